From an optimization exercise on the open Yosys and OpenROAD flow, aimed at small area; shortcuts taken in it are not production practice.
At most, simulation tests tie the RTL to the original design; equivalence was not proved.
Order is by start time. A run may have started before the one above it ended, and the first run may already hold edits.
Some runs may be left out. An edit can pass the tests and still lose a function that they never use.
The RTL of run 11 was laid out without a check of its function.
The clock port is modelled as an ideal driver; clocking choices that lean on that would not hold on a real chip.
Power is estimated from default activity; no workload was simulated.

==> design.v <==
`timescale 1ns / 1ps
module clock_dividers(
    input wire clk,
    input wire reset,
    output wire one_hz_tick,
    output wire refresh_tick
);
    localparam ONE_HZ_HALF  = 400;
    localparam REFRESH_HALF = 35;
    reg one_hz_clk_reg;
    reg refresh_clk_reg;
    reg [31:0] one_hz_counter;
    reg [31:0] refresh_counter;
    always @ (posedge(clk))
    begin
    if(reset == 1'b1)
        begin
            one_hz_counter <= 32'b0;
            one_hz_clk_reg <= 1'b0;
        end
        else if(one_hz_counter == ONE_HZ_HALF - 1)
        begin
            one_hz_counter <= 32'b0;
            one_hz_clk_reg <= ~one_hz_clk_reg;
        end
        else
        begin
            one_hz_counter <= one_hz_counter + 32'b1;
            one_hz_clk_reg <= one_hz_clk_reg;
        end
    end
    always @ (posedge(clk))
    begin
        if(reset == 1'b1)
        begin
            refresh_counter <= 32'b0;
            refresh_clk_reg <= 1'b0;
        end
      else if(refresh_counter == REFRESH_HALF - 1)
        begin
            refresh_counter <= 32'b0;
            refresh_clk_reg <= ~refresh_clk_reg;
        end
        else
        begin
            refresh_counter <= refresh_counter + 32'b1;
            refresh_clk_reg <= refresh_clk_reg;
        end
    end
    assign one_hz_tick  = (one_hz_counter == ONE_HZ_HALF - 1) && !one_hz_clk_reg;
    assign refresh_tick = (refresh_counter == REFRESH_HALF - 1) && !refresh_clk_reg;
endmodule
module debouncer (
    input wire clk,
    input wire ce,
    input wire reset,
    input wire raw_signal,
    output wire debounced_signal
);
reg [1:0] debounce_state;  
always @(posedge clk) begin
    if (reset) begin
        debounce_state <= 2'b00;  
    end else if (ce) begin
        case (debounce_state)
            2'b00: if (raw_signal) debounce_state <= 2'b01;  
            2'b01: if (raw_signal) debounce_state <= 2'b10;
            2'b10: if (!raw_signal) debounce_state <= 2'b00;  
            default: debounce_state <= 2'b00;
        endcase
    end
end
assign debounced_signal = (debounce_state == 2'b10);
endmodule
module grid_controller(
    input clk, ce, reset,
    input up, down, left, right,
    output reg [35:0] grid
);
reg [2:0] x_pos, y_pos;
always @(posedge clk) begin
    if (reset) begin
        x_pos <= 3'b000;
        y_pos <= 3'b000;
        grid <= 36'b1;
    end else if (ce) begin
        if (up && y_pos > 0) y_pos <= y_pos - 1;
        if (down && y_pos < 5) y_pos <= y_pos + 1;
        if (left && x_pos > 0) x_pos <= x_pos - 1;
        if (right && x_pos < 5) x_pos <= x_pos + 1;
        grid <= 36'b0;
        grid[(y_pos * 6) + x_pos] <= 1'b1;
    end
end
endmodule
module grid_attack(
    input clk,
    input ce,
    input reset,
    input attack,
    input [35:0] cursor,
    input [35:0] ships,
    output reg [35:0] grid_state,
    output reg [14:0] lives
);
always @(posedge clk) begin
    if (reset) begin
        grid_state <= 36'b0;
        lives <= 15'b111111111111111;
    end else if (ce && attack && lives > 0) begin
        grid_state <= grid_state | cursor;
         if ((ships & cursor) == 0) begin
            lives <= lives << 1;
         end
    end
end
endmodule
`timescale 1ns / 1ps
module vga_display
(
input wire clk, reset,
output wire Hsync, Vsync,
input wire [35:0] coloring_array,
   input wire [35:0] hitmiss_array,
        input wire [35:0] cursor,
output reg [3:0] vgaRed,
output reg [3:0] vgaGreen,
output reg [3:0] vgaBlue
);
localparam H_DISPLAY       = 640;  
localparam H_L_BORDER      =  48;  
localparam H_R_BORDER      =  16;  
localparam H_RETRACE       =  96;  
localparam H_MAX           = H_DISPLAY + H_L_BORDER + H_R_BORDER + H_RETRACE - 1;
localparam START_H_RETRACE = H_DISPLAY + H_R_BORDER;
localparam END_H_RETRACE   = H_DISPLAY + H_R_BORDER + H_RETRACE - 1;
localparam V_DISPLAY       = 480;  
localparam V_T_BORDER      =  10;  
localparam V_B_BORDER      =  33;  
localparam V_RETRACE       =   2;  
localparam V_MAX           = V_DISPLAY + V_T_BORDER + V_B_BORDER + V_RETRACE - 1;
        localparam START_V_RETRACE = V_DISPLAY + V_B_BORDER;
localparam END_V_RETRACE   = V_DISPLAY + V_B_BORDER + V_RETRACE - 1;
reg [1:0] pixel_reg;
wire [1:0] pixel_next;
wire pixel_tick;
always @(posedge clk)
if(reset)
 pixel_reg <= 0;
else
 pixel_reg <= pixel_next;
assign pixel_next = pixel_reg + 1;  
assign pixel_tick = (pixel_reg == 0);  
reg [9:0] h_count_reg, h_count_next, v_count_reg, v_count_next;
reg vsync_reg, hsync_reg;
wire vsync_next, hsync_next;
always @(posedge clk)
if(reset)
   begin
                    v_count_reg <= 0;
                    h_count_reg <= 0;
                    vsync_reg   <= 0;
                    hsync_reg   <= 0;
   end
else
   begin
                    v_count_reg <= v_count_next;
                    h_count_reg <= h_count_next;
                    vsync_reg   <= vsync_next;
                    hsync_reg   <= hsync_next;
   end
always @*
begin
h_count_next = pixel_tick ?
              h_count_reg == H_MAX ? 0 : h_count_reg + 1
      : h_count_reg;
v_count_next = pixel_tick && h_count_reg == H_MAX ?
              (v_count_reg == V_MAX ? 0 : v_count_reg + 1)
      : v_count_reg;
end
        assign hsync_next = h_count_reg >= START_H_RETRACE
                            && h_count_reg <= END_H_RETRACE;
        assign vsync_next = v_count_reg >= START_V_RETRACE
                            && v_count_reg <= END_V_RETRACE;
        parameter width = 80;
        parameter height = 80;
        integer curr_cell;
always @(*)
begin
curr_cell = (v_count_reg / height) * 6 + (h_count_reg / width);
if (v_count_reg >= 0 && v_count_reg < V_DISPLAY)
begin
     if(h_count_reg >= 0 && h_count_reg < 480) begin
         if(cursor[curr_cell] == 1) begin
             vgaRed = 4'b1111;
             vgaGreen = 4'b1111;
             vgaBlue = 4'b0000;
         end
         else
         begin
         if(coloring_array[curr_cell] == 1) begin
             if(hitmiss_array[curr_cell] == 1) begin
                 vgaRed = 4'b0000;
                 vgaGreen = 4'b1111;
                 vgaBlue = 4'b0000;
             end
             else
             begin
                 vgaRed = 4'b1111;
                 vgaGreen = 4'b0000;
                 vgaBlue = 4'b0000;  
             end
           end
          else begin
             vgaRed = 4'b0000;
             vgaGreen = 4'b0000;
             vgaBlue = 4'b0000;
             end
         end
     end
else
begin
vgaRed = 0;
vgaGreen = 0;
vgaBlue = 0;
end
end
else
begin
vgaRed = 0;
vgaGreen = 0;
vgaBlue = 0;
end
end
        assign Hsync  = hsync_reg;
        assign Vsync  = vsync_reg;
endmodule
module seven_seg(
      input [1:0] digit,
      output reg [6:0] seg
  );
  always @* begin
      case(digit)
      0: seg = 'b1000000;
      1: seg = 'b1000111;
      2: seg = 'b1111111;
      default: seg = 'b1111111;
     endcase
     end
endmodule
module top(
input wire clk, reset, raw_up, raw_down, raw_left, raw_right, raw_attack,
output wire Hsync, Vsync,
output wire [3:0] vgaRed,
output wire [3:0] vgaGreen,
output wire [3:0] vgaBlue,
output wire [14:0] lives,
output reg [3:0] an,
output wire [6:0] seg
    );
    wire [35:0] cursor, coloring_array;
    wire one_hz_tick, refresh_tick, up, down, left, right, attack;
    clock_dividers c(.clk(clk),
                    .reset(reset),
                    .one_hz_tick(one_hz_tick),
                    .refresh_tick(refresh_tick));
    debouncer d1(.clk(clk),
    .ce(refresh_tick),
    .reset(reset),
    .raw_signal(raw_up),
    .debounced_signal(up));
        debouncer d2(.clk(clk),
    .ce(refresh_tick),
    .reset(reset),
    .raw_signal(raw_down),
    .debounced_signal(down));
        debouncer d3(.clk(clk),
    .ce(refresh_tick),
    .reset(reset),
    .raw_signal(raw_left),
    .debounced_signal(left));
        debouncer d4(.clk(clk),
    .ce(refresh_tick),
    .reset(reset),
    .raw_signal(raw_right),
    .debounced_signal(right));
    debouncer d5(.clk(clk),
        .ce(refresh_tick),
        .reset(reset),
        .raw_signal(raw_attack),
        .debounced_signal(attack));
wire [35:0] hitmiss_array = 36'b000000000111111010000010110010000010;
    grid_controller g(.clk(clk),
        .ce(one_hz_tick),
        .reset(reset),
        .up(up),
        .down(down),
        .left(left),
        .right(right),
        .grid(cursor));
    grid_attack ga(.clk(clk),
    .ce(one_hz_tick),
    .reset(reset),
    .attack(attack),
    .cursor(cursor),
    .ships(hitmiss_array),
    .grid_state(coloring_array),
    .lives(lives));
    vga_display v(.clk(clk)
    ,.reset(reset)
    ,.Hsync(Hsync),
    .Vsync(Vsync),
    .coloring_array(coloring_array),
    .hitmiss_array(hitmiss_array),
    .cursor(cursor),
    .vgaRed(vgaRed),
    .vgaGreen(vgaGreen),
    .vgaBlue(vgaBlue));
    reg [1:0] dig_display;
    always @ (posedge clk) begin
     if (reset) begin
        an <= 4'b1110;
        dig_display <= 2;
     end else if (refresh_tick) begin
     an <= 4'b1110;
     if ((hitmiss_array & coloring_array) == hitmiss_array) begin
                dig_display <= 0;
             end
      else if(lives == 0) begin
            dig_display <= 1;
            end
       else begin
              dig_display <= 2;
            end
       end
     end
      seven_seg sev(.digit(dig_display), .seg(seg));
endmodule
==> run.sh <==
#!/bin/bash
# synth_recipe.tcl (not shown) runs the flow's synth.tcl, then flattens the netlist and writes it again
# the make line also repeats each setting of config.mk as NAME=value (left out here)
make -C /OpenROAD-flow-scripts/flow DESIGN_CONFIG=/design/flow/config.mk WORK_HOME=/design/flow/orfs CLKGATE_MAP_FILE= SYNTH_SCRIPT=/design/flow/synth_recipe.tcl finish
==> config.mk <==
export PLATFORM = sky130hd
export DESIGN_NAME = top
export DESIGN_NICKNAME = top
export VERILOG_FILES = /design/flow/design.v
export SDC_FILE = /design/flow/constraint.sdc
export NUM_CORES = 4
export LEC_CHECK = 0
export CAP_MARGIN = 20
export CORE_MARGIN = 2
export CORE_UTILIZATION = 40
export SLEW_MARGIN = 20
==> constraint.sdc <==
create_clock -name core_clock -period 10.0 [get_ports {clk}]
set_input_delay 2.0000 -clock core_clock [delete_from_list [all_inputs] [get_ports {clk}]]
set_output_delay 2.0000 -clock core_clock [all_outputs]
set_load 0.01 [all_outputs]
==> key figures, run 1 <==
Cells and area
  • Area Overhead vs Synth: 10.32%
  • # nets final: 1254
  • # fillers: 2490
  • Area taken by multi-input logic gates: 5813 µm²
  • Biggest regs: g.grid: 36 flops, ga.grid_state: 36 flops
  • Proportion of layout cells with a drive suffix above 1: 6.041%
  • Final Util: 44.87%
  • Storage element area: 3904 µm²
  • Most common cell after layout, fill and taps aside: nor2_1
  • Post-layout instance area: 11270 µm²
  • Commonest cells after routing, fill and taps aside: nor2_1 (219), dfxtp_1 (195), a21oi_1 (79)
  • Antenna cells: 0

Synthesis
  • Synthesized area per cell: 8.357 µm²
  • #FFs+latches synth: 195
  • Main combinational cell family by area after synthesis: simple AND/OR/NAND/NOR gates
  • Most common flop cell mapped by yosys: dfxtp_1
  • Synth area leaders: dfxtp_1 (38%), nor2_1 (8.0%), xor2_1 (4.7%)
  • Synth warn: 7
  • Synth Area in Adders: 4.827%
  • Post-synthesis compound-gate area fraction: 14.85%
  • Post-Syn Area: 10210 µm²
  • Mux cell area share after synthesis: 4.680%
  • Post-synth cell types: 77
  • Post-Synth Simple-Gate Area: 24.53%
  • Register area share after synthesis: 38.23%
  • Share of the synthesized area in the top cell type: 38.23%
  • Share of synthesized registers carrying an async set or reset: 0%
  • XOR/XNOR share of the synthesized area: 7.547%
  • Number of synthesized flops with an enable pin: 0
  • Synth area leader: dfxtp_1
  • Mapped Cells: 1222

Status
  • Status: finished clean

Global route
  • Met1 usage: 23.51%
  • Met3 Use GR: 2.854%
  • Remaining global-route overflow: 0
  • Met2 usage: 27.98%
  • Tot GR Track Use: 17.17%
  • Vias in the first global route: 7844
  • Busiest layer in global routing: met2
  • First-pass GRT wire length: 38010 µm
  • Initial antenna violation count: 0
  • Largest net degree at the start of global routing: 81

Clock network
  • H-tree levels: 4
  • Post-CTS setup buffers: 0
  • Post-CTS sizing: 0
  • Worst-path clk slew: 80 ps
  • TritonCTS Sinks: 195
  • Worst skew pair latency: 450 ps
  • Hold buffers post-CTS: 0
  • Clock Path Buffers: 2
  • CTS tree: yes
  • CTS root buffer: clkbuf_16
  • Clock buffer count from CTS: 17

Setup path
  • Reg-to-Reg Start: c.one_hz_counter[13]
  • Crit path top cell by count: ha_1
  • CP required: 8000 ps
  • Worst Path Class, Setup: reg -> out
  • WP data arrival: 6610 ps
  • R2r worst-path depth: 10
  • R2R Setup Slk: 6110 ps
  • Nature of the critical path startpoint: flop
  • Slowest stage delay, CP: 650 ps
  • Cell Chain, Critical Path: or2_2 -> ha_1 -> nor2b_1 -> nand2_1 -> a22o_1 -> xor2_1 -> nor2_1 -> o21ai_0 -> ha_1 -> fa_1 -> ha_1 -> a21oi_1 -> xor2_1 -> nor2_1 -> nand3_1 -> a21oi_1 -> a31oi_1 -> o21ai_0 -> and3b_1 -> o31ai_1 -> clkdlybuf4s50_1
  • Setup crit end kind: output pin
  • Critical path peak fanout: 10
  • Worst flop-to-flop path endpoint: ga.lives[2]
  • CP max-delay cell: clkdlybuf4s50_1

STA
  • Worst-margin pin slew: 1098 ps
  • Setup violators final: 0
  • Slew headroom: 26.33%
  • RSZ-0062 raised after global routing: no
  • Fmax: 0.1161 GHz
  • Post-route setup TNS: 0 ps
  • Slew Limit Fails: 0
  • Post-layout worst setup margin: 1388 ps
  • Final Cycle Share: 86.12%
  • Final count of hold timing violations: 0
  • Clock Skew: 18.45 ps
  • Tmin final: 8612 ps

Die
  • Starting Density: 40.67%
  • Die Height: 163.8 µm
  • DIE AREA: 26830 µm²
  • Rows: 58
  • DIE WIDTH: 163.8 µm
  • Core area: 25110 µm²
  • Boundary Pins: 47

Route
  • DR vias: 8348
  • DRC: 0
  • Iteration-0 DRC count of the detailed router: 564
  • Number of routed nets with antenna violations: 0
  • Drt via density: 5.368
  • Detailed Routing Iterations Pass 1: 5
  • DRT Wirelength: 22340 µm
  • Wire per inst: 14.37 µm

Pwr
  • Power Density: 133.2 nW/µm²
  • VDD IR max: 0.0001043 V
  • Leakage: 4.103 nW

Worst hold path
  • HP Start: v.pixel_reg[0]
  • Hold Crit Class: reg -> reg
  • Hold path endpoint: v.pixel_reg[0]
  • Hold Path Cell Cnt: 1

Place
  • Placer Congestion: 0.8606
  • Dpl ws: 1874 ps
  • DP HPWL: 15380 µm
  • Placed cell area: 10690 µm²
  • Buffers on Ports: 37

Flow run
  • Max_cap viols: 0
==> cells by family after synthesis <==
| group | count (synthesis) |
|---|---|
| simple gates | 516 |
| compound gates | 231 |
| flops | 195 |
| buf+inv | 117 |
| xor+xnor | 88 |
| mux | 37 |
| fa+ha+maj | 36 |
| other cells | 2 |
==> synthesized netlist by cell type, drive strengths merged (7+ instances only) <==
master and number:
a211o 16, a211oi 8, a21oi 80, a22oi 37, a31oi 7, and3 19, buf 31, clkbuf 48
dfxtp 195, ha 29, inv 38, mux2i 23, mux4 8, nand2 76, nand2b 11, nand3 34
nand4 26, nor2 221, nor2b 31, nor3 21, nor3b 7, nor4 20, o21ai 37, o22ai 8
or3 17, xnor2 33, xor2 55
==> worst max path at each step <==
stage | startpoint | end
after CTS | v.v_count_reg[7] | vgaRed[2]
after detailed placement | v.v_count_reg[7] | vgaRed[2]
after floorplan | v.v_count_reg[7] | vgaRed[1]
after global placement | v.v_count_reg[7] | vgaRed[1]
final | v.v_count_reg[7] | vgaRed[2]
after global routing | v.v_count_reg[7] | vgaRed[2]
==> worst max-delay path: cells and delay by family (launching register included) <==
family | cells | cell delay, ps
adder cells (fa/ha/maj) | 4 | 1360
flip-flops | 1 | 390
buffers and inverters | 1 | 650
AND/OR/NAND/NOR | 7 | 1210
AO/OA/AOI/OAI | 7 | 1830
XOR/XNOR | 2 | 740
==> power breakdown <==
| group | switching (W) | internal, W |
|---|---|---|
| clock | 0.000347 | 0.000336 |
| combinational | 0.0000216 | 0.0000117 |
| sequential | 0.00000384 | 0.000780 |
==> stage by stage <==
stage | hold slack [ps] | power (W) | cells
finish | 410.8 | 0.001500 | 1555
detailed placement | 400.6 | 0.0008363 | 1523
global placement | 399.0 | 0.0008359 | 1523
global route | 436.6 | 0.001552 | 1555
floorplan | 385.6 | 0.0008300 | 1229
CTS | 412.8 | 0.001522 | 1555
==> per-layer routing <==
metal | vias to the layer above | share of wire (%) | wire length (µm)
met5 | - | 0 | 0
met4 | 0 | 1.3 | 282
met3 | 20 | 3.4 | 750
met2 | 145 | 46 | 10180
met1 | 3941 | 50 | 11130
li1 | 4242 | - | -
==> layout make-up <==
type | instances | share of cell area, %
inverters | 38 | 1.266
well taps | 330 | 3.665
clock inverters | 15 | 1.377
repair buffers | 43 | 3.665
clock buffers | 17 | 3.776
flip-flops and latches | 195 | 34.65
multi-input cells | 917 | 51.60
==> run 2: changes to the inputs <==
==> design.v (replaced) <==
module top(
    input  wire clk, reset, raw_up, raw_down, raw_left, raw_right, raw_attack,
    output wire Hsync, Vsync,
    output wire [3:0] vgaRed,
    output wire [3:0] vgaGreen,
    output wire [3:0] vgaBlue,
    output wire [14:0] lives,
    output wire [3:0] an,
    output wire [6:0] seg
);
    localparam [35:0] SHIPS = 36'b000000000111111010000010110010000010;
    reg [1:0] p;             
    reg [2:0] hb;            
    reg [3:0] ha;            
    reg [3:0] hc;            
    reg [6:0] vr;            
    reg [2:0] vc;            
    reg [2:0] r7;            
    reg hs, vs;
    wire pix   = (p == 2'd0);
    wire hb_w  = (hb == 3'd4);
    wire ha_w  = (ha == 4'd15);
    wire h_end = hb_w && ha_w && (hc == 4'd9);
    wire v_end = (vc == 3'd6) && (vr == 7'd44);
    wire vr_w  = (vr == 7'd79) || v_end;
    always @(posedge clk) begin
        if (reset) begin
            p <= 2'd0; hb <= 3'd0; ha <= 4'd0; hc <= 4'd0;
            vr <= 7'd0; vc <= 3'd0; r7 <= 3'd0; hs <= 1'b0; vs <= 1'b0;
        end else begin
            p  <= p + 2'd1;
            r7 <= (r7 == 3'd6) ? 3'd0 : r7 + 3'd1;
            if (pix) begin
                hb <= hb_w ? 3'd0 : hb + 3'd1;
                if (hb_w) begin
                    ha <= ha + 4'd1;
                    if (ha_w) hc <= (hc == 4'd9) ? 4'd0 : hc + 4'd1;
                end
                if (h_end) begin
                    vr <= vr_w ? 7'd0 : vr + 7'd1;
                    if (vr_w) vc <= v_end ? 3'd0 : vc + 3'd1;
                end
            end
            hs <= ((hc == 4'd8) && ((ha > 4'd3) || (ha == 4'd3 && hb != 3'd0))) ||
                  ((hc == 4'd9) && ((ha < 4'd6) || (ha == 4'd6 && hb <= 3'd1)));
            vs <= (vc == 3'd6) && (vr == 7'd33 || vr == 7'd34);
        end
    end
    wire game_tick = (p == 2'd3) && (hb == 3'd0) &&
                     (((ha == 4'd4)  && (hc == 4'd1 || hc == 4'd6)) ||
                      ((ha == 4'd12) && (hc == 4'd3 || hc == 4'd8)));
    wire refresh_tick = (r7 == 3'd6) &&
                        (((p == 2'd0) && (hb == 3'd1)) || ((p == 2'd2) && (hb == 3'd4)));
    wire [4:0] raw = {raw_attack, raw_right, raw_left, raw_down, raw_up};
    reg  [1:0] db [0:4];
    wire [4:0] btn;
    genvar gi;
    generate
        for (gi = 0; gi < 5; gi = gi + 1) begin : g_db
            always @(posedge clk) begin
                if (reset) db[gi] <= 2'd0;
                else if (refresh_tick) begin
                    case (db[gi])
                        2'd0: if (raw[gi]) db[gi] <= 2'd1;
                        2'd1: if (raw[gi]) db[gi] <= 2'd2;
                        2'd2: if (!raw[gi]) db[gi] <= 2'd0;
                        default: db[gi] <= 2'd0;
                    endcase
                end
            end
            assign btn[gi] = (db[gi] == 2'd2);
        end
    endgenerate
    wire up = btn[0], down = btn[1], left = btn[2], right = btn[3], attack = btn[4];
    reg [2:0] x, y, dx, dy;     
    reg [35:0] att;             
    reg [3:0] miss;             
    wire alive = (miss != 4'd15);
    wire [5:0] dcell = dy * 3'd6 + dx;
    wire [35:0] dsel = 36'd1 << dcell;
    wire dship = |(SHIPS & dsel);
    always @(posedge clk) begin
        if (reset) begin
            x <= 3'd0; y <= 3'd0; dx <= 3'd0; dy <= 3'd0;
            att <= 36'd0; miss <= 4'd0;
        end else if (game_tick) begin
            dx <= x; dy <= y;
            if (down && y < 3'd5) y <= y + 3'd1;
            else if (up && y > 3'd0) y <= y - 3'd1;
            if (right && x < 3'd5) x <= x + 3'd1;
            else if (left && x > 3'd0) x <= x - 3'd1;
            if (attack && alive) begin
                att <= att | dsel;
                if (!dship) miss <= miss + 4'd1;
            end
        end
    end
    genvar li;
    generate
        for (li = 0; li < 15; li = li + 1) begin : g_lives
            assign lives[li] = (miss <= li);
        end
    endgenerate
    reg seg_blank, seg_nwin;
    wire win = &(att | ~SHIPS);
    always @(posedge clk) begin
        if (reset) begin
            seg_blank <= 1'b1; seg_nwin <= 1'b1;
        end else if (refresh_tick) begin
            seg_blank <= !win && alive;
            seg_nwin  <= !win;
        end
    end
    assign seg = {1'b1, {3{seg_blank}}, {3{seg_nwin}}};
    assign an  = 4'b1110;
    wire active = (hc < 4'd6) && (vc < 3'd6);
    wire [5:0] pcell = vc * 3'd6 + hc[2:0];
    wire p_att  = att[pcell];
    wire p_ship = SHIPS[pcell];
    wire p_cur  = (hc[2:0] == dx) && (vc == dy);
    wire red    = active && (p_cur || (p_att && !p_ship));
    wire green  = active && (p_cur || (p_att && p_ship));
    assign vgaRed   = {4{red}};
    assign vgaGreen = {4{green}};
    assign vgaBlue  = 4'd0;
    assign Hsync = hs;
    assign Vsync = vs;
endmodule
==> key figures, run 2 <==
STA
  • Setup violators final: 0 (unchanged)
  • Tmin final: 5832 ps (was 8612 ps)
  • Slew headroom: 41.36% (was 26.33%)
  • Clock Skew: 7.641 ps (was 18.45 ps)
  • Final Cycle Share: 58.32% (was 86.12%)
  • RSZ-0062 raised after global routing: no (unchanged)
  • Slew Limit Fails: 0 (unchanged)
  • Fmax: 0.1715 GHz (was 0.1161 GHz)
  • Final count of hold timing violations: 0 (unchanged)
  • Worst-margin pin slew: 879.6 ps (was 1098 ps)
  • Post-route setup TNS: 0 ps (unchanged)
  • Post-layout worst setup margin: 4168 ps (was 1388 ps)

Route
  • DRT Wirelength: 11730 µm (was 22340 µm)
  • DRC: 0 (unchanged)
  • Drt via density: 5.313 (was 5.368)
  • Number of routed nets with antenna violations: 0 (unchanged)
  • DR vias: 4420 (was 8348)
  • Detailed Routing Iterations Pass 1: 4 (was 5)
  • Wire per inst: 14.10 µm (was 14.37 µm)
  • Iteration-0 DRC count of the detailed router: 229 (was 564)

Global route
  • First-pass GRT wire length: 20020 µm (was 38010 µm)
  • Met3 Use GR: 4.370% (was 2.854%)
  • Vias in the first global route: 4107 (was 7844)
  • Met2 usage: 28.20% (was 27.98%)
  • Largest net degree at the start of global routing: 89 (was 81)
  • Busiest layer in global routing: met2 (unchanged)
  • Remaining global-route overflow: 0 (unchanged)
  • Initial antenna violation count: 0 (unchanged)
  • Met1 usage: 21.90% (was 23.51%)
  • Tot GR Track Use: 17.02% (was 17.17%)

Setup path
  • Nature of the critical path startpoint: flop (unchanged)
  • WP data arrival: 3830 ps (was 6610 ps)
  • Worst Path Class, Setup: reg -> out (unchanged)
  • CP max-delay cell: mux4_2 (was clkdlybuf4s50_1)
  • Critical path peak fanout: 6 (was 10)
  • Setup crit end kind: output pin (unchanged)
  • Crit path top cell by count: inv_1 (was ha_1)
  • Cell Chain, Critical Path: inv_1 -> ha_1 -> inv_1 -> fa_1 -> xnor2_1 -> mux4_2 -> inv_1 -> a32oi_1 -> o21ai_0 -> a31oi_1 -> clkdlybuf4s50_1 (was or2_2 -> ha_1 -> nor2b_1 -> nand2_1 -> a22o_1 -> xor2_1 -> nor2_1 -> o21ai_0 -> ha_1 -> fa_1 -> ha_1 -> a21oi_1 -> xor2_1 -> nor2_1 -> nand3_1 -> a21oi_1 -> a31oi_1 -> o21ai_0 -> and3b_1 -> o31ai_1 -> clkdlybuf4s50_1)
  • CP required: 8000 ps (about the same)
  • Slowest stage delay, CP: 560 ps (was 650 ps)

Synthesis
  • Most common cell in the netlist: nor2_1 (unchanged)
  • Synth area leader: dfxtp_1 (unchanged)
  • Register area share after synthesis: 33.36% (was 38.23%)
  • Number of synthesized flops with an enable pin: 0 (unchanged)
  • Post-synth cell types: 72 (was 77)
  • Synthesized area per cell: 8.480 µm² (was 8.357 µm²)
  • Mapped Cells: 651 (was 1222)
  • #FFs+latches synth: 92 (was 195)
  • Synth area leaders: dfxtp_1 (33%), nor2_1 (7.7%), ha_1 (7.0%) (was dfxtp_1 (38%), nor2_1 (8.0%), xor2_1 (4.7%))
  • Post-Syn Area: 5520 µm² (was 10210 µm²)
  • Share of synthesized registers carrying an async set or reset: 0% (unchanged)
  • Most instantiated cells after synthesis: nor2_1 (113), dfxtp_1 (92), a21oi_1 (42), inv_1 (36), ha_1 (31) (was nor2_1 (219), dfxtp_1 (195), a21oi_1 (79), nand2_1 (76), xor2_1 (55))
  • Most common flop cell mapped by yosys: dfxtp_1 (unchanged)
  • Share of the synthesized area in the top cell type: 33.36% (was 38.23%)
  • Synth warn: 2 (was 7)

Die
  • Boundary Pins: 47 (unchanged)
  • Starting Density: 41.36% (was 40.67%)
  • Die Height: 121.5 µm (was 163.8 µm)
  • Core area: 13350 µm² (was 25110 µm²)
  • Rows: 42 (was 58)
  • DIE WIDTH: 121.5 µm (was 163.8 µm)
  • DIE AREA: 14760 µm² (was 26830 µm²)

Cells and area
  • # nets final: 695 (was 1254)
  • Biggest regs: att: 36 flops, db: 10 flops, vr: 7 flops (was g.grid: 36 flops, ga.grid_state: 36 flops)
  • Final Util: 46.25% (was 44.87%)
  • Area Overhead vs Synth: 11.83% (was 10.32%)
  • Antenna cells: 0 (unchanged)
  • Max reg flops: 36
  • Most common cell after layout, fill and taps aside: nor2_1 (unchanged)
  • Reg with most FFs: att
  • Commonest cells after routing, fill and taps aside: nor2_1 (113), dfxtp_1 (92), a21oi_1 (42) (was nor2_1 (219), dfxtp_1 (195), a21oi_1 (79))
  • # fillers: 1317 (was 2490)
  • Proportion of layout cells with a drive suffix above 1: 7.470% (was 6.041%)
  • Post-layout instance area: 6173 µm² (was 11270 µm²)
  • Non-filler cells, final: 832 (was 1555)

Place
  • Dpl ws: 4560 ps (was 1874 ps)
  • Buffers on Ports: 37 (unchanged)
  • DP HPWL: 8596 µm (was 15380 µm)
  • Placed cell area: 5826 µm² (was 10690 µm²)
  • Placer Congestion: 0.8378 (was 0.8606)
  • DP Cell Count: 816 (was 1523)

Clock network
  • Post-CTS sizing: 0 (unchanged)
  • CTS root buffer: clkbuf_16 (unchanged)
  • CTS tree: yes (unchanged)
  • Worst skew pair latency: 340 ps (was 450 ps)
  • Clock Path Buffers: 2 (unchanged)
  • Post-CTS setup buffers: 0 (unchanged)
  • Hold buffers post-CTS: 0 (unchanged)
  • Clock buffer count from CTS: 9 (was 17)
  • Worst-path clk slew: 60 ps (was 80 ps)
  • TritonCTS Sinks: 92 (was 195)
  • H-tree levels: 3 (was 4)

Status
  • Status: finished clean (unchanged)

Pwr
  • Power Density: 128.3 nW/µm² (was 133.2 nW/µm²)
  • VDD IR max: 0.0001250 V (was 0.0001043 V)
  • Leakage: 2.266 nW (was 4.103 nW)

Flow run
  • Max_cap viols: 0 (unchanged)

Worst hold path
  • Hold Crit Class: reg -> reg (unchanged)
run 2: cell types whose count changed after synthesis, moves of 19 or more:
cell | before | now
nor2_1 | 219 | 113
dfxtp_1 | 195 | 92
nand2_1 | 76 | 20
a21oi_1 | 79 | 42
xor2_1 | 55 | 18
a22oi_1 | 37 | 8
clkbuf_1 | 48 | 23
nor2b_1 | 30 | 8
xnor2_1 | 33 | 14
run 2: worst paths after layout:
check | start | cells after the start | slack [ps] | end
setup / recovery | vc[0] | 11 | 4170 | vgaRed[1]
hold / removal | p[0] | 1 | 440 | p[0]
setup reg to reg | dy[0] | 9 | 6900 | miss[0]
hold reg to reg | p[0] | 1 | 440 | p[0]
run 2: routing by layer:
layer  wire (µm)  share of wire (%)  vias up
met5           0                  0        -
met1        5603                 48     2098
met4         162                1.4        0
met3         411                3.5       11
met2        5552                 47       76
li1            -                  -     2235
run 2: power by group:
part / internal [W] / switching, W / total (W)
sequential: 0.000370 / 0.00000318 / 0.000373
combinational: 0.0000104 / 0.0000169 / 0.0000273
clock: 0.000245 / 0.000146 / 0.000392
total: 0.000626 / 0.000166 / 0.000792
run 2: per-stage QoR:
| step | hold slack (ps) | total power, W |
|---|---|---|
| after floorplan | 417.3 | 0.0004044 |
| after global placement | 428.3 | 0.0004079 |
| after detailed placement | 441.4 | 0.0004087 |
| after CTS | 450.1 | 0.0008037 |
| after global routing | 468.1 | 0.0008212 |
| final | 444.3 | 0.0007920 |
run 2: critical path: cells and delay by family (launching register included):
| family | cells | cell delay, ps |
|---|---|---|
| flip-flops | 1 | 410 |
| XOR/XNOR | 1 | 510 |
| multiplexers | 1 | 560 |
| AO/OA/AOI/OAI | 3 | 450 |
| buffers and inverters | 4 | 760 |
| adder cells (fa/ha/maj) | 2 | 800 |
run 2: area by class of cell:
| type | instances | area (µm²) | area share, % |
|---|---|---|---|
| clock buffer | 9 | 225.2 | 3.648 |
| clock inverter | 7 | 122.6 | 1.986 |
| multi-input combinational | 473 | 3248 | 52.61 |
| inverter | 36 | 135.1 | 2.189 |
| timing repair buffer | 39 | 380.4 | 6.161 |
| tap | 176 | 220.2 | 3.567 |
| sequential | 92 | 1842 | 29.83 |
run 2: logic make-up after synthesis:
family	Yosys count	share of synthesized area (%)
AOI/OAI and AO/OA	124	15.14
adders and majority gates	37	9.202
DFF	92	33.36
muxes	23	6.278
and+or+nand+nor	247	22.03
xor gates and xnor gates	33	5.576
other	2	0.1360
buffers and inverters	93	8.273
==> run 3: changes to the inputs <==
==> design.v (replaced) <==
module bs_timing(
    input  wire clk, reset,
    output wire game_tick, refresh_tick, active, hsync,
    output reg  [3:0] hc,
    output reg  [2:0] vc,
    output reg  vs
);
    reg [4:0] j10;           
    reg [4:0] c32;           
    reg [6:0] vr;            
    reg [2:0] r7;            
    wire j_is2 = j10[1] & ~j10[2];
    wire j_is7 = j10[2] & ~j10[1];
    wire j_is9 = j10[4] & ~j10[3];
    wire j_ge5 = j10[4];
    wire j_le8 = ~j_is9;
    wire c32_w = j_is9 & (&c32);
    wire hc_w  = c32_w & (hc == 4'd9);
    wire v_end = (vc == 3'd6) && (vr == 7'd44);
    wire vr_w  = (vr == 7'd79) || v_end;
    always @(posedge clk) begin
        if (reset) begin
            j10 <= 5'b00111;       
            c32 <= 5'd0; hc <= 4'd0;
            vr <= 7'd0; vc <= 3'd0; r7 <= 3'd0; vs <= 1'b0;
        end else begin
            j10 <= {j10[3:0], ~j10[4]};
            r7  <= (r7 == 3'd6) ? 3'd0 : r7 + 3'd1;
            if (j_is9) c32 <= c32 + 5'd1;
            if (c32_w) hc <= (hc == 4'd9) ? 4'd0 : hc + 4'd1;
            if (hc_w) begin
                vr <= vr_w ? 7'd0 : vr + 7'd1;
                if (vr_w) vc <= v_end ? 3'd0 : vc + 3'd1;
            end
            vs <= (vc == 3'd6) && (vr == 7'd33 || vr == 7'd34);
        end
    end
    assign hsync = ((hc == 4'd8) && ((c32 > 5'd6) || (c32 == 5'd6 && j_ge5))) ||
                   ((hc == 4'd9) && ((c32 < 5'd12) || (c32 == 5'd12 && j_le8)));
    assign game_tick = j_is2 && (c32[3:0] == 4'd8) &&
                       (c32[4] ? (hc == 4'd3 || hc == 4'd8) : (hc == 4'd1 || hc == 4'd6));
    assign refresh_tick = j_is7 && (r7 == 3'd6);
    assign active = (hc < 4'd6) && (vc < 3'd6);
endmodule
module bs_debounce(
    input wire clk, reset, ce, raw,
    output wire btn
);
    reg a, b;
    always @(posedge clk) begin
        if (reset) begin
            a <= 1'b0; b <= 1'b0;
        end else if (ce) begin
            a <= raw & b;
            b <= raw | (b & ~a);
        end
    end
    assign btn = a;
endmodule
module bs_pos(
    input wire clk, reset, tick, inc, dec,
    output reg [2:0] pos, dpos
);
    always @(posedge clk) begin
        if (reset) begin
            pos <= 3'd0; dpos <= 3'd0;
        end else if (tick) begin
            dpos <= pos;
            if (inc && pos < 3'd5) pos <= pos + 3'd1;
            else if (dec && pos > 3'd0) pos <= pos - 3'd1;
        end
    end
endmodule
module bs_attack(
    input wire clk, reset, tick, attack,
    input wire [2:0] dx, dy,
    output reg [35:0] att,
    output reg [3:0] miss
);
    localparam [35:0] SHIPS = 36'b000000000111111010000010110010000010;
    wire alive = (miss != 4'd15);
    wire [5:0] dxo, dyo;
    wire [35:0] dsel;
    genvar ci, cj;
    generate
        for (ci = 0; ci < 6; ci = ci + 1) begin : g_dec
            assign dxo[ci] = (dx == ci);
            assign dyo[ci] = (dy == ci);
            for (cj = 0; cj < 6; cj = cj + 1) begin : g_cell
                assign dsel[ci*6+cj] = dyo[ci] & dxo[cj];
            end
        end
    endgenerate
    wire dship = |(SHIPS & dsel);
    always @(posedge clk) begin
        if (reset) begin
            att <= 36'd0; miss <= 4'd0;
        end else if (tick && attack && alive) begin
            att <= att | dsel;
            if (!dship) miss <= miss + 4'd1;
        end
    end
endmodule
module bs_lives(input wire [3:0] miss, output wire [14:0] lives);
    genvar li;
    generate
        for (li = 0; li < 15; li = li + 1) begin : g_lives
            assign lives[li] = (miss <= li);
        end
    endgenerate
endmodule
module bs_seg(
    input wire clk, reset, tick,
    input wire [35:0] att,
    input wire [3:0] miss,
    output reg seg_blank, seg_nwin
);
    localparam [35:0] SHIPS = 36'b000000000111111010000010110010000010;
    wire win = &(att | ~SHIPS);
    always @(posedge clk) begin
        if (reset) begin
            seg_blank <= 1'b1; seg_nwin <= 1'b1;
        end else if (tick) begin
            seg_blank <= !win && (miss != 4'd15);
            seg_nwin  <= !win;
        end
    end
endmodule
module bs_pixel(
    input wire active,
    input wire [3:0] hc,
    input wire [2:0] vc, dx, dy,
    input wire [35:0] att,
    output wire red, green
);
    localparam [35:0] SHIPS = 36'b000000000111111010000010110010000010;
    reg [5:0] arow, srow;
    always @(*) begin
        case (vc)
            3'd0: begin arow = att[5:0];   srow = SHIPS[5:0];   end
            3'd1: begin arow = att[11:6];  srow = SHIPS[11:6];  end
            3'd2: begin arow = att[17:12]; srow = SHIPS[17:12]; end
            3'd3: begin arow = att[23:18]; srow = SHIPS[23:18]; end
            3'd4: begin arow = att[29:24]; srow = SHIPS[29:24]; end
            default: begin arow = att[35:30]; srow = SHIPS[35:30]; end
        endcase
    end
    wire p_att  = hc[2] ? (hc[0] ? arow[5] : arow[4]) : arow[hc[1:0]];
    wire p_ship = hc[2] ? (hc[0] ? srow[5] : srow[4]) : srow[hc[1:0]];
    wire p_cur  = (hc[2:0] == dx) && (vc == dy);
    assign red   = active && (p_cur || (p_att && !p_ship));
    assign green = active && (p_cur || (p_att && p_ship));
endmodule
module top(
    input  wire clk, reset, raw_up, raw_down, raw_left, raw_right, raw_attack,
    output wire Hsync, Vsync,
    output wire [3:0] vgaRed,
    output wire [3:0] vgaGreen,
    output wire [3:0] vgaBlue,
    output wire [14:0] lives,
    output wire [3:0] an,
    output wire [6:0] seg
);
    wire game_tick, refresh_tick, active, hs, vs;
    wire [3:0] hc;
    wire [2:0] vc;
    bs_timing t(.clk(clk), .reset(reset), .game_tick(game_tick),
                .refresh_tick(refresh_tick), .active(active), .hsync(hs),
                .hc(hc), .vc(vc), .vs(vs));
    wire up, down, left, right, attack;
    bs_debounce d1(.clk(clk), .reset(reset), .ce(refresh_tick), .raw(raw_up),     .btn(up));
    bs_debounce d2(.clk(clk), .reset(reset), .ce(refresh_tick), .raw(raw_down),   .btn(down));
    bs_debounce d3(.clk(clk), .reset(reset), .ce(refresh_tick), .raw(raw_left),   .btn(left));
    bs_debounce d4(.clk(clk), .reset(reset), .ce(refresh_tick), .raw(raw_right),  .btn(right));
    bs_debounce d5(.clk(clk), .reset(reset), .ce(refresh_tick), .raw(raw_attack), .btn(attack));
    wire [2:0] x, y, dx, dy;
    bs_pos px(.clk(clk), .reset(reset), .tick(game_tick), .inc(right), .dec(left), .pos(x), .dpos(dx));
    bs_pos py(.clk(clk), .reset(reset), .tick(game_tick), .inc(down),  .dec(up),   .pos(y), .dpos(dy));
    wire [35:0] att;
    wire [3:0] miss;
    bs_attack ga(.clk(clk), .reset(reset), .tick(game_tick), .attack(attack),
                 .dx(dx), .dy(dy), .att(att), .miss(miss));
    bs_lives lv(.miss(miss), .lives(lives));
    wire seg_blank, seg_nwin;
    bs_seg sg(.clk(clk), .reset(reset), .tick(refresh_tick), .att(att), .miss(miss),
              .seg_blank(seg_blank), .seg_nwin(seg_nwin));
    assign seg = {1'b1, {3{seg_blank}}, {3{seg_nwin}}};
    assign an  = 4'b1110;
    wire red, green;
    bs_pixel pp(.active(active), .hc(hc), .vc(vc), .dx(dx), .dy(dy), .att(att),
                .red(red), .green(green));
    assign vgaRed   = {4{red}};
    assign vgaGreen = {4{green}};
    assign vgaBlue  = 4'd0;
    assign Hsync = hs;
    assign Vsync = vs;
endmodule
==> key figures, run 3 <==
Synthesis
  • Share of synthesized registers carrying an async set or reset: 0% (unchanged)
  • Synth warn: 6 (was 2)
  • Post-Syn Area: 4832 µm² (was 5520 µm²)
  • Mapped Cells: 582 (was 651)
  • Synth area leaders: dfxtp_1 (38%), o22ai_1 (4.9%), ha_1 (4.7%) (was dfxtp_1 (33%), nor2_1 (7.7%), ha_1 (7.0%))
  • Register area share after synthesis: 38.11% (was 33.36%)
  • Share of the synthesized area in the top cell type: 38.11% (was 33.36%)
  • #FFs+latches synth: 92 (unchanged)
  • Synth area leader: dfxtp_1 (unchanged)
  • Most common flop cell mapped by yosys: dfxtp_1 (unchanged)
  • Most common cell in the netlist: dfxtp_1 (was nor2_1)
  • Synthesized area per cell: 8.303 µm² (was 8.480 µm²)
  • Number of synthesized flops with an enable pin: 0 (unchanged)
  • Most instantiated cells after synthesis: dfxtp_1 (92), inv_1 (52), nor2_1 (43), o22ai_1 (38), nand2_1 (31) (was nor2_1 (113), dfxtp_1 (92), a21oi_1 (42), inv_1 (36), ha_1 (31))
  • Post-synth cell types: 61 (was 72)

Cells and area
  • # fillers: 1184 (was 1317)
  • # nets final: 604 (was 695)
  • Storage element area: 1842 µm² (unchanged)
  • Area Overhead vs Synth: 11.26% (was 11.83%)
  • Post-layout instance area: 5376 µm² (was 6173 µm²)
  • Reg with most FFs: ga.att (was att)
  • Area taken by multi-input logic gates: 2492 µm² (was 3248 µm²)
  • Antenna cells: 0 (unchanged)
  • Commonest cells after routing, fill and taps aside: dfxtp_1 (92), inv_1 (52), nor2_1 (43) (was nor2_1 (113), dfxtp_1 (92), a21oi_1 (42))
  • Proportion of layout cells with a drive suffix above 1: 7.732% (was 7.470%)
  • Most common cell after layout, fill and taps aside: dfxtp_1 (was nor2_1)
  • Max reg flops: 36 (unchanged)
  • Biggest regs: ga.att: 36 flops, t.vr: 7 flops (was att: 36 flops, db: 10 flops, vr: 7 flops)

Status
  • Status: finished clean (unchanged)

Pwr
  • Power Density: 132.4 nW/µm² (was 128.3 nW/µm²)
  • Clock share of power: 45.5% (was 49.5%)
  • VDD IR max: 0.00005727 V (was 0.0001250 V)
  • Combinational share of power: 2.5% (was 3.4%)
  • Tot Pwr: 0.0007116 W (was 0.0007920 W)
  • P_sw: 0.0001652 W (was 0.0001665 W)
  • Leakage: 1.825 nW (was 2.266 nW)
  • Sw Ratio: 23.22% (was 21.02%)
  • Internal Pwr Total: 0.0005464 W (was 0.0006256 W)
  • Reg power frac: 52.0% (was 47.1%)

Global route
  • Initial antenna violation count: 0 (unchanged)
  • First-pass GRT wire length: 18650 µm (was 20020 µm)
  • Met2 usage: 29.46% (was 28.20%)
  • Vias in the first global route: 3691 (was 4107)
  • Busiest layer in global routing: met2 (unchanged)
  • Largest net degree at the start of global routing: 99 (was 89)
  • Tot GR Track Use: 17.91% (was 17.02%)
  • Met1 usage: 23.99% (was 21.90%)
  • Remaining global-route overflow: 0 (unchanged)
  • Met3 Use GR: 2.550% (was 4.370%)

STA
  • Setup violators final: 0 (unchanged)
  • Post-layout worst setup margin: 4505 ps (was 4168 ps)
  • Final Cycle Share: 54.95% (was 58.32%)
  • Tmin final: 5495 ps (was 5832 ps)
  • Post-route setup TNS: 0 ps (unchanged)
  • Slew Limit Fails: 0 (unchanged)
  • Clock Skew: 11.07 ps (was 7.641 ps)
  • Worst-margin pin slew: 913.7 ps (was 879.6 ps)
  • Slew headroom: 39.08% (was 41.36%)
  • Fmax: 0.1820 GHz (was 0.1715 GHz)
  • Final count of hold timing violations: 0 (unchanged)
  • RSZ-0062 raised after global routing: no (unchanged)

Clock network
  • CTS root buffer: clkbuf_16 (unchanged)
  • Hold buffers post-CTS: 0 (unchanged)
  • H-tree levels: 3 (unchanged)
  • Clock buffer count from CTS: 9 (unchanged)
  • Worst skew pair latency: 350 ps (was 340 ps)
  • TritonCTS Sinks: 92 (unchanged)
  • Post-CTS sizing: 0 (unchanged)
  • CTS tree: yes (unchanged)
  • Post-CTS setup buffers: 0 (unchanged)
  • Worst-path clk slew: 70 ps (was 60 ps)
  • Clock Path Buffers: 2 (unchanged)

Setup path
  • Nature of the critical path startpoint: flop (unchanged)
  • Reg-to-Reg Start: t.hc[0] (was dy[0])
  • R2r worst-path depth: 5 (was 9)
  • Critical path peak fanout: 10 (was 6)
  • Worst flop-to-flop path endpoint: ga.att[12] (was miss[0])
  • CP required: 8000 ps (about the same)
  • R2R Setup Slk: 7680 ps (was 6900 ps)
  • Setup crit end kind: output pin (unchanged)
  • Worst Path Class, Setup: reg -> out (unchanged)
  • WP data arrival: 3490 ps (was 3830 ps)

Worst hold path
  • Hold Path Cell Cnt: 1 (unchanged)
  • Hold path endpoint: t.j10[1] (was p[0])
  • Hold Crit Class: reg -> reg (unchanged)
  • HP Start: t.j10[0] (was p[0])

Place
  • Buffers on Ports: 37 (unchanged)
  • Placer Congestion: 0.9474 (was 0.8378)
  • Placed cell area: 5094 µm² (was 5826 µm²)
  • DP HPWL: 7929 µm (was 8596 µm)
  • Dpl ws: 4912 ps (was 4560 ps)

Route
  • Wire per inst: 15.14 µm (was 14.10 µm)
  • Number of routed nets with antenna violations: 0 (unchanged)
  • Detailed Routing Iterations Pass 1: 5 (was 4)
  • DRC: 0 (unchanged)
  • DRT Wirelength: 11040 µm (was 11730 µm)
  • DR vias: 3952 (was 4420)
  • Iteration-0 DRC count of the detailed router: 205 (was 229)
  • Drt via density: 5.421 (was 5.313)

Die
  • Core area: 11910 µm² (was 13350 µm²)
  • Die Height: 113.9 µm (was 121.5 µm)
  • Rows: 40 (was 42)
  • Starting Density: 40.57% (was 41.36%)
  • Boundary Pins: 47 (unchanged)
  • DIE WIDTH: 113.9 µm (was 121.5 µm)
  • DIE AREA: 12980 µm² (was 14760 µm²)

Flow run
  • Max_cap viols: 0 (unchanged)
## run 3: per-layer routing
layer  routed length, µm  vias to the layer above
met5                   0                        -
met4                 178                        0
met3                 370                       10
met2                5153                       75
met1                5334                     1874
li1                    -                     1993
## run 3: power by group through the flow
stage          clock network [W]  registers, W  logic [W]
2_1_floorplan                  0      0.000378  0.0000159
3_5_place_dp                   0      0.000379  0.0000179
6_report                0.000324      0.000370  0.0000178
5_1_grt                 0.000348      0.000370  0.0000204
3_3_place_gp                   0      0.000379  0.0000173
4_1_cts                 0.000334      0.000370  0.0000179
## run 3: worst max-delay path by stage
stage	start	to	slack, ps
after floorplan	t.vc[2]	vgaGreen[0]	5800
after global placement	t.vc[2]	vgaGreen[2]	5100
after detailed placement	t.vc[2]	vgaGreen[2]	4910
after CTS	t.vc[2]	vgaGreen[2]	4530
after global routing	t.vc[2]	vgaGreen[3]	4210
final	t.vc[2]	vgaGreen[2]	4510
## run 3: cells by family (layout without fill, tap and decap cells)
kind of cell / Yosys count / in the layout / synth area share (%)
AND/OR/NAND/NOR: 190 / 190 / 21.15
AO/OA/AOI/OAI: 134 / 134 / 18.36
flip-flops: 92 / 92 / 38.12
multiplexers: 11 / 11 / 2.434
buffers and inverters: 114 / 107 / 10.85
other: 2 / 9 / 0.1554
adder cells (fa/ha/maj): 20 / 20 / 5.489
XOR/XNOR: 19 / 19 / 3.444
## run 3: through the flow
stage               utilization, %  instances  hold slack (ps)
detailed placement           42.76        713            412.7
global route                 45.14        729            456.5
global placement             42.76        713            404.8
finish                       45.14        729            428.1
CTS                          45.14        729            434.5
floorplan                        -        589            389.5
## run 3: area by class of cell
class / instances / area share (%)
Timing Repair Buffer: 39 / 7.075
Inverter: 52 / 3.630
Sequential cell: 92 / 34.26
Multi-Input combinational cell: 383 / 46.36
Tap cell: 147 / 3.421
Clock buffer: 9 / 4.189
Clock inverter: 7 / 1.071
## run 3: critical path: stages, from the launching register on
cell,delay (ps)
dfxtp_1,570
inv_1,210
ha_1,370
nor2_1,380
nand2_1,190
a32oi_1,240
a311oi_1,90
a211oi_1,460
clkdlybuf4s50_1,630
==> run 4: changes to the inputs <==
==> flow/run.sh (new file) <==
#!/bin/bash
# Own layout flow: the standard synthesis and ORFS flow, with
#  - synthesis buffers removed and every logic cell set to its smallest drive
#    strength right after synthesis (POST_SYNTH hook), timing is repaired later
#    by the standard resizer steps;
#  - port buffers of the smallest buffer cell;
#  - CTS without dummy loads, with small clock buffers.
set -euo pipefail
W=$(pwd)
KNOBS=(
  "POST_SYNTH_TCL=$W/flow/post_synth.tcl"
  "BUFFER_PORTS_ARGS=-buffer_cell sky130_fd_sc_hd__buf_1"
  "CTS_ARGS=-sink_clustering_enable -repair_clock_nets -dont_use_dummy_load -buf_list {sky130_fd_sc_hd__clkbuf_2 sky130_fd_sc_hd__clkbuf_4 sky130_fd_sc_hd__clkbuf_8}"
)
bash standard.sh "${KNOBS[@]}" synth > "$W/log_synth.txt" 2>&1
bash standard.sh "${KNOBS[@]}" finish > "$W/log_finish.txt" 2>&1
==> flow/post_synth.tcl (new file) <==
# Replace every combinational cell with the smallest-area cell of the same function and footprint.
proc my_downsize {} {
  set n 0
  set saved 0.0
  foreach inst [get_cells *] {
    set lc [get_lib_cells -of_objects $inst]
    set name [get_full_name $lc]
    set cname [get_name $lc]
    if {[regexp {df|dl|sdf|edf|conb|tap|fill|decap|clkbuf|clkinv|clkdly|dlygate|dlymetal|buf_|bufinv|inv_} $cname]} { continue }
    set eq [sta::find_equiv_cells $lc]
    set best $lc
    set barea [get_property $lc area]
    foreach c $eq {
      set cn [get_name $c]
      if {[regexp {lpflow|probe} $cn]} { continue }
      if {[regexp {probe|lpflow} $cn]} { continue }
      set a [get_property $c area]
      if {$a < $barea} { set best $c; set barea $a }
    }
    if {$best != $lc} {
      set saved [expr {$saved + [get_property $lc area] - $barea}]
      replace_cell $inst $best
      incr n
    }
  }
  puts "my_downsize: replaced $n cells, saved $saved um2"
}

sta::make_equiv_cells [sta::get_libs *]
remove_buffers
my_downsize
==> standard.sh (new file) <==
#!/bin/bash
# synth_recipe.tcl (not shown) runs the flow's synth.tcl, then flattens the netlist and writes it again
# the make line also repeats each setting of config.mk as NAME=value (left out here)
make -C /OpenROAD-flow-scripts/flow DESIGN_CONFIG=/design/flow/config.mk WORK_HOME=/design/flow/orfs CLKGATE_MAP_FILE= SYNTH_SCRIPT=/design/flow/synth_recipe.tcl "${@:-finish}"
removed: run.sh
==> key figures, run 4 <==
Place
  • Placer Congestion: 0.8529 (was 0.9474)
  • DP HPWL: 7728 µm (was 7929 µm)
  • Buffers on Ports: 37 (unchanged)

Route
  • DRT Wirelength: 10610 µm (was 11040 µm)
  • Iteration-0 DRC count of the detailed router: 194 (was 205)
  • DRC: 0 (unchanged)
  • Wire per inst: 14.82 µm (was 15.14 µm)
  • Detailed Routing Iterations Pass 1: 5 (unchanged)
  • Drt via density: 5.443 (was 5.421)
  • DR vias: 3897 (was 3952)
  • Number of routed nets with antenna violations: 0 (unchanged)

Clock network
  • Clock buffer count from CTS: 9 (unchanged)
  • Worst-path clk slew: 80 ps (was 70 ps)
  • H-tree levels: 3 (unchanged)
  • Clock Path Buffers: 2 (unchanged)
  • CTS root buffer: clkbuf_8 (was clkbuf_16)
  • Post-CTS setup buffers: 0 (unchanged)
  • Hold buffers post-CTS: 0 (unchanged)
  • Post-CTS sizing: 0 (unchanged)
  • CTS tree: yes (unchanged)
  • Worst skew pair latency: 380 ps (was 350 ps)
  • TritonCTS Sinks: 92 (unchanged)

Pwr
  • Leakage: 1.634 nW (was 1.825 nW)
  • Combinational share of power: 2.8% (was 2.5%)
  • Reg power frac: 63.3% (was 52.0%)
  • P_sw: 0.0001308 W (was 0.0001652 W)
  • Sw Ratio: 22.38% (was 23.22%)
  • Internal Pwr Total: 0.0004538 W (was 0.0005464 W)
  • Clock share of power: 33.9% (was 45.5%)
  • VDD IR max: 0.00008333 V (was 0.00005727 V)
  • Power Density: 118.1 nW/µm² (was 132.4 nW/µm²)
  • Tot Pwr: 0.0005846 W (was 0.0007116 W)

Die
  • Die Height: 109.6 µm (was 113.9 µm)
  • Rows: 38 (was 40)
  • Boundary Pins: 47 (unchanged)
  • DIE WIDTH: 109.6 µm (was 113.9 µm)
  • Core area: 10840 µm² (was 11910 µm²)
  • Starting Density: 41.15% (was 40.57%)
  • DIE AREA: 12010 µm² (was 12980 µm²)

Setup path
  • Cell Chain, Critical Path: inv_1 -> ha_1 -> nor2_1 -> nand2_1 -> a32oi_1 -> a311oi_1 -> a211oi_1 -> buf_1 (was inv_1 -> ha_1 -> nor2_1 -> nand2_1 -> a32oi_1 -> a311oi_1 -> a211oi_1 -> clkdlybuf4s50_1)
  • Worst Path Class, Setup: reg -> out (unchanged)
  • R2R Setup Slk: 7330 ps (was 7680 ps)
  • Setup crit end kind: output pin (unchanged)
  • CP required: 8000 ps (about the same)
  • Critical path peak fanout: 10 (unchanged)
  • Slowest stage delay, CP: 540 ps (was 630 ps)
  • CP max-delay cell: dfxtp_1 (was clkdlybuf4s50_1)
  • Crit. Startpoint: t.vc[2] (unchanged)
  • Reg-to-Reg Start: t.c32[0] (was t.hc[0])
  • WP data arrival: 2960 ps (was 3490 ps)
  • Worst flop-to-flop path endpoint: ga.att[33] (was ga.att[12])
  • Top Family by Delay on Critical Path: compound AO/OA/AOI/OAI gates (was buffers and inverters)
  • Buf+Inv Stages, Crit Path: 2 (unchanged)
  • Nature of the critical path startpoint: flop (unchanged)
  • R2r worst-path depth: 7 (was 5)

Global route
  • Met1 usage: 25.81% (was 23.99%)
  • Vias in the first global route: 3604 (was 3691)
  • First-pass GRT wire length: 17880 µm (was 18650 µm)
  • Initial antenna violation count: 0 (unchanged)
  • Met2 usage: 29.41% (was 29.46%)
  • Busiest layer in global routing: met2 (unchanged)
  • Met3 Use GR: 3.379% (was 2.550%)
  • Tot GR Track Use: 19.06% (was 17.91%)
  • Remaining global-route overflow: 0 (unchanged)
  • Largest net degree at the start of global routing: 58 (was 99)

STA
  • Fmax: 0.2016 GHz (was 0.1820 GHz)
  • Setup violators final: 0 (unchanged)
  • RSZ-0062 raised after global routing: no (unchanged)
  • Slew headroom: 37.75% (was 39.08%)
  • Clock Skew: 16.13 ps (was 11.07 ps)
  • Tmin final: 4961 ps (was 5495 ps)
  • Worst-margin pin slew: 931.9 ps (was 913.7 ps)
  • Slew Limit Fails: 0 (unchanged)
  • Final Cycle Share: 49.61% (was 54.95%)
  • Post-route setup TNS: 0 ps (unchanged)
  • Final count of hold timing violations: 0 (unchanged)

Synthesis
  • Synth warn: 6 (unchanged)
  • Synthesized area per cell: 8.578 µm² (was 8.303 µm²)
  • Mapped Cells: 520 (was 582)
  • Post-Syn Area: 4461 µm² (was 4832 µm²)

Cells and area
  • Most common cell after layout, fill and taps aside: dfxtp_1 (unchanged)
  • # nets final: 605 (was 604)
  • Antenna cells: 0 (unchanged)
  • Reg with most FFs: ga.att (unchanged)
  • Final Util: 45.65% (was 45.14%)
  • Commonest cells after routing, fill and taps aside: dfxtp_1 (92), inv_1 (52), nor2_1 (43) (unchanged)
  • Proportion of layout cells with a drive suffix above 1: 5.729% (was 7.732%)
  • Biggest regs: ga.att: 36 flops, t.vr: 7 flops (unchanged)
  • Area Overhead vs Synth: 10.94% (was 11.26%)
  • Max reg flops: 36 (unchanged)

Worst hold path
  • Hold path endpoint: t.j10[1] (unchanged)
  • Hold Crit Class: reg -> reg (unchanged)
  • HP Start: t.j10[0] (unchanged)
  • Hold Path Cell Cnt: 1 (unchanged)

Status
  • Status: finished clean (unchanged)

Flow run
  • Max_cap viols: 0 (unchanged)
-- run 4: changes by cell type in the layout (fill, tap and decap cells not counted), moves of 2 or more --
cell | before | now
buf_1 | 0 | 36
clkbuf_16 | 9 | 0
clkbuf_8 | 0 | 9
clkdlybuf4s50_1 | 36 | 0
clkinvlp_4 | 2 | 0
inv_6 | 2 | 0
nor3_1 | 13 | 15
-- run 4: area by class of cell --
| class | count | area (µm²) |
|---|---|---|
| Sequential cell | 92 | 1842 |
| Multi-Input combinational cell | 383 | 2450 |
| Inverter | 52 | 195.2 |
| Timing Repair Buffer | 40 | 162.7 |
| Tap cell | 140 | 175.2 |
| Clock buffer | 9 | 123.9 |
| Fill cell | 1123 | 5892 |
-- run 4: layer usage --
layer | part of all wire (%) | vias to the layer above
met5 | 0 | -
met4 | 2.4 | 0
met3 | 4.1 | 22
met2 | 45 | 89
met1 | 48 | 1799
li1 | - | 1987
-- run 4: how the worst max path moves through the flow --
stage / slack, ps / cells past startpoint / end
2_1_floorplan: 5400 / 7 / vgaGreen[0]
3_3_place_gp: 5560 / 8 / vgaGreen[3]
3_5_place_dp: 5480 / 8 / vgaRed[1]
4_1_cts: 5070 / 8 / vgaRed[1]
5_1_grt: 4660 / 8 / vgaGreen[1]
6_report: 5040 / 8 / vgaRed[1]
-- run 4: stage by stage --
stage | std cells | hold slack [ps] | area (µm²) | setup slack [ps]
2_1_floorplan | 527 | 389.5 | 4487 | 5403
3_3_place_gp | 707 | 400.3 | 4825 | 5565
3_5_place_dp | 707 | 393.8 | 4825 | 5482
4_1_cts | 716 | 416.4 | 4949 | 5069
5_1_grt | 716 | 422.4 | 4949 | 4656
6_report | 716 | 414.6 | 4949 | 5039
-- run 4: power groups by stage --
| stage | combinational (W) | sequential (W) | clock [W] |
|---|---|---|---|
| 6_report | 0.0000164 | 0.000370 | 0.000198 |
| 5_1_grt | 0.0000190 | 0.000370 | 0.000222 |
| 4_1_cts | 0.0000165 | 0.000370 | 0.000206 |
| 3_5_place_dp | 0.0000164 | 0.000379 | 0 |
| 3_3_place_gp | 0.0000159 | 0.000379 | 0 |
| 2_1_floorplan | 0.00000804 | 0.000378 | 0 |
==> run 5: changes to the inputs <==
--- a/flow/run.sh
+++ b/flow/run.sh
@@ -2,3 +2,4 @@
 # Own layout flow: the standard synthesis and ORFS flow, with
-#  - synthesis buffers removed and every logic cell set to its smallest drive
+#  - synthesis buffers removed, the combinational logic resynthesised for area
+#    (OpenROAD restructure) and every logic cell set to its smallest drive
 #    strength right after synthesis (POST_SYNTH hook), timing is repaired later
@@ -9,2 +10,5 @@
 W=$(pwd)
+# liberty without the platform's dont-use cells, for restructure's abc run
+python3 "$W/flow/striplib.py" "$FLOW_HOME/platforms/sky130hd/lib/sky130_fd_sc_hd__tt_025C_1v80.lib" "$W/rmp.lib" 'lpflow|probe' > "$W/log_striplib.txt" 2>&1
+export FLOW_RMP_LIB="$W/rmp.lib"
 KNOBS=(
--- a/flow/post_synth.tcl
+++ b/flow/post_synth.tcl
@@ -30,2 +30,7 @@
 remove_buffers
+# area-oriented resynthesis of the combinational logic (OpenROAD rmp / abc)
+file mkdir $::env(RESULTS_DIR)/rmp
+restructure -target area -liberty_file [file normalize [file join [file dirname [info script]] .. rmp.lib]] \
+  -tielo_port sky130_fd_sc_hd__conb_1/LO -tiehi_port sky130_fd_sc_hd__conb_1/HI \
+  -work_dir $::env(RESULTS_DIR)/rmp
 my_downsize
==> flow/striplib.py (new file) <==
#!/usr/bin/env python3
# Copy a liberty file without the cells whose names match a pattern (dont-use cells).
import re, sys
src, dst, pat = sys.argv[1], sys.argv[2], re.compile(sys.argv[3])
text = open(src).read()
out = []
i = 0
cell_re = re.compile(r'\n(\s*)cell\s*\(\s*"?([\w]+)"?\s*\)\s*\{')
while True:
    m = cell_re.search(text, i)
    if not m:
        out.append(text[i:]); break
    # find matching brace
    j = m.end(); depth = 1
    while depth:
        c = text[j]
        if c == '{': depth += 1
        elif c == '}': depth -= 1
        j += 1
    out.append(text[i:m.start()])
    if not pat.search(m.group(2)):
        out.append(text[m.start():j])
    i = j
open(dst, 'w').write(''.join(out))
==> key figures, run 5 <==
Cells and area
  • Biggest regs: ga.att: 36 flops, t.vr: 7 flops (unchanged)
  • Max reg flops: 36 (unchanged)
  • Post-layout instance area: 4447 µm² (was 4949 µm²)
  • Commonest cells after routing, fill and taps aside: dfxtp_1 (92), clkinv_1 (80), nor2_1 (49) (was dfxtp_1 (92), inv_1 (52), nor2_1 (43))
  • # nets final: 553 (was 605)
  • Most common cell after layout, fill and taps aside: dfxtp_1 (unchanged)
  • Proportion of layout cells with a drive suffix above 1: 2.574% (was 5.729%)
  • Storage element area: 1842 µm² (unchanged)
  • # fillers: 984 (was 1123)
  • Area Overhead vs Synth: 12.33% (was 10.94%)
  • Non-filler cells, final: 677 (was 716)
  • Antenna cells: 0 (unchanged)
  • Area taken by multi-input logic gates: 1854 µm² (was 2450 µm²)
  • Reg with most FFs: ga.att (unchanged)

Synthesis
  • Post-Syn Area: 3959 µm² (was 4461 µm²)
  • Synth warn: 6 (unchanged)
  • Mapped Cells: 488 (was 520)
  • Synthesized area per cell: 8.112 µm² (was 8.578 µm²)

Global route
  • Vias in the first global route: 3431 (was 3604)
  • Largest net degree at the start of global routing: 57 (was 58)
  • Tot GR Track Use: 20.71% (was 19.06%)
  • Remaining global-route overflow: 0 (unchanged)
  • Initial antenna violation count: 0 (unchanged)
  • First-pass GRT wire length: 17070 µm (was 17880 µm)

Worst hold path
  • Hold Crit Class: reg -> reg (unchanged)

Place
  • Placed cell area: 4312 µm² (was 4825 µm²)
  • DP HPWL: 7483 µm (was 7728 µm)
  • Placer Congestion: 0.9274 (was 0.8529)
  • Dpl ws: 5333 ps (was 5482 ps)
  • DP Cell Count: 667 (was 707)
  • Buffers on Ports: 37 (unchanged)

Clock network
  • H-tree levels: 3 (unchanged)
  • CTS tree: yes (unchanged)
  • TritonCTS Sinks: 92 (unchanged)
  • Post-CTS setup buffers: 0 (unchanged)
  • Clock Path Buffers: 2 (unchanged)
  • Hold buffers post-CTS: 0 (unchanged)
  • Clock buffer count from CTS: 9 (unchanged)
  • Worst-path clk slew: 90 ps (was 80 ps)
  • Post-CTS sizing: 0 (unchanged)
  • CTS root buffer: clkbuf_8 (unchanged)
  • Worst skew pair latency: 370 ps (was 380 ps)

Route
  • DR vias: 3812 (was 3897)
  • Wire per inst: 15.70 µm (was 14.82 µm)
  • DRT Wirelength: 10630 µm (was 10610 µm)
  • Number of routed nets with antenna violations: 0 (unchanged)
  • Drt via density: 5.631 (was 5.443)
  • Detailed Routing Iterations Pass 1: 5 (unchanged)
  • DRC: 0 (unchanged)
  • Iteration-0 DRC count of the detailed router: 327 (was 194)

Setup path
  • Nature of the critical path startpoint: flop (unchanged)
  • WP data arrival: 3120 ps (was 2960 ps)
  • Setup crit end kind: output pin (unchanged)
  • Critical path peak fanout: 8 (was 10)
  • CP required: 8000 ps (about the same)
  • Worst Path Class, Setup: reg -> out (unchanged)

STA
  • Slew Limit Fails: 0 (unchanged)
  • Final Cycle Share: 51.21% (was 49.61%)
  • Slew headroom: 53.24% (was 37.75%)
  • Post-layout worst setup margin: 4879 ps (was 5039 ps)
  • Setup violators final: 0 (unchanged)
  • Post-route setup TNS: 0 ps (unchanged)
  • RSZ-0062 raised after global routing: no (unchanged)
  • Fmax: 0.1953 GHz (was 0.2016 GHz)
  • Worst-margin pin slew: 700.6 ps (was 931.9 ps)
  • Tmin final: 5121 ps (was 4961 ps)
  • Final count of hold timing violations: 0 (unchanged)
  • Clock Skew: 29.03 ps (was 16.13 ps)

Pwr
  • Leakage: 1.396 nW (was 1.634 nW)
  • Tot Pwr: 0.0005993 W (was 0.0005846 W)
  • VDD IR max: 0.00006655 V (was 0.00008333 V)
  • Power Density: 134.8 nW/µm² (was 118.1 nW/µm²)

Flow run
  • Max_cap viols: 0 (unchanged)

Die
  • Die Height: 103.5 µm (was 109.6 µm)
  • Starting Density: 40.88% (was 41.15%)
  • Core area: 9684 µm² (was 10840 µm²)
  • Boundary Pins: 47 (unchanged)
  • DIE AREA: 10710 µm² (was 12010 µm²)
  • Rows: 36 (was 38)
  • DIE WIDTH: 103.5 µm (was 109.6 µm)

Status
  • Status: finished clean (unchanged)
[run 5: per-layer routing]
layer | share of wire, % | GRT usage (%) | vias up | wire length [µm]
met5 | 0 | 0 | - | 0
met4 | 0.91 | 5.769 | 0 | 97
met3 | 5.3 | 4.973 | 8 | 560
met2 | 47 | 33.65 | 106 | 4962
met1 | 47 | 27.56 | 1778 | 5008
li1 | - | - | 1920 | -
[run 5: area by class of cell]
class | instances | area share, %
clock buffer | 9 | 2.786
inverter | 80 | 6.753
multi-input combinational | 323 | 41.70
sequential | 92 | 41.42
tap | 133 | 3.742
timing repair buffer | 40 | 3.602
[run 5: worst paths after layout]
check	startpoint	end	slack [ps]	depth (start not counted)
worst max-delay path	t.vc[0]	vgaGreen[3]	4880	12
worst min-delay path	t.r7[0]	t.r7[0]	420	1
worst max register to register	t.hc[0]	ga.miss[0]	6530	10
worst min register to register	t.r7[0]	t.r7[0]	420	1
[run 5: report_power, final]
| group | switching [W] | leakage [nW] | internal (W) |
|---|---|---|---|
| clock | 0.000118 | 0.0647 | 0.0000809 |
| sequential | 0.00000185 | 0.743 | 0.000368 |
| combinational | 0.0000215 | 0.589 | 0.00000833 |
[run 5: worst max-delay path, stage by stage, from the launching register on]
cell	delay (ps)
dfxtp_1	350
nor2_1	480
nor2_1	90
clkinv_1	80
nor2_1	50
nor3_1	380
clkinv_1	290
nor2_1	150
nor2_1	60
o32a_1	160
or3_1	340
o2111a_1	180
buf_1	140
[run 5: through the flow]
stage | hold WS (ps) | util [%]
after floorplan | 374.6 | -
final | 423.5 | 45.92
after global placement | 400.1 | 44.52
after CTS | 423.0 | 45.80
after detailed placement | 400.7 | 44.52
after global routing | 441.0 | 45.92
==> run 6: changes to the inputs <==
--- a/design.v
+++ b/design.v
@@ -24,6 +24,6 @@
             c32 <= 5'd0; hc <= 4'd0;
-            vr <= 7'd0; vc <= 3'd0; r7 <= 3'd0; vs <= 1'b0;
+            vr <= 7'd0; vc <= 3'd0; r7 <= 3'b001; vs <= 1'b0;
         end else begin
             j10 <= {j10[3:0], ~j10[4]};
-            r7  <= (r7 == 3'd6) ? 3'd0 : r7 + 3'd1;
+            r7  <= {r7[1:0], r7[2] ^ r7[1]};
             if (j_is9) c32 <= c32 + 5'd1;
@@ -41,3 +41,3 @@
                        (c32[4] ? (hc == 4'd3 || hc == 4'd8) : (hc == 4'd1 || hc == 4'd6));
-    assign refresh_tick = j_is7 && (r7 == 3'd6);
+    assign refresh_tick = j_is7 && (r7 == 3'b100);
     assign active = (hc < 4'd6) && (vc < 3'd6);
@@ -76,5 +76,7 @@
     input wire [2:0] dx, dy,
-    output reg [35:0] att,
+    output wire [35:0] att,
     output reg [3:0] miss
 );
+    reg [35:0] natt;         
+    assign att = ~natt;
     localparam [35:0] SHIPS = 36'b000000000111111010000010110010000010;
@@ -96,5 +98,5 @@
         if (reset) begin
-            att <= 36'd0; miss <= 4'd0;
+            natt <= {36{1'b1}}; miss <= 4'd0;
         end else if (tick && attack && alive) begin
-            att <= att | dsel;
+            natt <= natt & ~dsel;
             if (!dship) miss <= miss + 4'd1;
==> flow/run.sh (replaced) <==
#!/bin/bash
# Own layout flow: the standard synthesis and ORFS flow, with
#  - the combinational logic of the synthesised netlist remapped for area by
#    yosys/abc (&deepsyn, several seeds in parallel, the smallest kept); the
#    registers are untouched black boxes;
#  - synthesis buffers removed and every logic cell set to its smallest drive
#    strength (POST_SYNTH hook); timing is repaired by the standard steps;
#  - port buffers of the smallest buffer cell;
#  - CTS without dummy loads, with small clock buffers.
set -euo pipefail
W=$(pwd)
R="$W/orfs/results/sky130hd/top/base"
# liberty without the platform's dont-use cells
python3 "$W/flow/striplib.py" "$FLOW_HOME/platforms/sky130hd/lib/sky130_fd_sc_hd__tt_025C_1v80.lib" "$W/rmp.lib" 'lpflow|probe' > "$W/log_striplib.txt" 2>&1
KNOBS=(
  "POST_SYNTH_TCL=$W/flow/post_synth.tcl"
  "BUFFER_PORTS_ARGS=-buffer_cell sky130_fd_sc_hd__buf_1"
  "CTS_ARGS=-sink_clustering_enable -repair_clock_nets -dont_use_dummy_load -buf_list {sky130_fd_sc_hd__clkbuf_2 sky130_fd_sc_hd__clkbuf_4 sky130_fd_sc_hd__clkbuf_8}"
)
bash standard.sh "${KNOBS[@]}" "$R/1_2_yosys.v" > "$W/log_synth_yosys.txt" 2>&1
cp "$R/1_2_yosys.v" "$W/std_1_2_yosys.v"

mkdir -p "$W/remap"
best=""; best_area=""
for s in 1 2 3 4; do
  printf 'strash\n&get -n\n&deepsyn -T 20 -S %s\n&dch -f\n&nf -R 1000\n&put\ntopo\n' "$s" > "$W/remap/s$s.abc"
  sed -e "s|@LIB@|$W/rmp.lib|g" -e "s|@IN@|$W/std_1_2_yosys.v|" -e "s|@TOP@|$FLOW_TOP|" \
      -e "s|@SCRIPT@|$W/remap/s$s.abc|" -e "s|@STAT@|$W/remap/s$s.stat|" -e "s|@OUT@|$W/remap/s$s.v|" \
      "$W/flow/remap.ys.in" > "$W/remap/s$s.ys"
  yosys -s "$W/remap/s$s.ys" > "$W/log_remap_s$s.txt" 2>&1 &
done
wait
for s in 1 2 3 4; do
  a=$(grep -o "Chip area for module '\\\\$FLOW_TOP': [0-9.]*" "$W/remap/s$s.stat" | awk '{print $NF}' || true)
  echo "seed $s area $a" >> "$W/log_remap_pick.txt"
  if [[ -n "$a" && -s "$W/remap/s$s.v" ]]; then
    if [[ -z "$best" ]] || awk -v a="$a" -v b="$best_area" 'BEGIN{exit !(a<b)}'; then best=$s; best_area=$a; fi
  fi
done
echo "picked seed $best area $best_area" >> "$W/log_remap_pick.txt"
if [[ -n "$best" ]]; then cp "$W/remap/s$best.v" "$R/1_2_yosys.v"; fi

bash standard.sh "${KNOBS[@]}" synth > "$W/log_synth.txt" 2>&1
bash standard.sh "${KNOBS[@]}" finish > "$W/log_finish.txt" 2>&1
--- a/flow/post_synth.tcl
+++ b/flow/post_synth.tcl
@@ -30,7 +30,2 @@
 remove_buffers
-# area-oriented resynthesis of the combinational logic (OpenROAD rmp / abc)
-file mkdir $::env(RESULTS_DIR)/rmp
-restructure -target area -liberty_file [file normalize [file join [file dirname [info script]] .. rmp.lib]] \
-  -tielo_port sky130_fd_sc_hd__conb_1/LO -tiehi_port sky130_fd_sc_hd__conb_1/HI \
-  -work_dir $::env(RESULTS_DIR)/rmp
 my_downsize
==> flow/remap.ys.in (new file) <==
# Area remap of the combinational logic of the standard synthesis netlist.
# The flip-flop cells are kept as black boxes, so every register keeps its
# instance name and cell type.
read_liberty -ignore_miss_func @LIB@
setattr -mod -set blackbox 1 sky130_fd_sc_hd__dfxtp_1
read_verilog @IN@
hierarchy -top @TOP@
flatten
techmap
opt
abc -script @SCRIPT@ -liberty @LIB@
setattr -mod -set blackbox 1 sky130_fd_sc_hd__*
opt_clean -purge
setundef -zero
hilomap -singleton -hicell sky130_fd_sc_hd__conb_1 HI -locell sky130_fd_sc_hd__conb_1 LO
splitnets
insbuf -buf sky130_fd_sc_hd__buf_1 A X
opt_clean -purge
tee -o @STAT@ stat -liberty @LIB@
write_verilog -noexpr -noattr -nohex -nodec @OUT@
==> key figures, run 6 <==
Die
  • Core area: 9153 µm² (was 9684 µm²)
  • DIE WIDTH: 100.8 µm (was 103.5 µm)
  • Rows: 35 (was 36)
  • Die Height: 100.8 µm (was 103.5 µm)
  • DIE AREA: 10160 µm² (was 10710 µm²)
  • Boundary Pins: 47 (unchanged)
  • Starting Density: 40.96% (was 40.88%)

Pwr
  • Clock share of power: 32.8% (was 33.2%)
  • Combinational share of power: 5.1% (was 5.0%)
  • Leakage: 1.424 nW (was 1.396 nW)
  • Power Density: 142.7 nW/µm² (was 134.8 nW/µm²)
  • Internal Pwr Total: 0.0004588 W (was 0.0004577 W)
  • Sw Ratio: 23.33% (was 23.63%)
  • VDD IR max: 0.00008159 V (was 0.00006655 V)
  • Tot Pwr: 0.0005984 W (was 0.0005993 W)
  • Reg power frac: 62.1% (was 61.8%)
  • P_sw: 0.0001396 W (was 0.0001416 W)

Route
  • Wire per inst: 14.97 µm (was 15.70 µm)
  • Drt via density: 5.527 (was 5.631)
  • DRT Wirelength: 9056 µm (was 10630 µm)
  • DRT met1 WL: 4344 µm (was 5008 µm)
  • Iteration-0 DRC count of the detailed router: 158 (was 327)
  • Number of routed nets with antenna violations: 0 (unchanged)
  • Top Metal Used: met4 (unchanged)
  • Metal3 WL: 479 µm (was 560 µm)
  • DRC: 0 (unchanged)
  • Detailed Routing Iterations Pass 1: 4 (was 5)
  • Met2 WL: 4048 µm (was 4962 µm)
  • DR vias: 3344 (was 3812)

STA
  • Slew Limit Fails: 0 (unchanged)
  • Slew headroom: 32.84% (was 53.24%)
  • Tmin final: 4646 ps (was 5121 ps)
  • RSZ-0062 raised after global routing: no (unchanged)
  • Fmax: 0.2153 GHz (was 0.1953 GHz)
  • Post-layout worst setup margin: 5354 ps (was 4879 ps)
  • Setup violators final: 0 (unchanged)
  • Post-route setup TNS: 0 ps (unchanged)
  • Clock Skew: 28.11 ps (was 29.03 ps)
  • Final Cycle Share: 46.46% (was 51.21%)
  • Final count of hold timing violations: 0 (unchanged)
  • Worst-margin pin slew: 993.4 ps (was 700.6 ps)

Clock network
  • Worst-path clk slew: 90 ps (about the same)
  • Post-CTS setup buffers: 0 (unchanged)
  • Clock Path Buffers: 2 (unchanged)
  • TritonCTS Sinks: 92 (unchanged)
  • CTS tree: yes (unchanged)
  • Post-CTS sizing: 0 (unchanged)
  • Hold buffers post-CTS: 0 (unchanged)
  • Clock buffer count from CTS: 9 (unchanged)
  • H-tree levels: 3 (unchanged)
  • Worst skew pair latency: 360 ps (was 370 ps)
  • CTS root buffer: clkbuf_8 (unchanged)

Setup path
  • Worst flop-to-flop path endpoint: t.vc[2] (was ga.miss[0])
  • R2R Setup Slk: 6410 ps (was 6530 ps)
  • Crit. path cell count: 10 (was 12)
  • CP max-delay cell: dfxtp_1 (was nor2_1)
  • WP data arrival: 2650 ps (was 3120 ps)
  • Cell Chain, Critical Path: nand2b_1 -> or2_0 -> o22ai_1 -> nor3_1 -> o311ai_0 -> nor3_1 -> o211ai_1 -> nand2_1 -> a21oi_1 -> buf_1 (was nor2_1 -> nor2_1 -> clkinv_1 -> nor2_1 -> nor3_1 -> clkinv_1 -> nor2_1 -> nor2_1 -> o32a_1 -> or3_1 -> o2111a_1 -> buf_1)
  • Critical path peak fanout: 10 (was 8)
  • Buf+Inv Stages, Crit Path: 1 (was 3)
  • Top Family by Delay on Critical Path: compound AO/OA/AOI/OAI gates (was simple AND/OR/NAND/NOR gates)
  • Worst Path Class, Setup: reg -> out (unchanged)
  • R2r worst-path depth: 15 (was 10)
  • Slowest stage delay, CP: 400 ps (was 480 ps)
  • Crit path top cell by count: nor3_1 (was nor2_1)
  • Setup crit end kind: output pin (unchanged)
  • Nature of the critical path startpoint: flop (unchanged)
  • Reg-to-Reg Start: t.j10[4] (was t.hc[0])
  • CP required: 8000 ps (about the same)

Worst hold path
  • HP Start: t.j10[0] (was t.r7[0])
  • Hold path endpoint: t.j10[1] (was t.r7[0])
  • Hold Path Cell Cnt: 1 (unchanged)
  • Hold Crit Class: reg -> reg (unchanged)

Place
  • DP HPWL: 6177 µm (was 7483 µm)
  • Buffers on Ports: 37 (unchanged)
  • Placed cell area: 4070 µm² (was 4312 µm²)
  • Placer Congestion: 0.8561 (was 0.9274)
  • Dpl ws: 5697 ps (was 5333 ps)

Cells and area
  • Storage element area: 1842 µm² (unchanged)
  • Area taken by multi-input logic gates: 1901 µm² (was 1854 µm²)
  • # fillers: 900 (was 984)
  • Commonest cells after routing, fill and taps aside: dfxtp_1 (92), nor2_1 (76), a21oi_1 (59) (was dfxtp_1 (92), clkinv_1 (80), nor2_1 (49))
  • Area Overhead vs Synth: 11.88% (was 12.33%)
  • # nets final: 503 (was 553)
  • Reg with most FFs: ga.natt (was ga.att)
  • Proportion of layout cells with a drive suffix above 1: 2.632% (was 2.574%)
  • Antenna cells: 0 (unchanged)
  • Max reg flops: 36 (unchanged)
  • Most common cell after layout, fill and taps aside: dfxtp_1 (unchanged)
  • Post-layout instance area: 4194 µm² (was 4447 µm²)
  • Biggest regs: ga.natt: 36 flops, t.vr: 7 flops (was ga.att: 36 flops, t.vr: 7 flops)

Global route
  • First-pass GRT wire length: 15190 µm (was 17070 µm)
  • Largest net degree at the start of global routing: 65 (was 57)
  • Remaining global-route overflow: 0 (unchanged)
  • Vias in the first global route: 3102 (was 3431)
  • Initial antenna violation count: 0 (unchanged)
  • Tot GR Track Use: 18.87% (was 20.71%)

Synthesis
  • Synth warn: 6 (unchanged)
  • Mapped Cells: 439 (was 488)
  • Synthesized area per cell: 8.539 µm² (was 8.112 µm²)
  • Post-Syn Area: 3749 µm² (was 3959 µm²)

Flow run
  • Max_cap viols: 0 (unchanged)

Status
  • Status: finished clean (unchanged)
-- run 6: cell type report --
type,count,share of cell area (%)
Tap cell,111,3.311
Timing Repair Buffer,39,3.699
Sequential cell,92,43.91
Clock buffer,9,2.953
Multi-Input combinational cell,345,45.32
Inverter,9,0.8055
-- run 6: routing by layer --
| metal | GRT usage (%) | vias to the layer above |
|---|---|---|
| met2 | 29.90 | 82 |
| met1 | 24.70 | 1533 |
| met3 | 5.270 | 16 |
| met4 | 6.533 | 0 |
| met5 | 0 | - |
| li1 | - | 1713 |
-- run 6: stage by stage --
step	std cells	hold WS, ps	util [%]
finish	605	412.9	45.82
global placement	596	401.8	44.47
global route	605	441.9	45.82
CTS	605	416.3	45.82
floorplan	446	374.6	-
detailed placement	596	392.3	44.47
-- run 6: how the worst max path moves through the flow --
stage                       start        end  slack (ps)
after floorplan           t.vc[2]  vgaRed[0]        5780
after global placement      reset    t.vc[2]        5720
after detailed placement    reset    t.vc[2]        5700
after CTS                 t.vc[2]  vgaRed[1]        5340
after global routing      t.vc[2]  vgaRed[1]        5040
final                     t.vc[2]  vgaRed[1]        5350
-- run 6: worst register-to-register path, cell delays in order, from the launching register on --
cell     delay [ps]
dfxtp_1         360
nor2b_1         190
and2_0          260
and3_1          240
and3_1          230
and2_0          250
and3_1          260
and3_1          250
and3_1          270
a21oi_1         110
and3_1          220
o21ai_0         160
nand2_1         200
o21ai_0         210
nor3_1           80
a21o_1          170
-- run 6: power by group through the flow --
stage | Combinational, W | Clock (W) | Sequential (W)
final | 0.0000303 | 0.000196 | 0.000372
after floorplan | 0.0000178 | 0 | 0.000379
after detailed placement | 0.0000306 | 0 | 0.000380
after global routing | 0.0000341 | 0.000217 | 0.000373
after global placement | 0.0000305 | 0 | 0.000380
after CTS | 0.0000307 | 0.000201 | 0.000372
==> run 7: changes to the inputs <==
--- a/flow/run.sh
+++ b/flow/run.sh
@@ -7,4 +7,5 @@
 #    strength (POST_SYNTH hook); timing is repaired by the standard steps;
-#  - port buffers of the smallest buffer cell;
-#  - CTS without dummy loads, with small clock buffers.
+#  - port buffers of the smallest buffer cell; tie cells shared, not one per pin;
+#  - CTS without dummy loads, with small clock buffers, each then downsized
+#    while the flip-flop clock-pin slews stay below 110 ps (POST_CTS hook).
 set -euo pipefail
@@ -16,2 +17,4 @@
   "POST_SYNTH_TCL=$W/flow/post_synth.tcl"
+  "POST_CTS_TCL=$W/flow/post_cts.tcl"
+  "SKIP_REPAIR_TIE_FANOUT=1"
   "BUFFER_PORTS_ARGS=-buffer_cell sky130_fd_sc_hd__buf_1"
==> flow/post_cts.tcl (new file) <==
proc my_worst_clk_slew {} {
  set w 0.0
  foreach p [get_pins -hierarchical */CLK] {
    if {[catch {get_property $p slew_max} s]} { continue }
    if {$s > $w} { set w $s }
  }
  return $w
}
proc my_downsize_clock_buffers { limit } {
  estimate_parasitics -placement
  set n 0
  foreach inst [get_cells *] {
    if {[catch {get_lib_cells -of_objects $inst} lc] || $lc == "" || $lc == "NULL"} { continue }
    set m [get_name $lc]
    if {![string match sky130_fd_sc_hd__clkbuf_* $m]} { continue }
    set area [get_property $lc area]
    foreach cand {sky130_fd_sc_hd__clkbuf_1 sky130_fd_sc_hd__clkbuf_2 sky130_fd_sc_hd__clkbuf_4} {
      set clc [lindex [get_lib_cells */$cand] 0]
      if {[get_property $clc area] >= $area} { continue }
      replace_cell $inst $clc
      estimate_parasitics -placement
      if {[my_worst_clk_slew] <= $limit} {
        incr n
        break
      }
      replace_cell $inst $lc
      estimate_parasitics -placement
    }
  }
  puts "my_downsize_clock_buffers: downsized $n, worst clock slew [my_worst_clk_slew]"
}
my_downsize_clock_buffers 0.110
detailed_placement
check_placement -verbose
estimate_parasitics -placement
==> key figures, run 7 <==
Status
  • Status: finished clean (unchanged)

Setup path
  • Crit path top cell by count: nor3_1 (unchanged)
  • CP required: 8000 ps (about the same)
  • Slowest stage delay, CP: 420 ps (was 400 ps)
  • Worst Path Class, Setup: reg -> out (unchanged)
  • Setup crit end kind: output pin (unchanged)
  • CP max-delay cell: dfxtp_1 (unchanged)
  • Critical path peak fanout: 10 (unchanged)
  • WP data arrival: 3280 ps (was 2650 ps)
  • Cell Chain, Critical Path: nand2b_1 -> or2_0 -> o22ai_1 -> nor3_1 -> o311ai_0 -> nor3_1 -> o211ai_1 -> nand2_1 -> a21oi_1 -> buf_1 (unchanged)
  • Nature of the critical path startpoint: flop (unchanged)

Place
  • Buffers on Ports: 37 (unchanged)
  • DP HPWL: 6107 µm (was 6177 µm)
  • DP Cell Count: 589 (was 596)
  • Placer Congestion: 0.8167 (was 0.8561)

Die
  • Boundary Pins: 47 (unchanged)
  • DIE WIDTH: 100.8 µm (unchanged)
  • DIE AREA: 10160 µm² (unchanged)
  • Rows: 35 (unchanged)
  • Starting Density: 40.96% (unchanged)
  • Core area: 9153 µm² (unchanged)
  • Die Height: 100.8 µm (unchanged)

Global route
  • Initial antenna violation count: 1 (was 0)
  • Remaining global-route overflow: 0 (unchanged)
  • First-pass GRT wire length: 14770 µm (was 15190 µm)
  • Largest net degree at the start of global routing: 65 (unchanged)
  • Vias in the first global route: 3035 (was 3102)
  • Tot GR Track Use: 18.48% (was 18.87%)

Clock network
  • Worst-path clk slew: 100 ps (was 90 ps)
  • Worst skew pair latency: 850 ps (was 360 ps)
  • CTS tree: yes (unchanged)
  • TritonCTS Sinks: 92 (unchanged)

Worst hold path
  • Hold Crit Class: reg -> reg (unchanged)

Cells and area
  • Biggest regs: ga.natt: 36 flops, t.vr: 7 flops (unchanged)
  • # nets final: 496 (was 503)
  • Commonest cells after routing, fill and taps aside: dfxtp_1 (92), nor2_1 (76), a21oi_1 (59) (unchanged)
  • Reg with most FFs: ga.natt (unchanged)
  • Area Overhead vs Synth: 11.08% (was 11.88%)
  • Proportion of layout cells with a drive suffix above 1: 2.464% (was 2.632%)
  • Max reg flops: 36 (unchanged)
  • Most common cell after layout, fill and taps aside: dfxtp_1 (unchanged)
  • # fillers: 904 (was 900)
  • Non-filler cells, final: 599 (was 605)

Pwr
  • Reg power frac: 62.6% (was 62.1%)
  • P_sw: 0.0001439 W (was 0.0001396 W)
  • Clock share of power: 32.1% (was 32.8%)
  • Combinational share of power: 5.3% (was 5.1%)
  • Leakage: 1.392 nW (was 1.424 nW)
  • Sw Ratio: 24.23% (was 23.33%)
  • VDD IR max: 0.00005514 V (was 0.00008159 V)
  • Internal Pwr Total: 0.0004500 W (was 0.0004588 W)
  • Power Density: 142.6 nW/µm² (was 142.7 nW/µm²)

Route
  • Iteration-0 DRC count of the detailed router: 198 (was 158)
  • Number of routed nets with antenna violations: 0 (unchanged)
  • DRC: 0 (unchanged)
  • Top Metal Used: met4 (unchanged)
  • DR vias: 3386 (was 3344)
  • DRT met1 WL: 4371 µm (was 4344 µm)
  • Wire per inst: 14.97 µm (about the same)
  • Met2 WL: 3978 µm (was 4048 µm)
  • DRT Wirelength: 8970 µm (was 9056 µm)
  • Drt via density: 5.653 (was 5.527)
  • Detailed Routing Iterations Pass 1: 4 (unchanged)
  • Metal3 WL: 473 µm (was 479 µm)

STA
  • Slew headroom: 32.57% (was 32.84%)
  • Post-route setup TNS: 0 ps (unchanged)
  • Worst-margin pin slew: 997.4 ps (was 993.4 ps)
  • Slew Limit Fails: 0 (unchanged)
  • Setup violators final: 0 (unchanged)
  • Clock Skew: 23.43 ps (was 28.11 ps)
  • Final Cycle Share: 52.79% (was 46.46%)
  • RSZ-0062 raised after global routing: no (unchanged)
  • Fmax: 0.1894 GHz (was 0.2153 GHz)
  • Tmin final: 5279 ps (was 4646 ps)
  • Final count of hold timing violations: 0 (unchanged)

Synthesis
  • Synthesized area per cell: 8.539 µm² (unchanged)
  • Mapped Cells: 439 (unchanged)
  • Post-Syn Area: 3749 µm² (unchanged)
  • Synth warn: 6 (unchanged)

Flow run
  • Max_cap viols: 0 (unchanged)
==> run 7: cell types whose count changed in the layout (fill, tap and decap cells not counted) <==
cell       before  now
clkbuf_8        9    8
conb_1          9    2
a2111oi_1       1    0
clkbuf_1        0    2
diode_2         0    1
a2111oi_2       0    1
clkbuf_2        1    0
==> run 7: per-layer routing <==
metal	vias up	track usage, %
li1	1708	-
met1	1581	25.09
met2	84	28.56
met3	13	4.161
met4	0	7.271
met5	-	0
==> run 7: layout make-up <==
type,instances,area [µm²],share of cell area [%]
Timing Repair Buffer,39,153.9,3.696
Sequential cell,92,1842,44.23
Clock buffer,9,113.9,2.734
Multi-Input combinational cell,338,1879,45.13
Antenna cell,1,2.502,0.06010
Inverter,9,33.78,0.8113
Tap cell,111,138.9,3.335
==> run 7: critical path: cells and delay by family, from the launching register on <==
family	cells	cell delay, ps
AO/OA/AOI/OAI	4	1000
AND/OR/NAND/NOR	5	820
flip-flops	1	420
buffers and inverters	1	190
==> run 7: metrics by stage <==
| step | instance area (µm²) | utilization (%) | hold slack [ps] | worst slack (ps) | total power [W] |
|---|---|---|---|---|---|
| finish | 4164 | 45.50 | 419.5 | 4722 | 0.0005939 |
| floorplan | 3749 | - | 374.6 | 5778 | 0.0003973 |
| global placement | 4049 | 44.24 | 403.0 | 5625 | 0.0004114 |
| global route | 4164 | 45.50 | 445.4 | 4413 | 0.0006158 |
| detailed placement | 4049 | 44.24 | 398.9 | 5617 | 0.0004118 |
==> run 7: final timing paths <==
path	startpoint	endpoint	slack [ps]	cells after the start
worst max-delay path	t.vc[2]	vgaRed[2]	4720	10
worst min-delay path	t.j10[4]	t.j10[0]	420	1
worst max register to register	t.j10[4]	t.vc[2]	6370	15
worst min register to register	t.j10[4]	t.j10[0]	420	1
==> run 7: power groups by stage <==
stage	Clock, W	Combinational, W	Sequential, W
after floorplan	0	0.0000178	0.000379
after detailed placement	0	0.0000314	0.000380
after global routing	0.000208	0.0000350	0.000373
final	0.000191	0.0000313	0.000372
after global placement	0	0.0000312	0.000380
==> run 8: changes to the inputs <==
--- a/design.v
+++ b/design.v
@@ -61,11 +61,13 @@
     input wire clk, reset, tick, inc, dec,
-    output reg [2:0] pos, dpos
-);
-    always @(posedge clk) begin
-        if (reset) begin
-            pos <= 3'd0; dpos <= 3'd0;
+    output reg [2:0] dpos
+);
+    reg [1:0] mv;
+    wire [2:0] pos = mv[0] ? dpos + 3'd1 : mv[1] ? dpos - 3'd1 : dpos;
+    always @(posedge clk) begin
+        if (reset) begin
+            dpos <= 3'd0; mv <= 2'd0;
         end else if (tick) begin
             dpos <= pos;
-            if (inc && pos < 3'd5) pos <= pos + 3'd1;
-            else if (dec && pos > 3'd0) pos <= pos - 3'd1;
+            mv[0] <= inc && pos != 3'd5;
+            mv[1] <= !(inc && pos != 3'd5) && dec && pos != 3'd0;
         end
@@ -177,5 +179,5 @@
     bs_debounce d5(.clk(clk), .reset(reset), .ce(refresh_tick), .raw(raw_attack), .btn(attack));
-    wire [2:0] x, y, dx, dy;
-    bs_pos px(.clk(clk), .reset(reset), .tick(game_tick), .inc(right), .dec(left), .pos(x), .dpos(dx));
-    bs_pos py(.clk(clk), .reset(reset), .tick(game_tick), .inc(down),  .dec(up),   .pos(y), .dpos(dy));
+    wire [2:0] dx, dy;
+    bs_pos px(.clk(clk), .reset(reset), .tick(game_tick), .inc(right), .dec(left), .dpos(dx));
+    bs_pos py(.clk(clk), .reset(reset), .tick(game_tick), .inc(down),  .dec(up),   .dpos(dy));
     wire [35:0] att;
--- a/config.mk
+++ b/config.mk
@@ -9,3 +9,3 @@
 export CORE_MARGIN = 2
-export CORE_UTILIZATION = 40
+export CORE_UTILIZATION = 60
 export SLEW_MARGIN = 20
==> key figures, run 8 <==
Status
  • Status: finished clean (unchanged)

Clock network
  • TritonCTS Sinks: 90 (was 92)
  • CTS tree: yes (unchanged)
  • Worst-path clk slew: 80 ps (was 100 ps)
  • Worst skew pair latency: 830 ps (was 850 ps)

Die
  • Core area: 5956 µm² (was 9153 µm²)
  • DIE WIDTH: 82.90 µm (was 100.8 µm)
  • Die Height: 82.90 µm (was 100.8 µm)
  • Starting Density: 62.71% (was 40.96%)
  • Boundary Pins: 47 (unchanged)
  • Rows: 28 (was 35)
  • DIE AREA: 6872 µm² (was 10160 µm²)

Synthesis
  • Post-Syn Area: 3735 µm² (was 3749 µm²)
  • Mapped Cells: 449 (was 439)
  • Synthesized area per cell: 8.318 µm² (was 8.539 µm²)
  • Synth warn: 6 (unchanged)

STA
  • Post-layout worst setup margin: 4945 ps (was 4722 ps)
  • Hold Slack: 408.8 ps (was 419.5 ps)
  • Tmin final: 5055 ps (was 5279 ps)
  • Clock Skew: 15.16 ps (was 23.43 ps)
  • Fmax: 0.1978 GHz (was 0.1894 GHz)
  • Slew Limit Fails: 0 (unchanged)
  • Setup violators final: 0 (unchanged)
  • Worst-margin pin slew: 1185 ps (was 997.4 ps)
  • Slew headroom: 20.26% (was 32.57%)
  • Post-route setup TNS: 0 ps (unchanged)
  • RSZ-0062 raised after global routing: no (unchanged)
  • Final count of hold timing violations: 0 (unchanged)
  • Final Cycle Share: 50.55% (was 52.79%)

Setup path
  • WP data arrival: 3050 ps (was 3280 ps)
  • Slowest stage delay, CP: 560 ps (was 420 ps)
  • Critical path peak fanout: 14 (was 10)
  • Nature of the critical path startpoint: flop (unchanged)
  • CP max-delay cell: dfxtp_1 (unchanged)
  • Worst flop-to-flop path endpoint: ga.natt[24] (was t.vc[2])
  • Worst Path Class, Setup: reg -> out (unchanged)
  • R2R Setup Slk: 6790 ps (was 6370 ps)
  • Setup crit end kind: output pin (unchanged)
  • CP required: 8000 ps (about the same)
  • Reg-to-Reg Start: t.hc[1] (was t.j10[4])
  • Cell Chain, Critical Path: nor2b_1 -> nand2b_1 -> o22ai_1 -> nor3_1 -> o32ai_1 -> nand3_1 -> o21bai_1 -> buf_1 (was nand2b_1 -> or2_0 -> o22ai_1 -> nor3_1 -> o311ai_0 -> nor3_1 -> o211ai_1 -> nand2_1 -> a21oi_1 -> buf_1)
  • R2r worst-path depth: 11 (was 15)

Global route
  • First-pass GRT wire length: 14660 µm (was 14770 µm)
  • Initial antenna violation count: 0 (was 1)
  • Largest net degree at the start of global routing: 56 (was 65)
  • Remaining global-route overflow: 0 (unchanged)
  • Vias in the first global route: 3064 (was 3035)
  • Tot GR Track Use: 25.69% (was 18.48%)

Cells and area
  • Proportion of layout cells with a drive suffix above 1: 2.213% (was 2.464%)
  • Reg with most FFs: ga.natt (unchanged)
  • Max reg flops: 36 (unchanged)
  • Post-layout instance area: 4100 µm² (was 4164 µm²)
  • Commonest cells after routing, fill and taps aside: dfxtp_1 (90), nor2_1 (68), a21oi_1 (55) (was dfxtp_1 (92), nor2_1 (76), a21oi_1 (59))
  • Most common cell after layout, fill and taps aside: dfxtp_1 (unchanged)
  • Antenna cells: 0 (was 1)
  • Biggest regs: ga.natt: 36 flops, t.vr: 7 flops (unchanged)
  • Area Overhead vs Synth: 9.782% (was 11.08%)
  • # nets final: 506 (was 496)

Worst hold path
  • HP Start: t.j10[4] (unchanged)
  • Hold Crit Class: reg -> reg (unchanged)
  • Hold Path Cell Cnt: 1 (unchanged)
  • Hold path endpoint: t.j10[0] (unchanged)

Pwr
  • Leakage: 1.411 nW (was 1.392 nW)
  • Power Density: 135.2 nW/µm² (was 142.6 nW/µm²)
  • Tot Pwr: 0.0005545 W (was 0.0005939 W)
  • VDD IR max: 0.0001010 V (was 0.00005514 V)

Place
  • Buffers on Ports: 37 (unchanged)
  • DP HPWL: 6242 µm (was 6107 µm)
  • Placer Congestion: 0.9730 (was 0.8167)
  • Placed cell area: 3983 µm² (was 4049 µm²)
  • Dpl ws: 5770 ps (was 5617 ps)

Flow run
  • Max_cap viols: 0 (unchanged)

Route
  • Drt via density: 6.295 (was 5.653)
  • Detailed Routing Iterations Pass 1: 5 (was 4)
  • Wire per inst: 16.02 µm (was 14.97 µm)
  • Iteration-0 DRC count of the detailed router: 356 (was 198)
  • DR vias: 3601 (was 3386)
  • DRC: 0 (unchanged)
  • Number of routed nets with antenna violations: 0 (unchanged)
  • DRT Wirelength: 9164 µm (was 8970 µm)
-- run 8: cell count changes in the layout (fill, tap and decap cells not counted), sizes merged, moves of 3 or more --
cell / previous run / this run
o311ai: 3 / 0
nor4: 2 / 8
a22o: 6 / 1
nor2: 76 / 68
o21bai: 0 / 3
a21oi: 59 / 55
nand2: 23 / 48
or2: 6 / 3
nor3: 30 / 27
and3: 10 / 13
-- run 8: area by class of cell --
type / count / area (µm²)
multi-input combinational: 350 / 1906
fill: 505 / 1856
sequential: 90 / 1802
timing repair buffer: 39 / 151.4
clock buffer: 9 / 113.9
tap: 75 / 93.84
inverter: 9 / 33.78
-- run 8: how the worst max path moves through the flow --
| stage | depth (start not counted) | startpoint | end |
|---|---|---|---|
| global route | 8 | t.vc[0] | vgaGreen[3] |
| global placement | 6 | reset | t.vr[4] |
| floorplan | 6 | t.vc[2] | vgaGreen[0] |
| detailed placement | 6 | reset | t.vr[4] |
| finish | 8 | t.vc[0] | vgaGreen[0] |
-- run 8: metal layers --
| metal | share of wire [%] | global-route usage, % | wire (µm) | vias to the layer above |
|---|---|---|---|---|
| met1 | 46 | 35.91 | 4241 | 1665 |
| met5 | 0 | 0 | 0 | - |
| met3 | 6.9 | 4.672 | 635 | 26 |
| met4 | 2.5 | 11.03 | 228 | 0 |
| li1 | - | - | - | 1751 |
| met2 | 44 | 39.08 | 4059 | 159 |
-- run 8: report_power, final --
| part | switching [W] | internal (W) | total, W | leakage [nW] |
|---|---|---|---|---|
| clock network | 0.000108 | 0.0000721 | 0.000180 | 0.0587 |
| registers | 0.00000129 | 0.000360 | 0.000361 | 0.728 |
| logic | 0.00000990 | 0.00000302 | 0.0000129 | 0.624 |
-- run 8: per-stage QoR --
step / utilization, % / std cells
final: 68.84 / 572
after global routing: 68.84 / 572
after detailed placement: 66.87 / 562
after global placement: 66.76 / 562
after floorplan: - / 449
-- run 8: critical path, delay by kind of cell (launching register included) --
family                 cells  cell delay, ps
AOI/OAI and AO/OA          3             860
and+or+nand+nor            4             630
buffers and inverters      1             190
DFF                        1             560
==> run 9: changes to the inputs <==
--- a/flow/run.sh
+++ b/flow/run.sh
@@ -9,3 +9,3 @@
 #  - CTS without dummy loads, with small clock buffers, each then downsized
-#    while the flip-flop clock-pin slews stay below 110 ps (POST_CTS hook).
+#    while the flip-flop clock-pin slews stay below 115 ps (POST_CTS hook).
 set -euo pipefail
--- a/flow/post_cts.tcl
+++ b/flow/post_cts.tcl
@@ -31,3 +31,3 @@
 }
-my_downsize_clock_buffers 0.110
+my_downsize_clock_buffers 0.115
 detailed_placement
--- a/config.mk
+++ b/config.mk
@@ -9,3 +9,3 @@
 export CORE_MARGIN = 2
-export CORE_UTILIZATION = 60
+export CORE_UTILIZATION = 75
 export SLEW_MARGIN = 20
==> key figures, run 9 <==
Status
  • Status: finished clean (unchanged)

Cells and area
  • Most common cell after layout, fill and taps aside: dfxtp_1 (unchanged)
  • Area taken by multi-input logic gates: 1918 µm² (was 1906 µm²)
  • Proportion of layout cells with a drive suffix above 1: 2.419% (was 2.213%)
  • Max reg flops: 36 (unchanged)
  • Storage element area: 1802 µm² (unchanged)
  • # fillers: 317 (was 505)
  • Reg with most FFs: ga.natt (unchanged)
  • Area Overhead vs Synth: 9.380% (was 9.782%)
  • Commonest cells after routing, fill and taps aside: dfxtp_1 (90), nor2_1 (68), a21oi_1 (55) (unchanged)
  • Final Util: 85.92% (was 68.84%)
  • Antenna cells: 0 (unchanged)
  • Biggest regs: ga.natt: 36 flops, t.vr: 7 flops (unchanged)
  • Post-layout instance area: 4085 µm² (was 4100 µm²)
  • # nets final: 505 (was 506)

Setup path
  • WP data arrival: 3150 ps (was 3050 ps)
  • Buf+Inv Stages, Crit Path: 1 (unchanged)
  • Worst flop-to-flop path endpoint: t.vc[2] (was ga.natt[24])
  • Setup crit end kind: output pin (unchanged)
  • CP max-delay cell: dfxtp_1 (unchanged)
  • Crit. path cell count: 10 (was 8)
  • Nature of the critical path startpoint: flop (unchanged)
  • CP required: 8000 ps (about the same)
  • Cell Chain, Critical Path: nor2b_1 -> nand2b_1 -> o22ai_1 -> nor3_1 -> a21oi_1 -> a21oi_1 -> o32ai_1 -> nand3_1 -> o21bai_1 -> buf_1 (was nor2b_1 -> nand2b_1 -> o22ai_1 -> nor3_1 -> o32ai_1 -> nand3_1 -> o21bai_1 -> buf_1)
  • R2r worst-path depth: 12 (was 11)
  • Crit path top cell by count: a21oi_1
  • Critical Path End: vgaGreen[0] (unchanged)
  • Worst Path Class, Setup: reg -> out (unchanged)
  • Top Family by Delay on Critical Path: compound AO/OA/AOI/OAI gates (unchanged)
  • Slowest stage delay, CP: 590 ps (was 560 ps)
  • Reg-to-Reg Start: t.j10[4] (was t.hc[1])
  • Critical path peak fanout: 14 (unchanged)
  • R2R Setup Slk: 6810 ps (was 6790 ps)
  • Crit. Startpoint: t.vc[0] (unchanged)

Worst hold path
  • Hold Crit Class: reg -> reg (unchanged)
  • HP Start: t.j10[0] (was t.j10[4])

Place
  • Buffers on Ports: 37 (unchanged)
  • DP HPWL: 6655 µm (was 6242 µm)
  • Placer Congestion: 1.017 (was 0.9730)
  • Placed cell area: 3966 µm² (was 3983 µm²)

Global route
  • Tot GR Track Use: 37.67% (was 25.69%)
  • Largest net degree at the start of global routing: 56 (unchanged)
  • Vias in the first global route: 3434 (was 3064)
  • Initial antenna violation count: 0 (unchanged)
  • Remaining global-route overflow: 0 (unchanged)
  • First-pass GRT wire length: 15880 µm (was 14660 µm)

STA
  • Post-route setup TNS: 0 ps (unchanged)
  • Clock Skew: 46.04 ps (was 15.16 ps)
  • Final Cycle Share: 51.50% (was 50.55%)
  • Worst-margin pin slew: 979.6 ps (was 1185 ps)
  • Setup violators final: 0 (unchanged)
  • Fmax: 0.1942 GHz (was 0.1978 GHz)
  • Slew headroom: 33.77% (was 20.26%)
  • Final count of hold timing violations: 0 (unchanged)
  • RSZ-0062 raised after global routing: no (unchanged)
  • Slew Limit Fails: 0 (unchanged)
  • Hold Slack: 424.5 ps (was 408.8 ps)
  • Tmin final: 5150 ps (was 5055 ps)

Clock network
  • Worst skew pair latency: 870 ps (was 830 ps)
  • Worst-path clk slew: 90 ps (was 80 ps)
  • CTS tree: yes (unchanged)
  • TritonCTS Sinks: 90 (unchanged)

Route
  • Metal3 WL: 943 µm (was 635 µm)
  • DRT met1 WL: 3929 µm (was 4241 µm)
  • Drt via density: 6.837 (was 6.295)
  • Met2 WL: 4712 µm (was 4059 µm)
  • Detailed Routing Iterations Pass 1: 8 (was 5)
  • Top Metal Used: met4 (unchanged)
  • DRT Wirelength: 10100 µm (was 9164 µm)
  • Wire per inst: 17.94 µm (was 16.02 µm)
  • DR vias: 3849 (was 3601)
  • DRC: 0 (unchanged)
  • Number of routed nets with antenna violations: 0 (unchanged)
  • Iteration-0 DRC count of the detailed router: 436 (was 356)

Die
  • Boundary Pins: 47 (unchanged)
  • Core area: 4755 µm² (was 5956 µm²)
  • DIE WIDTH: 74.57 µm (was 82.90 µm)
  • Rows: 25 (was 28)
  • Die Height: 74.57 µm (was 82.90 µm)
  • DIE AREA: 5560 µm² (was 6872 µm²)
  • Starting Density: 78.55% (was 62.71%)

Synthesis
  • Synthesized area per cell: 8.318 µm² (unchanged)
  • Mapped Cells: 449 (unchanged)
  • Synth warn: 6 (unchanged)
  • Post-Syn Area: 3735 µm² (unchanged)

Flow run
  • Max_cap viols: 0 (unchanged)

Pwr
  • Tot Pwr: 0.0005460 W (was 0.0005545 W)
  • Leakage: 1.404 nW (was 1.411 nW)
  • VDD IR max: 0.0001307 V (was 0.0001010 V)
  • Power Density: 133.7 nW/µm² (was 135.2 nW/µm²)
## run 9: where the power goes
part	internal [W]	switching [W]
Combinational	0.00000296	0.0000103
Sequential	0.000360	0.00000158
Clock	0.0000636	0.000107
## run 9: layout make-up
cell class / instances / share of cell area, %
clock buffers: 9 / 2.481
inverters: 9 / 0.8270
multi-input cells: 350 / 46.95
flip-flops and latches: 90 / 44.10
well taps: 67 / 2.052
repair buffers: 38 / 3.583
## run 9: how the worst min path moves through the flow
stage               endpoint  depth (start not counted)
detailed placement  t.j10[0]                          1
floorplan           t.j10[0]                          1
finish              t.j10[1]                          1
global placement    t.j10[0]                          1
global route        t.j10[1]                          1
## run 9: per-layer routing
layer / global-route usage, % / vias to the layer above
li1: - / 1756
met1: 44.43 / 1743
met2: 61.36 / 278
met3: 11.52 / 72
met4: 20.63 / 0
met5: 0 / -
## run 9: worst reg2reg max path, cell delays in order (launching register included)
cell and delay (ps):
dfxtp_1 370, nor2b_1 200, and2_0 260, and3_1 230, and2_0 270, and3_1 260
and3_1 310, and3_1 270, and3_1 280, nand3_1 160, nor3_1 310, o21bai_1 100
a21oi_1 120
## run 9: metrics by stage
stage | worst slack [ps] | std cells
6_report | 4850 | 563
3_3_place_gp | 5858 | 554
5_1_grt | 4684 | 563
2_1_floorplan | 5957 | 449
3_5_place_dp | 5807 | 554
==> run 10: changes to the inputs <==
--- a/design.v
+++ b/design.v
@@ -9,3 +9,4 @@
     reg [4:0] c32;           
-    reg [6:0] vr;            
+    reg [2:0] va;            
+    reg [3:0] vb;            
     reg [2:0] r7;            
@@ -18,4 +19,5 @@
     wire hc_w  = c32_w & (hc == 4'd9);
-    wire v_end = (vc == 3'd6) && (vr == 7'd44);
-    wire vr_w  = (vr == 7'd79) || v_end;
+    wire v_end = (vc == 3'd6) && (va == 3'd2) && (vb == 4'd12);
+    wire vb_w  = (vb == 4'd15);
+    wire vr_w  = (vb_w && va == 3'd4) || v_end;
     always @(posedge clk) begin
@@ -24,3 +26,3 @@
             c32 <= 5'd0; hc <= 4'd0;
-            vr <= 7'd0; vc <= 3'd0; r7 <= 3'b001; vs <= 1'b0;
+            va <= 3'd0; vb <= 4'd0; vc <= 3'd0; r7 <= 3'b001; vs <= 1'b0;
         end else begin
@@ -31,6 +33,8 @@
             if (hc_w) begin
-                vr <= vr_w ? 7'd0 : vr + 7'd1;
+                vb <= v_end ? 4'd0 : vb + 4'd1;
+                if (vr_w) va <= 3'd0;
+                else if (vb_w) va <= va + 3'd1;
                 if (vr_w) vc <= v_end ? 3'd0 : vc + 3'd1;
             end
-            vs <= (vc == 3'd6) && (vr == 7'd33 || vr == 7'd34);
+            vs <= (vc == 3'd6) && (va == 3'd2) && (vb == 4'd1 || vb == 4'd2);
         end
--- a/flow/run.sh
+++ b/flow/run.sh
@@ -9,3 +9,3 @@
 #  - CTS without dummy loads, with small clock buffers, each then downsized
-#    while the flip-flop clock-pin slews stay below 115 ps (POST_CTS hook).
+#    while the flip-flop clock-pin slews stay below 110 ps (POST_CTS hook).
 set -euo pipefail
--- a/flow/post_cts.tcl
+++ b/flow/post_cts.tcl
@@ -31,3 +31,3 @@
 }
-my_downsize_clock_buffers 0.115
+my_downsize_clock_buffers 0.110
 detailed_placement
--- a/config.mk
+++ b/config.mk
@@ -9,3 +9,3 @@
 export CORE_MARGIN = 2
-export CORE_UTILIZATION = 75
+export CORE_UTILIZATION = 60
 export SLEW_MARGIN = 20
==> key figures, run 10 <==
Status
  • Status: finished clean (unchanged)

Die
  • Boundary Pins: 47 (unchanged)
  • DIE AREA: 6870 µm² (was 5560 µm²)
  • Core area: 5956 µm² (was 4755 µm²)
  • Rows: 28 (was 25)
  • Starting Density: 62.69% (was 78.55%)
  • DIE WIDTH: 82.89 µm (was 74.57 µm)
  • Die Height: 82.89 µm (was 74.57 µm)

Route
  • DRC: 0 (unchanged)
  • Drt via density: 6.126 (was 6.837)
  • Wire per inst: 15.36 µm (was 17.94 µm)
  • DR vias: 3455 (was 3849)
  • Number of routed nets with antenna violations: 0 (unchanged)
  • Iteration-0 DRC count of the detailed router: 221 (was 436)
  • Detailed Routing Iterations Pass 1: 5 (was 8)
  • DRT Wirelength: 8665 µm (was 10100 µm)

STA
  • Post-route setup TNS: 0 ps (unchanged)
  • Fmax: 0.2018 GHz (was 0.1942 GHz)
  • Final count of hold timing violations: 0 (unchanged)
  • Slew Limit Fails: 0 (unchanged)
  • Tmin final: 4954 ps (was 5150 ps)
  • Clock Skew: 40.84 ps (was 46.04 ps)
  • Final Cycle Share: 49.54% (was 51.50%)
  • Slew headroom: 33.51% (was 33.77%)
  • Hold Slack: 421.8 ps (was 424.5 ps)
  • Post-layout worst setup margin: 5046 ps (was 4850 ps)
  • Setup violators final: 0 (unchanged)
  • Worst-margin pin slew: 989.8 ps (was 979.6 ps)
  • RSZ-0062 raised after global routing: no (unchanged)

Setup path
  • CP required: 8000 ps (about the same)
  • Worst flop-to-flop path endpoint: ga.natt[12] (was t.vc[2])
  • Critical path peak fanout: 14 (unchanged)
  • Critical Path End: vgaRed[3] (was vgaGreen[0])
  • WP data arrival: 2950 ps (was 3150 ps)
  • Crit. Startpoint: t.vc[0] (unchanged)
  • Nature of the critical path startpoint: flop (unchanged)
  • Setup crit end kind: output pin (unchanged)
  • Worst Path Class, Setup: reg -> out (unchanged)
  • R2R Setup Slk: 7060 ps (was 6810 ps)
  • Reg-to-Reg Start: t.hc[1] (was t.j10[4])
  • R2r worst-path depth: 10 (was 12)

Place
  • Dpl ws: 5857 ps (was 5807 ps)
  • DP HPWL: 5944 µm (was 6655 µm)
  • Placer Congestion: 0.8800 (was 1.017)
  • Buffers on Ports: 37 (unchanged)

Global route
  • First-pass GRT wire length: 14240 µm (was 15880 µm)
  • Remaining global-route overflow: 0 (unchanged)
  • Initial antenna violation count: 0 (unchanged)
  • Tot GR Track Use: 25.15% (was 37.67%)
  • Largest net degree at the start of global routing: 61 (was 56)
  • Vias in the first global route: 3051 (was 3434)

Cells and area
  • Antenna cells: 0 (unchanged)
  • Proportion of layout cells with a drive suffix above 1: 2.454% (was 2.419%)
  • # nets final: 498 (was 505)
  • Area Overhead vs Synth: 9.383% (was 9.380%)
  • Most common cell after layout, fill and taps aside: dfxtp_1 (unchanged)
  • Max reg flops: 36 (unchanged)
  • Biggest regs: ga.natt: 36 flops, t.c32: 5 flops, t.j10: 5 flops (was ga.natt: 36 flops, t.vr: 7 flops)
  • Reg with most FFs: ga.natt (unchanged)
  • Commonest cells after routing, fill and taps aside: dfxtp_1 (90), nor2_1 (79), a21oi_1 (58) (was dfxtp_1 (90), nor2_1 (68), a21oi_1 (55))

Clock network
  • Worst skew pair latency: 770 ps (was 870 ps)
  • Worst-path clk slew: 90 ps (about the same)
  • TritonCTS Sinks: 90 (unchanged)
  • CTS tree: yes (unchanged)

Synthesis
  • Synth warn: 6 (unchanged)
  • Mapped Cells: 440 (was 449)
  • Post-Syn Area: 3734 µm² (was 3735 µm²)
  • Synthesized area per cell: 8.485 µm² (was 8.318 µm²)

Worst hold path
  • Hold Path Cell Cnt: 1 (unchanged)
  • Hold Crit Class: reg -> reg (unchanged)

Pwr
  • Leakage: 1.435 nW (was 1.404 nW)
  • Power Density: 130.7 nW/µm² (was 133.7 nW/µm²)
  • VDD IR max: 0.0001103 V (was 0.0001307 V)

Flow run
  • Max_cap viols: 0 (unchanged)
[run 10: where the power goes]
part | switching (W) | internal [W] | leakage (nW)
logic | 0.00000907 | 0.00000278 | 0.659
clock network | 0.000105 | 0.0000550 | 0.0483
registers | 0.00000145 | 0.000360 | 0.728
total | 0.000116 | 0.000418 | 1.44
[run 10: worst max-delay path, cell delays in order, from the launching register on]
cell	delay, ps
dfxtp_1	570
nand2b_1	120
or2_0	320
o221ai_1	220
nor3_1	60
o41ai_1	300
o21ai_0	180
a21oi_1	260
buf_1	200
[run 10: worst min-delay path by stage]
stage          startpoint        to  slack [ps]
2_1_floorplan    t.j10[4]  t.j10[0]         370
3_3_place_gp     t.j10[0]  t.j10[1]         390
3_5_place_dp     t.j10[4]  t.j10[0]         400
5_1_grt          t.j10[0]  t.j10[1]         440
6_report         t.j10[4]  t.j10[0]         420
[run 10: per-layer routing]
metal	GRT usage, %	up-vias	routed length [µm]
met4	11.77	0	191
met2	38.86	106	3957
met5	0	-	0
met1	34.37	1608	4104
li1	-	1721	-
met3	4.374	20	411
[run 10: stage by stage]
step / std cells / total power [W] / area (µm²) / utilization [%]
global placement: 555 / 0.0003814 / 3990 / 67.00
finish: 564 / 0.0005336 / 4084 / 68.57
floorplan: 440 / 0.0003752 / 3734 / -
global route: 564 / 0.0005511 / 4084 / 68.57
detailed placement: 555 / 0.0003816 / 3990 / 67.00
[run 10: final cells by class]
class	count	area [µm²]
multi-input cells	343	1912
fillers	512	1872
flip-flops and latches	90	1802
repair buffers	40	161.4
well taps	75	93.84
clock buffers	9	88.84
inverters	7	26.28
==> run 11: changes to the inputs <==
--- a/design.v
+++ b/design.v
@@ -9,4 +9,3 @@
     reg [4:0] c32;           
-    reg [2:0] va;            
-    reg [3:0] vb;            
+    reg [6:0] vr;            
     reg [2:0] r7;            
@@ -19,5 +18,4 @@
     wire hc_w  = c32_w & (hc == 4'd9);
-    wire v_end = (vc == 3'd6) && (va == 3'd2) && (vb == 4'd12);
-    wire vb_w  = (vb == 4'd15);
-    wire vr_w  = (vb_w && va == 3'd4) || v_end;
+    wire v_end = (vc == 3'd6) && (vr == 7'd92);
+    wire vr_w  = (&vr) || v_end;
     always @(posedge clk) begin
@@ -26,3 +24,3 @@
             c32 <= 5'd0; hc <= 4'd0;
-            va <= 3'd0; vb <= 4'd0; vc <= 3'd0; r7 <= 3'b001; vs <= 1'b0;
+            vr <= 7'd48; vc <= 3'd0; r7 <= 3'b001; vs <= 1'b0;
         end else begin
@@ -33,8 +31,6 @@
             if (hc_w) begin
-                vb <= v_end ? 4'd0 : vb + 4'd1;
-                if (vr_w) va <= 3'd0;
-                else if (vb_w) va <= va + 3'd1;
+                vr <= vr_w ? 7'd48 : vr + 7'd1;
                 if (vr_w) vc <= v_end ? 3'd0 : vc + 3'd1;
             end
-            vs <= (vc == 3'd6) && (va == 3'd2) && (vb == 4'd1 || vb == 4'd2);
+            vs <= (vc == 3'd6) && (vr == 7'd81 || vr == 7'd82);
         end
==> key figures, run 11 <==
Status
  • Status: finished clean (unchanged)

Synthesis
  • Mapped Cells: 440 (unchanged)
  • Post-Syn Area: 3747 µm² (was 3734 µm²)
  • Synth warn: 6 (unchanged)
  • Synthesized area per cell: 8.517 µm² (was 8.485 µm²)

Global route
  • Remaining global-route overflow: 0 (unchanged)
  • Largest net degree at the start of global routing: 62 (was 61)
  • First-pass GRT wire length: 14970 µm (was 14240 µm)
  • Initial antenna violation count: 0 (unchanged)
  • Vias in the first global route: 3094 (was 3051)
  • Tot GR Track Use: 26.42% (was 25.15%)

Route
  • DR vias: 3527 (was 3455)
  • Drt via density: 6.254 (was 6.126)
  • Detailed Routing Iterations Pass 1: 6 (was 5)
  • DRT Wirelength: 8994 µm (was 8665 µm)
  • Iteration-0 DRC count of the detailed router: 366 (was 221)
  • Number of routed nets with antenna violations: 0 (unchanged)
  • Wire per inst: 15.95 µm (was 15.36 µm)
  • DRC: 0 (unchanged)

Cells and area
  • Most common cell after layout, fill and taps aside: dfxtp_1 (unchanged)
  • Post-layout instance area: 4104 µm² (was 4084 µm²)
  • Max reg flops: 36 (unchanged)
  • # nets final: 498 (unchanged)
  • Reg with most FFs: ga.natt (unchanged)
  • Area Overhead vs Synth: 9.516% (was 9.383%)
  • Biggest regs: ga.natt: 36 flops, t.vr: 7 flops (was ga.natt: 36 flops, t.c32: 5 flops, t.j10: 5 flops)
  • Commonest cells after routing, fill and taps aside: dfxtp_1 (90), nor2_1 (58), a21oi_1 (53) (was dfxtp_1 (90), nor2_1 (79), a21oi_1 (58))
  • Antenna cells: 0 (unchanged)
  • Proportion of layout cells with a drive suffix above 1: 2.249% (was 2.454%)
  • Non-filler cells, final: 564 (unchanged)

STA
  • Post-layout worst setup margin: 5014 ps (was 5046 ps)
  • Final count of hold timing violations: 0 (unchanged)
  • Final Cycle Share: 49.86% (was 49.54%)
  • Post-route setup TNS: 0 ps (unchanged)
  • Fmax: 0.2006 GHz (was 0.2018 GHz)
  • Tmin final: 4986 ps (was 4954 ps)
  • Setup violators final: 0 (unchanged)
  • Worst-margin pin slew: 997.0 ps (was 989.8 ps)
  • Slew Limit Fails: 0 (unchanged)
  • RSZ-0062 raised after global routing: no (unchanged)
  • Slew headroom: 33.03% (was 33.51%)
  • Clock Skew: 37.09 ps (was 40.84 ps)

Die
  • Rows: 28 (unchanged)
  • DIE AREA: 6894 µm² (was 6870 µm²)
  • Starting Density: 62.55% (was 62.69%)
  • Die Height: 83.03 µm (was 82.89 µm)
  • DIE WIDTH: 83.03 µm (was 82.89 µm)
  • Core area: 5991 µm² (was 5956 µm²)
  • Boundary Pins: 47 (unchanged)

Setup path
  • Setup crit end kind: output pin (unchanged)
  • CP required: 8000 ps (about the same)
  • Critical path peak fanout: 10 (was 14)
  • Worst Path Class, Setup: reg -> out (unchanged)
  • WP data arrival: 2990 ps (was 2950 ps)
  • Nature of the critical path startpoint: flop (unchanged)
  • R2R Setup Slk: 6680 ps (was 7060 ps)

Worst hold path
  • Hold Crit Class: reg -> reg (unchanged)

Pwr
  • Leakage: 1.363 nW (was 1.435 nW)
  • Tot Pwr: 0.0005466 W (was 0.0005336 W)
  • Power Density: 133.2 nW/µm² (was 130.7 nW/µm²)
  • VDD IR max: 0.0001046 V (was 0.0001103 V)

Place
  • Buffers on Ports: 37 (unchanged)
  • DP Cell Count: 555 (unchanged)
  • DP HPWL: 6178 µm (was 5944 µm)
  • Dpl ws: 5929 ps (was 5857 ps)
  • Placer Congestion: 0.8884 (was 0.8800)
  • Placed cell area: 4004 µm² (was 3990 µm²)

Clock network
  • TritonCTS Sinks: 90 (unchanged)
  • Worst skew pair latency: 830 ps (was 770 ps)
  • CTS tree: yes (unchanged)
  • Worst-path clk slew: 100 ps (was 90 ps)

Flow run
  • Max_cap viols: 0 (unchanged)
==> run 11: per-layer routing <==
| layer | share of wire [%] | track usage, % |
|---|---|---|
| met1 | 48 | 36.79 |
| met5 | 0 | 0 |
| met2 | 44 | 40.47 |
| met4 | 2.8 | 11.92 |
| met3 | 6.0 | 4.274 |
==> run 11: area by class of cell <==
cell class,instances,area [µm²]
clock buffers,9,101.3
fillers,531,1887
inverters,9,33.78
multi-input cells,341,1912
flip-flops and latches,90,1802
well taps,75,93.84
repair buffers,40,161.4
==> run 11: power by group <==
group / switching, W / internal [W] / leakage (nW)
registers: 0.00000138 / 0.000360 / 0.728
logic: 0.00000899 / 0.00000271 / 0.581
clock network: 0.000110 / 0.0000636 / 0.0535
==> run 11: through the flow <==
stage	utilization, %	hold slack (ps)
finish	68.50	416.1
global route	68.50	435.5
detailed placement	66.83	399.8
global placement	66.83	389.2
floorplan	-	374.6
==> run 11: path summary, 6_finish.rpt <==
path / cells past startpoint / end / from
max: 8 / vgaGreen[1] / t.vc[0]
min: 1 / t.j10[0] / t.j10[4]
max reg2reg: 11 / ga.natt[5] / t.hc[0]
min reg2reg: 1 / t.j10[0] / t.j10[4]
==> run 11: worst max-delay path, stage by stage (launching register included) <==
cell and delay (ps):
dfxtp_1 480, nand2b_1 380, o22a_1 200, o21ai_0 90, o41ai_1 340, o22ai_1 120
o21ai_0 250, a21oi_1 110, buf_1 180
==> run 12: changes to the inputs <==
--- a/design.v
+++ b/design.v
@@ -9,3 +9,4 @@
     reg [4:0] c32;           
-    reg [6:0] vr;            
+    reg [2:0] va;            
+    reg [3:0] vb;            
     reg [2:0] r7;            
@@ -18,4 +19,5 @@
     wire hc_w  = c32_w & (hc == 4'd9);
-    wire v_end = (vc == 3'd6) && (vr == 7'd92);
-    wire vr_w  = (&vr) || v_end;
+    wire v_end = (vc == 3'd6) && (va == 3'd2) && (vb == 4'd12);
+    wire vb_w  = (vb == 4'd15);
+    wire vr_w  = (vb_w && va == 3'd4) || v_end;
     always @(posedge clk) begin
@@ -24,3 +26,3 @@
             c32 <= 5'd0; hc <= 4'd0;
-            vr <= 7'd48; vc <= 3'd0; r7 <= 3'b001; vs <= 1'b0;
+            va <= 3'd0; vb <= 4'd0; vc <= 3'd0; r7 <= 3'b001; vs <= 1'b0;
         end else begin
@@ -31,6 +33,8 @@
             if (hc_w) begin
-                vr <= vr_w ? 7'd48 : vr + 7'd1;
+                vb <= v_end ? 4'd0 : vb + 4'd1;
+                if (vr_w) va <= 3'd0;
+                else if (vb_w) va <= va + 3'd1;
                 if (vr_w) vc <= v_end ? 3'd0 : vc + 3'd1;
             end
-            vs <= (vc == 3'd6) && (vr == 7'd81 || vr == 7'd82);
+            vs <= (vc == 3'd6) && (va == 3'd2) && (vb == 4'd1 || vb == 4'd2);
         end
--- a/flow/run.sh
+++ b/flow/run.sh
@@ -3,3 +3,3 @@
 #  - the combinational logic of the synthesised netlist remapped for area by
-#    yosys/abc (&deepsyn, several seeds in parallel, the smallest kept); the
+#    yosys/abc (&deepsyn, 8 seeds, 4 at a time, the smallest kept); the
 #    registers are untouched black boxes;
@@ -27,4 +27,4 @@
 best=""; best_area=""
-for s in 1 2 3 4; do
-  printf 'strash\n&get -n\n&deepsyn -T 20 -S %s\n&dch -f\n&nf -R 1000\n&put\ntopo\n' "$s" > "$W/remap/s$s.abc"
+for s in 1 2 3 4 5 6 7 8; do
+  printf 'strash\n&get -n\n&deepsyn -T 40 -S %s\n&dch -f\n&nf -R 1000\n&put\ntopo\n' "$s" > "$W/remap/s$s.abc"
   sed -e "s|@LIB@|$W/rmp.lib|g" -e "s|@IN@|$W/std_1_2_yosys.v|" -e "s|@TOP@|$FLOW_TOP|" \
@@ -33,5 +33,6 @@
   yosys -s "$W/remap/s$s.ys" > "$W/log_remap_s$s.txt" 2>&1 &
+  if [[ $s == 4 ]]; then wait; fi
 done
 wait
-for s in 1 2 3 4; do
+for s in 1 2 3 4 5 6 7 8; do
   a=$(grep -o "Chip area for module '\\\\$FLOW_TOP': [0-9.]*" "$W/remap/s$s.stat" | awk '{print $NF}' || true)
==> key figures, run 12 <==
Cells and area
  • Reg with most FFs: ga.natt (unchanged)
  • Final Util: 68.57% (was 68.50%)
  • Biggest regs: ga.natt: 36 flops, t.c32: 5 flops, t.j10: 5 flops (was ga.natt: 36 flops, t.vr: 7 flops)
  • Most common cell after layout, fill and taps aside: dfxtp_1 (unchanged)
  • # nets final: 498 (unchanged)
  • Max reg flops: 36 (unchanged)
  • Commonest cells after routing, fill and taps aside: dfxtp_1 (90), nor2_1 (79), a21oi_1 (58) (was dfxtp_1 (90), nor2_1 (58), a21oi_1 (53))
  • Antenna cells: 0 (unchanged)
  • Proportion of layout cells with a drive suffix above 1: 2.454% (was 2.249%)
  • Area Overhead vs Synth: 9.383% (was 9.516%)

Die
  • Starting Density: 62.69% (was 62.55%)
  • Core area: 5956 µm² (was 5991 µm²)
  • DIE AREA: 6870 µm² (was 6894 µm²)
  • Die Height: 82.89 µm (was 83.03 µm)
  • Rows: 28 (unchanged)
  • DIE WIDTH: 82.89 µm (was 83.03 µm)
  • Boundary Pins: 47 (unchanged)

Global route
  • First-pass GRT wire length: 14240 µm (was 14970 µm)
  • Initial antenna violation count: 0 (unchanged)
  • Largest net degree at the start of global routing: 61 (was 62)
  • Vias in the first global route: 3051 (was 3094)
  • Remaining global-route overflow: 0 (unchanged)
  • Tot GR Track Use: 25.15% (was 26.42%)

STA
  • Final count of hold timing violations: 0 (unchanged)
  • Tmin final: 4954 ps (was 4986 ps)
  • Worst-margin pin slew: 989.8 ps (was 997.0 ps)
  • Fmax: 0.2018 GHz (was 0.2006 GHz)
  • RSZ-0062 raised after global routing: no (unchanged)
  • Final Cycle Share: 49.54% (was 49.86%)
  • Post-route setup TNS: 0 ps (unchanged)
  • Clock Skew: 40.84 ps (was 37.09 ps)
  • Setup violators final: 0 (unchanged)
  • Slew headroom: 33.51% (was 33.03%)
  • Slew Limit Fails: 0 (unchanged)

Setup path
  • Slowest stage delay, CP: 570 ps (was 480 ps)
  • Setup crit end kind: output pin (unchanged)
  • Top Family by Delay on Critical Path: compound AO/OA/AOI/OAI gates (unchanged)
  • Cell Chain, Critical Path: nand2b_1 -> or2_0 -> o221ai_1 -> nor3_1 -> o41ai_1 -> o21ai_0 -> a21oi_1 -> buf_1 (was nand2b_1 -> o22a_1 -> o21ai_0 -> o41ai_1 -> o22ai_1 -> o21ai_0 -> a21oi_1 -> buf_1)
  • Worst Path Class, Setup: reg -> out (unchanged)
  • CP max-delay cell: dfxtp_1 (unchanged)
  • Nature of the critical path startpoint: flop (unchanged)
  • CP required: 8000 ps (about the same)
  • Critical path peak fanout: 14 (was 10)
  • WP data arrival: 2950 ps (was 2990 ps)
  • Buf+Inv Stages, Crit Path: 1 (unchanged)

Clock network
  • Worst-path clk slew: 90 ps (was 100 ps)
  • CTS tree: yes (unchanged)
  • Worst skew pair latency: 770 ps (was 830 ps)
  • TritonCTS Sinks: 90 (unchanged)

Worst hold path
  • Hold Crit Class: reg -> reg (unchanged)

Route
  • DRC: 0 (unchanged)
  • DRT Wirelength: 8665 µm (was 8994 µm)
  • Iteration-0 DRC count of the detailed router: 221 (was 366)
  • Detailed Routing Iterations Pass 1: 5 (was 6)
  • Number of routed nets with antenna violations: 0 (unchanged)
  • DR vias: 3455 (was 3527)
  • Wire per inst: 15.36 µm (was 15.95 µm)
  • Drt via density: 6.126 (was 6.254)

Place
  • Buffers on Ports: 37 (unchanged)
  • Placer Congestion: 0.8800 (was 0.8884)
  • DP HPWL: 5944 µm (was 6178 µm)

Synthesis
  • Synth warn: 6 (unchanged)
  • Mapped Cells: 440 (unchanged)
  • Post-Syn Area: 3734 µm² (was 3747 µm²)
  • Synthesized area per cell: 8.485 µm² (was 8.517 µm²)

Pwr
  • Power Density: 130.7 nW/µm² (was 133.2 nW/µm²)
  • VDD IR max: 0.0001103 V (was 0.0001046 V)
  • Tot Pwr: 0.0005336 W (was 0.0005466 W)
  • Leakage: 1.435 nW (was 1.363 nW)

Status
  • Status: finished clean (unchanged)

Flow run
  • Max_cap viols: 0 (unchanged)
[run 12: final cells by class]
cell class	instances	area (µm²)
Clock buffer	9	88.84
Fill cell	512	1872
Inverter	7	26.28
Multi-Input combinational cell	343	1912
Sequential cell	90	1802
Tap cell	75	93.84
Timing Repair Buffer	40	161.4
[run 12: stage by stage]
stage | instances | worst slack [ps] | hold slack (ps) | area (µm²)
finish | 564 | 5046 | 421.8 | 4084
global route | 564 | 4720 | 439.5 | 4084
detailed placement | 555 | 5857 | 400.9 | 3990
global placement | 555 | 5876 | 394.1 | 3990
floorplan | 440 | 5850 | 374.6 | 3734
[run 12: worst paths after layout]
| path | startpoint | cells past startpoint | end | slack, ps |
|---|---|---|---|---|
| worst min-delay path | t.j10[4] | 1 | t.j10[0] | 420 |
| worst max-delay path | t.vc[0] | 8 | vgaRed[3] | 5050 |
| worst max register to register | t.hc[1] | 10 | ga.natt[12] | 7060 |
| worst min register to register | t.j10[4] | 1 | t.j10[0] | 420 |
[run 12: layer usage]
metal | track usage (%) | share of wire, % | routed length (µm)
met2 | 38.86 | 46 | 3957
met5 | 0 | 0 | 0
met3 | 4.374 | 4.7 | 411
met4 | 11.77 | 2.2 | 191
met1 | 34.37 | 47 | 4104
[run 12: worst reg2reg max path: cells and delay by family (launching register included)]
kind                   cells  cell delay [ps]
flip-flops                 1              470
buffers and inverters      1              210
AO/OA/AOI/OAI              2              230
AND/OR/NAND/NOR            7             1860
[run 12: power breakdown]
part           switching, W  internal (W)
logic            0.00000907    0.00000278
clock network      0.000105     0.0000550
registers        0.00000145      0.000360
total              0.000116      0.000418

[re-timing with driven ports]
How much do the figures lean on ideal ports? The routed layouts below were timed once more, with nothing changed but the port constraints.
Step 1 assumes that a clkbuf_16 drives the clock port and a buf_2 every other input.
Step 2 also shifts input and output timing later by t, the mid clock arrival at the registers, as if the neighbouring blocks saw the same clock.
a / b / c = ideal / step 1 / step 2; a / b = the first two.
run	t, ns	setup WS [ns]	worst setup path at the end	worst data-port slew with drivers (ns)	cell pins on the clock port's net
run 1	0.485	1.388 / 1.341 / 1.826	register to output	0.05	1
run 2	0.379	4.168 / 4.128 / 4.507	register to output	0.03	1
run 3	0.382	4.505 / 4.470 / 4.851	register to output	0.03	1
run 4	0.404	5.039 / 5.005 / 5.409	register to output	0.03	1
run 5	0.389	4.879 / 4.845 / 5.234	register to output	0.03	1
run 6	0.379	5.354 / 5.321 / 5.695	input to register	0.03	1
run 7	0.872	4.721 / 4.686 / 5.558	register to output	0.04	1
run 8	0.853	4.945 / 4.913 / 5.766	register to output	0.03	1
run 9	0.877	4.850 / 4.819 / 5.696	register to output	0.04	1
run 10	0.778	5.046 / 5.017 / 5.794	register to output	0.03	1
run 11	0.843	5.014 / 4.983 / 5.826	register to output	0.04	1
run 12	0.778	5.046 / 5.017 / 5.794	register to output	0.03	1
After both steps every run listed still meets setup and hold.
